Source: an optimization exercise on an open RTL-to-GDS flow (aim: small area). Production flows keep margins and buffers that such runs may drop. The RTL was checked by simulation tests, not by an equivalence proof against the original design. Runs are listed by start time; runs that overlapped did not see each other's results, and the first one shown may already differ from the original design. Not every run is shown, and edits may drop behaviour that the tests do not exercise. No driver is modelled on the clock port, so clocking that relies on it looks cheaper here than on a real chip.

[flow/run.sh]
#!/bin/bash
# synth_recipe.tcl (not shown) runs the flow's synth.tcl, then flattens the netlist and writes it again
# the make line also repeats each setting of config.mk as NAME=value (left out here)
make -C /OpenROAD-flow-scripts/flow DESIGN_CONFIG=/design/flow/config.mk WORK_HOME=/design/flow/orfs CLKGATE_MAP_FILE= SYNTH_SCRIPT=/design/flow/synth_recipe.tcl finish
[flow/design.v]
module clickingNoise(i_clk, o_led, i_sel, i_rst);
input i_clk;
input [3:0]i_sel;
output reg o_led;
input i_rst;
reg[31:0] r_counter;
reg[31:0] r_offCounter;  
reg s;
reg reset;
wire onPulse;
wire offPulse;
wire [31:0] w_quot = (i_sel == 4'd0) ? 32'hFFFFFFFF : 32'd50 / i_sel;
always @(posedge i_clk)
begin
	if(i_rst == 1) begin
		o_led <= 0;
		r_counter <= 0;
		r_offCounter <= 0;
		s <= 0;
		reset <= 0;
	end else
	if(reset == 1) begin
		r_counter <= 0;
		r_offCounter <= 0;
		s <= 0;
		reset <= 0;
	end else begin
		if(offPulse == 1) s <= 1;
		r_counter <= r_counter + 1'b1;
		if(s == 0) begin
			o_led <= 0;	
		end
		if(s == 1) begin	
			o_led <= 1;
			r_offCounter <= r_offCounter + 1'b1;
			if(r_offCounter >= w_quot << 20)
			begin
				reset <= 1;
			end
		end
	end
end
assign offPulse = (r_counter == 30000);  
endmodule
module UARTrx 
  (
   input        i_Clock,
   input        i_RX_Serial,
   output       o_RX_DV,
   output [7:0] o_RX_Byte,
   input        i_Rst
   );
  parameter CLKS_PER_BIT = 5208;
  parameter IDLE         = 3'b000;
  parameter RX_START_BIT = 3'b001;
  parameter RX_DATA_BITS = 3'b010;
  parameter RX_STOP_BIT  = 3'b011;
  parameter CLEANUP      = 3'b100;
  reg [31:0]    r_Clock_Count;
  reg [2:0]     r_Bit_Index  ;  
  reg [7:0]     r_RX_Byte    ;
  reg           r_RX_DV      ;
  reg [2:0]     r_SM_Main    ;
  always @(posedge i_Clock)
  begin
    if (i_Rst)
    begin
      r_Clock_Count <= 0;
      r_Bit_Index   <= 0;
      r_RX_Byte     <= 0;
      r_RX_DV       <= 0;
      r_SM_Main     <= 0;
    end
    else
    case (r_SM_Main)
      IDLE :
        begin
          r_RX_DV       <= 1'b0;
          r_Clock_Count <= 0;
          r_Bit_Index   <= 0;
          if (i_RX_Serial == 1'b0)           
            r_SM_Main <= RX_START_BIT;
          else
            r_SM_Main <= IDLE;
        end
      RX_START_BIT :
        begin
          if (r_Clock_Count == (CLKS_PER_BIT-1) >> 1)
          begin
            if (i_RX_Serial == 1'b0)
            begin
              r_Clock_Count <= 0;   
              r_SM_Main     <= RX_DATA_BITS;
            end
            else
              r_SM_Main <= IDLE;
          end
          else
          begin
            r_Clock_Count <= r_Clock_Count + 1;
            r_SM_Main     <= RX_START_BIT;
          end
        end  
      RX_DATA_BITS :
        begin
          if (r_Clock_Count < CLKS_PER_BIT-1)
          begin
            r_Clock_Count <= r_Clock_Count + 1;
            r_SM_Main     <= RX_DATA_BITS;
          end
          else
          begin
            r_Clock_Count          <= 0;
            r_RX_Byte[r_Bit_Index] <= i_RX_Serial;
            if (r_Bit_Index < 7)
            begin
              r_Bit_Index <= r_Bit_Index + 1;
              r_SM_Main   <= RX_DATA_BITS;
            end
            else
            begin
              r_Bit_Index <= 0;
              r_SM_Main   <= RX_STOP_BIT;
            end
          end
        end  
      RX_STOP_BIT :
        begin
          if (r_Clock_Count < CLKS_PER_BIT-1)
          begin
            r_Clock_Count <= r_Clock_Count + 1;
				r_SM_Main     <= RX_STOP_BIT;
          end
          else
          begin
       	   r_RX_DV       <= 1'b1;
            r_Clock_Count <= 0;
            r_SM_Main     <= CLEANUP;
          end
        end  
      CLEANUP :
        begin
          r_SM_Main <= IDLE;
          r_RX_DV   <= 1'b0;
        end
      default :
        r_SM_Main <= IDLE;
    endcase
  end    
  assign o_RX_DV   = r_RX_DV;
  assign o_RX_Byte = ~r_RX_Byte;
endmodule  
module SEVEN_SEG(i_clk, o_led,o_led2,o_led3,o_seg,num,i_rst);
	input wire i_clk;
	output wire o_led;
	output wire o_led2;
	output wire o_led3;
	output reg[6:0] o_seg;
	input [7:0] num;
	input wire i_rst;
reg [12:0] counter;
reg [3:0] bcd;
function [6:0] sevseg;
input [3:0] bcd;
	case (bcd)  
            0 : sevseg = 7'b0000001;
            1 : sevseg = 7'b1001111;
            2 : sevseg = 7'b0010010;
            3 : sevseg = 7'b0000110;
            4 : sevseg = 7'b1001100;
            5 : sevseg = 7'b0100100;
            6 : sevseg = 7'b0100000;
            7 : sevseg = 7'b0001111;
            8 : sevseg = 7'b0000000;
            9 : sevseg = 7'b0000100;
            default : sevseg = 7'b1111111; 
	endcase
endfunction
always @(posedge i_clk) begin
	if(i_rst) counter <= 0;
	else counter <= counter + 1'b1;
end
always @(posedge i_clk)
begin
if(i_rst)
begin
	bcd <= 0;
	o_seg <= 0;
end
else
begin
if(!o_led)
begin
	bcd <= num % 10;
	o_seg <= sevseg(bcd);
end
if(!o_led2)
begin
	bcd <= (num % 100) / 10;
	o_seg <= sevseg(bcd);
end
if(!o_led3)
begin
	bcd <= (num % 1000) /100;
	o_seg <= sevseg(bcd);
end
end
end
assign o_led = !(counter[12:11] == 2'b11);
assign o_led2 = !(counter[12:11] == 2'b01);
assign o_led3 =  !(counter[12:11] == 2'b10);
endmodule
module Ghostbox(i_clk, o_buzzer,i_uart_serial,i_mode,o_sel1,o_sel10,o_sel100,o_sevseg,i_rst);
parameter SEV_SEG = 1;
parameter CLICKER = 2;
input [1:0]i_mode;
input i_uart_serial;
input i_clk;
input i_rst;
output o_sel1;
output o_sel10;
output o_sel100;
output [6:0] o_sevseg;
output o_buzzer;
wire uartDone;
wire[7:0]w_UARTrx;
reg [3:0]r_buzz_freq;
reg [7:0]r_sevseg_num;
clickingNoise CLICKER_INST(
	i_clk,
	o_buzzer,
	r_buzz_freq,
	i_rst
);
UARTrx UARTRX_INST
(
	i_clk,
	i_uart_serial,
	uartDone,
	w_UARTrx,
	i_rst
);
SEVEN_SEG SEV_SEG_INST
(
	i_clk,
	o_sel1,
	o_sel10,
	o_sel100,
	o_sevseg,
	r_sevseg_num,
	i_rst
);
always @(posedge i_clk) begin
if(i_rst) begin
	r_buzz_freq <= 1;
	r_sevseg_num <= 0;
end else begin
if(i_mode[0] == 1) r_sevseg_num <= ~w_UARTrx;
if(i_mode[1] == 1) r_buzz_freq <= ~w_UARTrx[3:0]; 
end
end
endmodule
[flow/config.mk]
export PLATFORM = sky130hd
export DESIGN_NAME = Ghostbox
export DESIGN_NICKNAME = Ghostbox
export VERILOG_FILES = /design/flow/design.v
export SDC_FILE = /design/flow/constraint.sdc
export NUM_CORES = 4
export LEC_CHECK = 0
export CAP_MARGIN = 20
export CORE_MARGIN = 2
export CORE_UTILIZATION = 40
export PLACE_DENSITY = 0.6
export SLEW_MARGIN = 20
[flow/constraint.sdc]
create_clock -name core_clock -period 80.0 [get_ports {i_clk}]
set_input_delay 16.0000 -clock core_clock [delete_from_list [all_inputs] [get_ports {i_clk}]]
set_output_delay 16.0000 -clock core_clock [all_outputs]
set_load 0.01 [all_outputs]
==> results of run 1 <==
==> cell type report <==
type | instances | area [µm²]
clock inverter | 12 | 206
timing repair buffer | 51 | 428
inverter | 98 | 368
sequential | 156 | 3120
clock buffer | 20 | 467
tap | 978 | 1220
multi-input combinational | 3858 | 26100
fill | 7883 | 43900
==> per-stage QoR <==
step / setup WS, ps / instance area (µm²) / std cells / utilization [%]
4_1_cts: 3180 / 31700 / 5164 / 41.8
3_5_place_dp: 3710 / 31000 / 5132 / 40.9
2_1_floorplan: 17020 / 30600 / 4298 / -
6_report: 7240 / 31900 / 5173 / 42.1
3_3_place_gp: 6330 / 31000 / 5132 / 40.9
5_1_grt: 43.1 / 31900 / 5173 / 42.1
==> final timing paths <==
path | slack [ps] | to | from
setup reg to reg | 7240 | CLICKER_INST.reset$_SDFF_PP0_ | r_buzz_freq[0]$_SDFFE_PP1P_
setup / recovery | 7240 | CLICKER_INST.reset$_SDFF_PP0_ | r_buzz_freq[0]$_SDFFE_PP1P_
hold / removal | 440 | SEV_SEG_INST.counter[0]$_SDFF_PP0_ | SEV_SEG_INST.counter[0]$_SDFF_PP0_
hold reg to reg | 440 | SEV_SEG_INST.counter[0]$_SDFF_PP0_ | SEV_SEG_INST.counter[0]$_SDFF_PP0_
==> sequential cells by signal, indices dropped and copies added, names as in the netlist, named ones only <==
| register | count |
|---|---|
| UARTRX_INST.r_Clock_Count | 32 |
| UARTRX_INST.r_Bit_Index | 3 |
| UARTRX_INST.r_RX_Byte | 8 |
| SEV_SEG_INST.o_seg | 7 |
| CLICKER_INST.r_offCounter | 32 |
| CLICKER_INST.o_led | 1 |
| UARTRX_INST.r_SM_Main | 3 |
| CLICKER_INST.s | 1 |
| CLICKER_INST.r_counter | 32 |
| r_buzz_freq | 4 |
| CLICKER_INST.reset | 1 |
| r_sevseg_num | 8 |
| SEV_SEG_INST.bcd | 4 |
| SEV_SEG_INST.counter | 13 |
==> metal layers <==
layer	part of all wire [%]	vias to the layer above	GRT usage (%)	routed length (µm)
met5	0	-	0	0
met2	46	1016	37.2	41700
met3	5.1	122	1.65	4660
met4	1.7	0	5.36	1550
li1	-	16200	-	-
met1	48	15300	31.4	43500
==> what timing repair did <==
action	4_1_cts	5_1_grt
endpoints found under the setup margin	0	1
gates resized for setup	0	24
hold endpoints to repair	0	0
buffers inserted	0	9
==> logic make-up (layout without fill, tap and decap cells) <==
| family | count (synthesis) | count (layout) | synth area share [%] |
|---|---|---|---|
| DFF | 156 | 156 | 10.2 |
| AOI/OAI and AO/OA | 1266 | 1266 | 30.5 |
| muxes | 133 | 133 | 4.61 |
| buffers and inverters | 284 | 181 | 4.85 |
| and+or+nand+nor | 1997 | 1997 | 34.8 |
| xor gates and xnor gates | 337 | 337 | 9.90 |
| adders and majority gates | 125 | 125 | 5.08 |
==> layout by cell type, fill, tap and decap left out, drive strengths merged, types with 32 or more instances in the layout <==
| cell | count |
|---|---|
| xnor2 | 185 |
| nor2b | 40 |
| nand4 | 91 |
| a2111oi | 32 |
| o2111ai | 32 |
| nor2 | 534 |
| or2 | 53 |
| mux2i | 93 |
| nand3 | 180 |
| xor2 | 151 |
| o31ai | 46 |
| buf | 37 |
| o21ai | 238 |
| a21oi | 269 |
| a31oi | 58 |
| and3 | 76 |
| or3 | 76 |
| nand2b | 59 |
| o21bai | 34 |
| dfxtp | 156 |
| nand2 | 374 |
| inv | 101 |
| and2 | 59 |
| nor4 | 98 |
| o211ai | 60 |
| ha | 121 |
| nor3 | 167 |
| a21o | 48 |
| o21a | 37 |
| a211oi | 57 |
| mux2 | 40 |
==> flow_summary_export.csv, run 1 <==
group,metric,value,unit
status,outcome,"finished clean",
drt,vias,32600,
synth,yosysWarningCount,4,
timing,setup_violations,0,
drt,drt_iter0_markers,2791,
timing,worst_pin_slew,1070,ps
floorplan,ios,16,
critical_path,cp_top_family,"simple AND/OR/NAND/NOR gates",
floorplan,num_rows,101,
critical_path,end_kind,"register",
clock_tree,clockBufferDepth,2,
timing,rsz0062_at_grt,"false",
hold_path,hp-class,"register to register",
global_route,grt_usage,22.4,%
critical_path,crit_top_cell,"o21ai_0",
floorplan,initial_core_util,40.3,%
clock_tree,cts_made_buffers,17,
run,maxCapViolations,0,
drt,viasPerCell,6.30,
critical_path,crit_cells,302,
floorplan,die_x,280,µm
critical_path,path_class,"register to register",
global_route,grt_pass1_wl,151000,µm
layout,drive_gt1_share,9.54,%
synth,avgSynthCellArea,7.11,µm²
timing,fmax,13.7,MHz
drt,drtAntennaViolNets,0,
critical_path,cp-start-kind,"register",
timing,finClkSkew,10.7,ps
critical_path,reg2reg_depth,302,
drt,wl_per_cell,17.7,µm
synth,synth_top_area_share,10.2,%
critical_path,worstPathRequired,80320,ps
floorplan,die_y,280,µm
synth,synthTopCellsByCount,"528 x nor2_1, 370 x nand2_1, 259 x a21oi_1",
placed_design,gp_congestion,0.903,
clock_tree,clock-sinks,156,
clock_tree,htreeDepth,4,
timing,slew_viol_final,0,
global_route,grt_pass1_vias,29400,
synth,yosysMostFrequentCell,"nor2_1",
global_route,overflow,0,
critical_path,critPathArrivalTime,73080,ps
timing,final_hold_viol_count,0,
synth,async_flop_share,0,%
floorplan,die-area,0.0787,mm²
clock_tree,root_buffer,"clkbuf_16",
synth,syn_nets,4424,
drt,remaining_drc_errors,0,
synth,synth_edf_count,0,
timing,finalCritPeriodShare,90.9,%
synth,synth_area_leaders,"dfxtp_1 10%, nor2_1 6.5%, xnor2_1 5.1%, ha_1 5.0%, nand2_1 4.5%",
hold_path,hold_path_depth,1,
layout,layout.nets,4308,
critical_path,cp_num_buf_inv,21,
timing,slew_headroom,26.4,%
synth,yosysUniqueCellTypes,162,
placed_design,dpl.hpwl,70900,µm
clock_tree,hold_buffers,0,
critical_path,cp_slowest_cell,"and3_1",
placed_design,io_buffers,15,
drt,routed_wl,91400,µm
critical_path,max_stage_delay,630,ps
layout,antenna_cells,0,
layout,syn_to_final_growth,4.37,%
timing,setup_tns,0,ps
synth,synth_area,0.0306,mm²
synth,yosysSeqAreaShare,10.2,%
floorplan,fp.coreArea,0.0758,mm²
clock_tree,cts_tree,"done",
timing,fin_crit,72760,ps
synth,post-synth-top-area-cell,"dfxtp_1",
clock_tree,insertion_delay,440,ps
synth,ys_ff_latch,156,
synth,ys_dominant_reg_cell,"dfxtp_1",
global_route,antenna_found_initial,0,
global_route,grt_max_degree,60,
drt,first_pass_iters,6,
timing,hold_ws,445,ps
critical_path,worstPathMaxFanout,55,
clock_tree,cts.clk_slew.worst_paths,70,ps
synth,synth_cells,4298,
Power of run 1 is left out: the tool's default activity adds up to more than one toggle a clock period on the data nets, which glitch-free logic cannot reach.
==> run 2: changes to the inputs <==
==> flow/design.v (replaced) <==
module clickingNoise(i_clk, o_led, i_sel, i_rst);
  input i_clk;
  input [3:0] i_sel;
  output reg o_led;
  input i_rst;
  reg [19:0] r_lo;
  reg [11:0] r_hi;
  reg r_on;
  wire lo_z = ~|r_lo[18:0];
  wire carry = r_lo[19] & lo_z;
  wire lo_ge;
  gb_limit LIMIT_INST({i_sel, r_hi[5:0]}, lo_ge);
  wire ge = (i_sel == 4'd0) ? (&r_hi[11:6] & lo_ge) : (|r_hi[11:6] | lo_ge);
  wire [11:0] hi_c;
  assign hi_c[0] = carry;
  genvar gi;
  generate for (gi = 1; gi < 12; gi = gi + 1) begin : hi_chain
    assign hi_c[gi] = hi_c[gi-1] & r_hi[gi-1];
  end endgenerate
  wire done = r_on & ge;
  always @(posedge i_clk) begin
    if (i_rst) begin
      r_lo <= 20'b01100001011000011111;
      r_hi <= 12'hFFF;
      r_on <= 1'b0;
      o_led <= 1'b0;
    end else begin
      o_led <= r_on | (o_led & ~r_lo[4]);
      if (done) begin
        r_lo <= 20'b00110000101100001111;
        r_hi <= 12'hFFF;
        r_on <= 1'b0;
      end else begin
        r_lo <= {r_lo[18:0], r_lo[19] ^ r_lo[16] ^ lo_z};
        r_hi <= r_hi ^ hi_c;
        if (carry) r_on <= 1'b1;
      end
    end
  end
endmodule
module gb_limit(input [9:0] x, output [0:0] z);
  wire new_n12, new_n13, new_n14, new_n15, new_n16, new_n17, new_n18,
    new_n19, new_n20, new_n21, new_n22, new_n23, new_n24, new_n25, new_n26,
    new_n27, new_n28, new_n29, new_n30, new_n31, new_n32, new_n33, new_n34,
    new_n35, new_n36, new_n37, new_n38, new_n39, new_n40, new_n41, new_n42,
    new_n43, new_n44, new_n45, new_n46, new_n47;
  assign new_n12 = ~x[5] & ~x[3];
  assign new_n13 = x[2] & x[1];
  assign new_n14 = x[0] & new_n13;
  assign new_n15 = ~x[2] & ~x[1];
  assign new_n16 = ~x[7] & new_n15;
  assign new_n17 = x[6] & ~new_n16;
  assign new_n18 = ~x[3] & ~new_n17;
  assign new_n19 = ~x[7] & ~x[6];
  assign new_n20 = ~new_n14 & new_n19;
  assign new_n21 = ~x[6] & ~x[0];
  assign new_n22 = new_n15 & new_n21;
  assign new_n23 = ~x[7] & ~x[5];
  assign new_n24 = ~new_n22 & ~new_n23;
  assign new_n25 = ~new_n20 & new_n24;
  assign new_n26 = ~new_n18 & new_n25;
  assign new_n27 = new_n14 & new_n26;
  assign new_n28 = new_n12 & ~new_n27;
  assign new_n29 = ~x[2] & new_n23;
  assign new_n30 = ~new_n17 & new_n29;
  assign new_n31 = x[8] & ~new_n30;
  assign new_n32 = ~new_n28 & new_n31;
  assign new_n33 = ~x[8] & ~new_n26;
  assign new_n34 = x[9] & x[2];
  assign new_n35 = ~x[4] & ~new_n34;
  assign new_n36 = ~new_n33 & ~new_n35;
  assign new_n37 = x[7] & x[5];
  assign new_n38 = ~x[9] & ~new_n37;
  assign new_n39 = x[8] & x[1];
  assign new_n40 = ~x[2] & ~new_n39;
  assign new_n41 = x[0] & ~new_n19;
  assign new_n42 = ~new_n40 & new_n41;
  assign new_n43 = ~x[4] & ~new_n13;
  assign new_n44 = new_n12 & new_n43;
  assign new_n45 = ~new_n42 & new_n44;
  assign new_n46 = ~new_n38 & ~new_n45;
  assign new_n47 = ~new_n36 & ~new_n46;
  assign z[0] = new_n32 | ~new_n47;
endmodule
module UARTrx (
    input        i_Clock,
    input        i_RX_Serial,
    output [7:0] o_RX_Byte,
    input        i_Rst
);
  localparam [3:0] IDLE = 4'b0000, START = 4'b0001, STOP = 4'b0010, CLEANUP = 4'b0011;
  reg [3:0] r_st;
  reg [12:0] r_cnt;
  reg [7:0] r_byte;
  wire tick = r_cnt[0] & ~r_cnt[1] & ~r_cnt[2] & ~r_cnt[5] & r_cnt[6] & ~r_cnt[7] & ~r_cnt[8] & r_cnt[9] & r_cnt[11];
  wire [12:0] cnt_step = {r_cnt[11:0], r_cnt[12] ^ r_cnt[2]};
  always @(posedge i_Clock) begin
    if (r_st == IDLE) r_cnt <= 13'b1000000011101;
    else if (tick) r_cnt <= 13'b0001011110100;
    else r_cnt <= cnt_step;
  end
  always @(posedge i_Clock) begin
    if (i_Rst) begin
      r_st <= IDLE;
      r_byte <= 8'd0;
    end else begin
      case (r_st)
        IDLE: if (!i_RX_Serial) r_st <= START;
        START: if (tick) r_st <= i_RX_Serial ? IDLE : 4'b1000;
        STOP: if (tick) r_st <= CLEANUP;
        CLEANUP: r_st <= IDLE;
        default: if (tick) begin
          r_byte[r_st[2:0]] <= i_RX_Serial;
          r_st <= (r_st == 4'b1111) ? STOP : {1'b1, r_st[2] ^ (r_st[1] & r_st[0]), r_st[1] ^ r_st[0], ~r_st[0]};
        end
      endcase
    end
  end
  assign o_RX_Byte = r_byte;
endmodule
module SEVEN_SEG(i_clk, o_led, o_led2, o_led3, o_seg, num, i_rst);
  input wire i_clk;
  output wire o_led;
  output wire o_led2;
  output wire o_led3;
  output wire [6:0] o_seg;
  input [7:0] num;
  input wire i_rst;
  reg [10:0] r_pre;
  reg [1:0] r_sel;
  reg [3:0] bcd;
  reg [3:0] r_prev;    
  wire pre_z = ~|r_pre[9:0];
  wire pre_carry = r_pre[10] & pre_z;
  always @(posedge i_clk) begin
    if (i_rst) begin
      r_pre <= 11'd0;
      r_sel <= 2'd0;
    end else begin
      r_pre <= {r_pre[9:0], r_pre[10] ^ r_pre[8] ^ pre_z};
      r_sel <= {r_sel[1] ^ (pre_carry & r_sel[0]), r_sel[0] ^ pre_carry};
    end
  end
  wire [3:0] digit;
  gb_digit DIGIT_INST({r_sel, num}, digit);
  always @(posedge i_clk) begin
    if (i_rst) begin
      bcd <= 4'd0;
      r_prev <= 4'd8;
    end else if (r_sel != 2'b00) begin
      bcd <= digit;
      r_prev <= bcd;
    end
  end
  gb_sevseg SEG_INST(r_prev, o_seg);
  assign o_led = !(r_sel == 2'b11);
  assign o_led2 = !(r_sel == 2'b01);
  assign o_led3 = !(r_sel == 2'b10);
endmodule
module gb_digit(input [9:0] x, output [3:0] z);
  wire new_n15, new_n16, new_n17, new_n18, new_n19, new_n20, new_n21,
    new_n22, new_n23, new_n24, new_n25, new_n26, new_n27, new_n28, new_n29,
    new_n30, new_n31, new_n32, new_n33, new_n34, new_n35, new_n36, new_n37,
    new_n38, new_n39, new_n40, new_n41, new_n42, new_n43, new_n44, new_n45,
    new_n46, new_n47, new_n48, new_n49, new_n50, new_n51, new_n52, new_n53,
    new_n54, new_n55, new_n56, new_n57, new_n58, new_n59, new_n60, new_n61,
    new_n62, new_n63, new_n64, new_n65, new_n66, new_n67, new_n68, new_n69,
    new_n70, new_n71, new_n72, new_n73, new_n74, new_n75, new_n76, new_n77,
    new_n78, new_n79, new_n80, new_n81, new_n82, new_n83, new_n84, new_n85,
    new_n86, new_n87, new_n88, new_n89, new_n90, new_n91, new_n92, new_n93,
    new_n94, new_n95, new_n96, new_n97, new_n98, new_n99, new_n100,
    new_n101, new_n102, new_n103, new_n105, new_n106, new_n107, new_n108,
    new_n109, new_n110, new_n111, new_n112, new_n113, new_n114, new_n115,
    new_n116, new_n117, new_n118, new_n119, new_n121, new_n122, new_n123,
    new_n124, new_n125, new_n126, new_n127, new_n128, new_n129, new_n130,
    new_n131, new_n132, new_n133, new_n134, new_n135, new_n136, new_n137,
    new_n139, new_n140, new_n141, new_n142, new_n143, new_n144, new_n145,
    new_n146, new_n147, new_n148, new_n149, new_n150;
  assign new_n15 = ~x[5] & ~x[4];
  assign new_n16 = ~x[3] & new_n15;
  assign new_n17 = ~x[9] & new_n16;
  assign new_n18 = x[7] & ~new_n17;
  assign new_n19 = x[6] & ~new_n18;
  assign new_n20 = ~x[4] & x[2];
  assign new_n21 = x[6] & new_n20;
  assign new_n22 = x[4] & ~x[2];
  assign new_n23 = ~x[6] & new_n22;
  assign new_n24 = x[5] & ~x[3];
  assign new_n25 = ~new_n23 & new_n24;
  assign new_n26 = ~new_n21 & new_n25;
  assign new_n27 = ~x[5] & x[3];
  assign new_n28 = x[6] & ~new_n22;
  assign new_n29 = ~new_n20 & ~new_n28;
  assign new_n30 = new_n27 & ~new_n29;
  assign new_n31 = ~new_n24 & ~new_n27;
  assign new_n32 = new_n23 & new_n31;
  assign new_n33 = ~new_n30 & ~new_n32;
  assign new_n34 = ~new_n26 & new_n33;
  assign new_n35 = ~x[1] & new_n34;
  assign new_n36 = ~new_n22 & ~new_n31;
  assign new_n37 = ~new_n20 & ~new_n27;
  assign new_n38 = ~new_n36 & ~new_n37;
  assign new_n39 = x[6] & ~new_n38;
  assign new_n40 = ~new_n20 & ~new_n22;
  assign new_n41 = ~new_n24 & ~new_n40;
  assign new_n42 = ~new_n22 & new_n24;
  assign new_n43 = ~new_n41 & ~new_n42;
  assign new_n44 = ~new_n31 & new_n43;
  assign new_n45 = ~x[6] & ~new_n44;
  assign new_n46 = ~new_n39 & ~new_n45;
  assign new_n47 = ~new_n35 & ~new_n46;
  assign new_n48 = x[9] & ~new_n47;
  assign new_n49 = x[1] & ~new_n34;
  assign new_n50 = ~new_n35 & ~new_n49;
  assign new_n51 = new_n29 & ~new_n31;
  assign new_n52 = ~new_n29 & new_n31;
  assign new_n53 = ~x[1] & ~new_n52;
  assign new_n54 = ~new_n51 & new_n53;
  assign new_n55 = ~new_n50 & ~new_n54;
  assign new_n56 = new_n48 & ~new_n55;
  assign new_n57 = ~new_n19 & ~new_n56;
  assign new_n58 = ~x[3] & ~x[2];
  assign new_n59 = x[4] & ~new_n58;
  assign new_n60 = ~x[9] & new_n59;
  assign new_n61 = ~x[1] & ~new_n38;
  assign new_n62 = new_n20 & new_n27;
  assign new_n63 = x[1] & ~new_n62;
  assign new_n64 = x[9] & ~new_n63;
  assign new_n65 = ~new_n61 & new_n64;
  assign new_n66 = ~x[7] & x[1];
  assign new_n67 = new_n24 & new_n66;
  assign new_n68 = new_n40 & new_n67;
  assign new_n69 = ~x[7] & ~new_n68;
  assign new_n70 = ~new_n65 & new_n69;
  assign new_n71 = ~new_n60 & ~new_n70;
  assign new_n72 = ~x[4] & new_n58;
  assign new_n73 = x[5] & ~new_n72;
  assign new_n74 = ~x[9] & ~new_n15;
  assign new_n75 = ~new_n73 & new_n74;
  assign new_n76 = ~new_n71 & ~new_n75;
  assign new_n77 = ~new_n57 & ~new_n76;
  assign new_n78 = x[7] & ~x[1];
  assign new_n79 = new_n38 & new_n78;
  assign new_n80 = new_n43 & new_n66;
  assign new_n81 = new_n62 & ~new_n66;
  assign new_n82 = ~new_n27 & new_n40;
  assign new_n83 = ~new_n24 & new_n78;
  assign new_n84 = ~new_n67 & ~new_n83;
  assign new_n85 = new_n82 & new_n84;
  assign new_n86 = ~new_n81 & ~new_n85;
  assign new_n87 = ~new_n80 & new_n86;
  assign new_n88 = ~new_n79 & new_n87;
  assign new_n89 = x[9] & ~new_n88;
  assign new_n90 = ~x[6] & new_n89;
  assign new_n91 = x[6] & x[5];
  assign new_n92 = ~x[6] & ~x[5];
  assign new_n93 = ~new_n91 & ~new_n92;
  assign new_n94 = x[7] & new_n93;
  assign new_n95 = ~x[9] & ~new_n94;
  assign new_n96 = x[6] & ~new_n89;
  assign new_n97 = ~new_n95 & ~new_n96;
  assign new_n98 = ~new_n90 & new_n97;
  assign new_n99 = ~x[7] & ~new_n55;
  assign new_n100 = ~new_n19 & new_n76;
  assign new_n101 = ~new_n99 & new_n100;
  assign new_n102 = new_n98 & new_n101;
  assign new_n103 = ~new_n77 & ~new_n102;
  assign z[3] = x[8] & ~new_n103;
  assign new_n105 = new_n98 & new_n103;
  assign new_n106 = x[8] & new_n105;
  assign new_n107 = ~x[4] & ~new_n93;
  assign new_n108 = ~new_n30 & new_n107;
  assign new_n109 = ~x[9] & x[8];
  assign new_n110 = x[4] & new_n30;
  assign new_n111 = new_n109 & ~new_n110;
  assign new_n112 = ~new_n108 & new_n111;
  assign new_n113 = x[6] & x[4];
  assign new_n114 = ~new_n92 & ~new_n113;
  assign new_n115 = ~x[7] & ~new_n114;
  assign new_n116 = ~x[4] & new_n24;
  assign new_n117 = ~new_n94 & ~new_n116;
  assign new_n118 = ~new_n115 & new_n117;
  assign new_n119 = new_n112 & new_n118;
  assign z[2] = new_n106 | new_n119;
  assign new_n121 = ~new_n105 & new_n112;
  assign new_n122 = x[9] & x[8];
  assign new_n123 = ~new_n55 & new_n122;
  assign new_n124 = ~new_n121 & ~new_n123;
  assign new_n125 = x[6] & ~new_n16;
  assign new_n126 = ~x[8] & ~new_n125;
  assign new_n127 = x[7] & ~new_n126;
  assign new_n128 = new_n124 & new_n127;
  assign new_n129 = new_n34 & new_n59;
  assign new_n130 = ~x[6] & x[3];
  assign new_n131 = ~x[4] & ~new_n130;
  assign new_n132 = ~x[9] & ~new_n131;
  assign new_n133 = ~new_n129 & new_n132;
  assign new_n134 = ~new_n127 & ~new_n133;
  assign new_n135 = ~new_n48 & new_n134;
  assign new_n136 = new_n103 & new_n135;
  assign new_n137 = ~new_n124 & new_n136;
  assign z[1] = new_n128 | new_n137;
  assign new_n139 = new_n34 & new_n109;
  assign new_n140 = ~new_n54 & new_n139;
  assign new_n141 = new_n127 & ~new_n140;
  assign new_n142 = x[1] & new_n46;
  assign new_n143 = new_n34 & ~new_n142;
  assign new_n144 = new_n109 & ~new_n143;
  assign new_n145 = ~x[8] & new_n91;
  assign new_n146 = ~new_n72 & new_n145;
  assign new_n147 = ~x[7] & ~new_n146;
  assign new_n148 = ~new_n144 & new_n147;
  assign new_n149 = ~new_n141 & ~new_n148;
  assign new_n150 = x[0] & new_n122;
  assign z[0] = new_n149 | new_n150;
endmodule
module gb_sevseg(input [3:0] x, output [6:0] z);
  wire new_n12, new_n13, new_n14, new_n15, new_n16, new_n17, new_n18,
    new_n19, new_n21, new_n22, new_n24, new_n26;
  assign new_n12 = ~x[3] & x[0];
  assign new_n13 = ~x[1] & ~new_n12;
  assign new_n14 = ~x[2] & ~x[1];
  assign new_n15 = x[3] & ~new_n14;
  assign new_n16 = ~x[3] & new_n14;
  assign new_n17 = ~new_n15 & ~new_n16;
  assign new_n18 = ~new_n13 & new_n17;
  assign new_n19 = ~new_n12 & new_n14;
  assign z[6] = ~new_n18 & ~new_n19;
  assign new_n21 = x[2] & x[1];
  assign new_n22 = x[0] & new_n21;
  assign z[3] = z[6] | new_n22;
  assign new_n24 = x[2] & ~z[3];
  assign z[5] = new_n15 | new_n24;
  assign new_n26 = ~new_n13 & ~new_n24;
  assign z[1] = new_n15 | new_n26;
  assign z[4] = ~new_n12 & z[1];
  assign z[2] = x[0] | z[6];
  assign z[0] = ~new_n17 | new_n22;
endmodule
module Ghostbox(i_clk, o_buzzer, i_uart_serial, i_mode, o_sel1, o_sel10, o_sel100, o_sevseg, i_rst);
  input [1:0] i_mode;
  input i_uart_serial;
  input i_clk;
  input i_rst;
  output o_sel1;
  output o_sel10;
  output o_sel100;
  output [6:0] o_sevseg;
  output o_buzzer;
  wire [7:0] w_byte;
  reg [3:0] r_buzz_freq;
  reg [7:0] r_sevseg_num;
  clickingNoise CLICKER_INST(i_clk, o_buzzer, r_buzz_freq, i_rst);
  UARTrx UARTRX_INST(i_clk, i_uart_serial, w_byte, i_rst);
  SEVEN_SEG SEV_SEG_INST(i_clk, o_sel1, o_sel10, o_sel100, o_sevseg, r_sevseg_num, i_rst);
  always @(posedge i_clk) begin
    if (i_rst) begin
      r_buzz_freq <= 4'd1;
      r_sevseg_num <= 8'd0;
    end else begin
      if (i_mode[0]) r_sevseg_num <= w_byte;
      if (i_mode[1]) r_buzz_freq <= w_byte[3:0];
    end
  end
endmodule
==> run 2 against run 1 <==
- still clean on timing, DRC and antenna
- non-clock buffer count shrank 35
- die area down 86%
- count of clock-buffer cells in the layout fell by 11
- utilization increased by 3.2 points
- first-iteration DRC count decreased by 94%
- worst setup slack improved by 54000 ps
- routed wire length fell by 91%
- worst hold slack worse by 31 ps
- largest cell class unchanged
- highest routed layer unchanged
==> flow_summary_export.csv, run 2 <==
group,metric,value,unit
layout,largestRegisters,"CLICKER_INST.r_lo x20, UARTRX_INST.r_cnt x13, CLICKER_INST.r_hi x12",
critical_path,max_stage_delay,520,ps
clock_tree,clockBufferDepth,2,
critical_path,worstPathRequired,64000,ps
layout,largest_reg_flops,20,
synth,avgSynthCellArea,9.02,µm²
global_route,overflow,0,
drt,wl_per_cell,12.9,µm
drt,remaining_drc_errors,0,
drt,drtAntennaViolNets,0,
timing,finClkSkew,15.4,ps
timing,worst_pin_slew,649,ps
floorplan,fp.coreArea,0.0103,mm²
synth,synthTopCellsByCount,"92 x dfxtp_1, 40 x nor2_1, 37 x nand2_1",
floorplan,die-area,0.0114,mm²
timing,slew_headroom,56.1,%
layout,drive_gt1_share,6.30,%
clock_tree,cts.clk_slew.worst_paths,90,ps
global_route,grt_pass1_vias,3036,
drt,vias,3246,
synth,syn_nets,498,
layout,fill_cells,1023,
clock_tree,htreeDepth,3,
floorplan,ios,16,
status,outcome,"finished clean",
synth,ys_ff_latch,92,
synth,ys_dominant_reg_cell,"dfxtp_1",
critical_path,end_kind,"output pin",
synth,synth_cells,468,
clock_tree,cts_tree,"done",
global_route,grt_max_degree,55,
global_route,grt_pass1_wl,14200,µm
clock_tree,post_cts_buffers,0,
layout,syn_to_final_growth,10.3,%
timing,finalCritPeriodShare,23.0,%
drt,drt_iter0_markers,171,
critical_path,crit_path_cell_trace,"or2_2 -> ha_1 -> nor2_1 -> a21oi_1 -> a31o_2 -> clkdlybuf4s50_1",
floorplan,num_rows,37,
placed_design,io_buffers,15,
synth,yosysUniqueCellTypes,58,
layout,antenna_cells,0,
critical_path,path_class,"register to output pin",
synth,synth_top_area_share,43.7,%
timing,fin_crit,18390,ps
timing,fmax,54.4,MHz
clock_tree,ctsResizeCount,0,
timing,setup_tns,0,ps
drt,routed_wl,7870,µm
drt,first_pass_iters,4,
timing,setup_violations,0,
synth,yosysSeqAreaShare,43.7,%
synth,post-synth-top-area-cell,"dfxtp_1",
clock_tree,cts_made_buffers,9,
placed_design,gp_congestion,0.890,
synth,yosysWarningCount,4,
synth,synth_edf_count,0,
synth,yosysMostFrequentCell,"dfxtp_1",
floorplan,initial_core_util,41.1,%
critical_path,cp_slowest_cell,"clkdlybuf4s50_1",
run,maxCapViolations,0,
layout,layout_common_cells,"92 x dfxtp_1, 40 x nor2_1, 37 x nand2_1, 32 x a21oi_1",
critical_path,worstPathMaxFanout,7,
critical_path,cp-start-kind,"register",
critical_path,critPathArrivalTime,2390,ps
drt,viasPerCell,5.30,
timing,slew_viol_final,0,
clock_tree,hold_buffers,0,
layout,mostFrequentLayoutCell,"dfxtp_1",
global_route,grt_usage,15.1,%
placed_design,dpl.hpwl,5400,µm
synth,async_flop_share,0,%
clock_tree,clock-sinks,92,
floorplan,die_x,107,µm
hold_path,hp-class,"register to register",
clock_tree,insertion_delay,360,ps
layout,layout.nets,501,
timing,rsz0062_at_grt,"false",
synth,synth_area,0.00422,mm²
clock_tree,root_buffer,"clkbuf_8",
global_route,antenna_found_initial,0,
synth,synth_area_leaders,"dfxtp_1 44%, ha_1 7.4%, mux2i_1 4.0%, a21oi_1 3.8%, nand2b_1 3.7%",
floorplan,die_y,107,µm
timing,final_hold_viol_count,0,
layout,top_register,"CLICKER_INST.r_lo",
## run 2: through the flow
step / cell area (µm²) / utilization, % / hold WS, ps / setup WS [ps] / cells
after global placement: 4440 / 43.2 / 394 / 62060 / 596
final: 4650 / 45.3 / 413 / 61610 / 612
after CTS: 4640 / 45.2 / 418 / 61600 / 612
after floorplan: 4220 / - / 386 / 62600 / 468
after global routing: 4650 / 45.3 / 456 / 61420 / 612
after detailed placement: 4440 / 43.2 / 393 / 62010 / 596
## run 2: cell type report
cell class	instances	area, µm²	area share, %
sequential	92	1840	39.6
clock buffer	9	124	2.66
tap	136	170	3.66
clock inverter	7	80.1	1.72
inverter	19	71.3	1.53
multi-input combinational	333	2210	47.6
timing repair buffer	16	153	3.28
## run 2: critical path: cells and delay by family, from the launching register on
family / cells / cell delay [ps]
buf+inv: 1 / 520
compound gates: 2 / 450
flops: 1 / 370
simple gates: 2 / 350
fa+ha+maj: 1 / 340
## run 2: logic make-up (layout without fill, tap and decap cells)
logic type               count (synthesis)  in the layout  synth area share (%)
multiplexers                            17             17                  4.03
AND/OR/NAND/NOR                        173            173                  21.5
buffers and inverters                   43             51                  4.09
adder cells (fa/ha/maj)                 25             25                  7.41
XOR/XNOR                                 7              7                  1.45
AO/OA/AOI/OAI                          111            111                  17.9
flip-flops                              92             92                  43.7
## run 2: metal layers
metal	up-vias	track usage, %	wire length, µm
li1	1660	-	-
met1	1515	20.4	3870
met2	57	23.9	3580
met3	14	2.67	268
met4	0	6.31	150
met5	-	0	0
## run 2: path summary, 6_finish.rpt
check                                      startpoint                               end  slack, ps  cells past startpoint
hold / removal        UARTRX_INST.r_cnt[3]$_SDFF_PP1_   UARTRX_INST.r_cnt[4]$_SDFF_PP1_        410                      1
hold reg to reg       UARTRX_INST.r_cnt[3]$_SDFF_PP1_   UARTRX_INST.r_cnt[4]$_SDFF_PP1_        410                      1
setup reg to reg      CLICKER_INST.r_lo[2]$_SDFF_PP1_  CLICKER_INST.r_hi[11]$_SDFF_PP1_      76700                     17
setup / recovery  SEV_SEG_INST.r_prev[2]$_SDFFE_PP0P_                       o_sevseg[5]      61610                      6
Power of run 2 is not shown: the default activity estimate is doubtful for this run.
==> run 3: changes to the inputs <==
==> flow/flow/run.sh (new file) <==
#!/bin/bash
# Layout flow: the standard synthesis, then its combinational logic re-mapped for
# area (flip-flops untouched), then the standard ORFS layout steps with
# small port buffers and no CTS dummy loads. Each tool's output goes to a log here.
set -euo pipefail
R=$PWD/orfs/results/sky130hd/Ghostbox/base
LIB=$FLOW_HOME/platforms/sky130hd/lib/sky130_fd_sc_hd__tt_025C_1v80.lib
bash standard.sh synth > synth.log 2>&1
cp "$R/1_2_yosys.v" std_1_2_yosys.v
ABCSCRIPT="${ABCSCRIPT:-strash;&get -n;&deepsyn -T 200;&put;dch;map -a;topo}" \
  bash flow/reopt.sh std_1_2_yosys.v "$R/1_2_yosys.v" "$LIB" > reopt.log 2>&1
rm -f "$R/1_synth.odb" "$R/1_synth.sdc"
export BUFFER_PORTS_ARGS="-buffer_cell sky130_fd_sc_hd__buf_1"
export CTS_ARGS="-sink_clustering_enable -repair_clock_nets -dont_use_dummy_load"
bash standard.sh finish > layout.log 2>&1
==> flow/flow/reopt.sh (new file) <==
#!/bin/bash
# reopt.sh IN.v OUT.v LIB SECONDS : re-optimise the combinational logic of a mapped
# netlist with ABC deepsyn, keeping every flip-flop instance (name, cell, pins) as is.
set -euo pipefail
IN=$1; OUT=$2; LIB=$3; T=${4:-120}
DU="sky130_fd_sc_hd__probe_p_8 sky130_fd_sc_hd__probec_p_8 sky130_fd_sc_hd__lpflow_bleeder_1 sky130_fd_sc_hd__lpflow_clkbufkapwr_1 sky130_fd_sc_hd__lpflow_clkbufkapwr_16 sky130_fd_sc_hd__lpflow_clkbufkapwr_2 sky130_fd_sc_hd__lpflow_clkbufkapwr_4 sky130_fd_sc_hd__lpflow_clkbufkapwr_8 sky130_fd_sc_hd__lpflow_clkinvkapwr_1 sky130_fd_sc_hd__lpflow_clkinvkapwr_16 sky130_fd_sc_hd__lpflow_clkinvkapwr_2 sky130_fd_sc_hd__lpflow_clkinvkapwr_4 sky130_fd_sc_hd__lpflow_clkinvkapwr_8 sky130_fd_sc_hd__lpflow_decapkapwr_12 sky130_fd_sc_hd__lpflow_decapkapwr_3 sky130_fd_sc_hd__lpflow_decapkapwr_4 sky130_fd_sc_hd__lpflow_decapkapwr_6 sky130_fd_sc_hd__lpflow_decapkapwr_8 sky130_fd_sc_hd__lpflow_inputiso0n_1 sky130_fd_sc_hd__lpflow_inputiso0p_1 sky130_fd_sc_hd__lpflow_inputiso1n_1 sky130_fd_sc_hd__lpflow_inputiso1p_1 sky130_fd_sc_hd__lpflow_inputisolatch_1 sky130_fd_sc_hd__lpflow_isobufsrc_1 sky130_fd_sc_hd__lpflow_isobufsrc_16 sky130_fd_sc_hd__lpflow_isobufsrc_2 sky130_fd_sc_hd__lpflow_isobufsrc_4 sky130_fd_sc_hd__lpflow_isobufsrc_8 sky130_fd_sc_hd__lpflow_isobufsrckapwr_16 sky130_fd_sc_hd__lpflow_lsbuf_lh_hl_isowell_tap_1 sky130_fd_sc_hd__lpflow_lsbuf_lh_hl_isowell_tap_2 sky130_fd_sc_hd__lpflow_lsbuf_lh_hl_isowell_tap_4 sky130_fd_sc_hd__lpflow_lsbuf_lh_isowell_4 sky130_fd_sc_hd__lpflow_lsbuf_lh_isowell_tap_1 sky130_fd_sc_hd__lpflow_lsbuf_lh_isowell_tap_2 sky130_fd_sc_hd__lpflow_lsbuf_lh_isowell_tap_4 sky130_fd_sc_hd__fill_1 sky130_fd_sc_hd__fill_2 sky130_fd_sc_hd__fill_4 sky130_fd_sc_hd__fill_8 sky130_fd_sc_hd__einvn_0 sky130_fd_sc_hd__einvn_1 sky130_fd_sc_hd__einvn_2 sky130_fd_sc_hd__einvn_4 sky130_fd_sc_hd__einvn_8 sky130_fd_sc_hd__einvp_1 sky130_fd_sc_hd__einvp_2 sky130_fd_sc_hd__einvp_4 sky130_fd_sc_hd__einvp_8 sky130_fd_sc_hd__ebufn_1 sky130_fd_sc_hd__ebufn_2 sky130_fd_sc_hd__ebufn_4 sky130_fd_sc_hd__ebufn_8"
DUA=""
for c in $DU; do DUA="$DUA -dont_use $c"; done
W=$(mktemp -d "$PWD/reopt.XXXX")
if [ -n "${ABCSCRIPT:-}" ]; then
  echo "$ABCSCRIPT" | tr ';' '\n' > "$W/deep.abc"
else
cat > "$W/deep.abc" <<EOF
strash
&get -n
&deepsyn -T $T
&put
dch
map -a
topo
EOF
fi
cat > "$W/ff.v" <<EOF
(* blackbox *)
module sky130_fd_sc_hd__dfxtp_1(input CLK, input D, output Q);
endmodule
EOF
cat > "$W/reopt.ys" <<EOF
read_verilog -lib $W/ff.v
read_liberty -ignore_redef -ignore_miss_func $LIB
read_verilog $IN
hierarchy -top Ghostbox
flatten
opt_clean -purge
tee -o $W/before.txt stat -liberty $LIB
abc -liberty $LIB $DUA -script $W/deep.abc
read_liberty -lib -ignore_redef $LIB
opt_clean -purge
hilomap -singleton -hicell sky130_fd_sc_hd__conb_1 HI -locell sky130_fd_sc_hd__conb_1 LO
insbuf -buf sky130_fd_sc_hd__buf_4 A X
splitnets
opt_clean -purge
check -assert
tee -o $W/after.txt stat -liberty $LIB
write_verilog -noattr -nohex -nodec $OUT
EOF
yosys -q -l "$W/yosys.log" "$W/reopt.ys"
grep "Chip area" "$W/before.txt" "$W/after.txt"
==> flow/standard.sh (new file) <==
#!/bin/bash
# synth_recipe.tcl (not shown) runs the flow's synth.tcl, then flattens the netlist and writes it again
# the make line also repeats each setting of config.mk as NAME=value (left out here)
make -C /OpenROAD-flow-scripts/flow DESIGN_CONFIG=/design/flow/config.mk WORK_HOME=/design/flow/orfs CLKGATE_MAP_FILE= SYNTH_SCRIPT=/design/flow/synth_recipe.tcl "${@:-finish}"
removed: flow/run.sh
==> run 3 against run 2 <==
- still clean on timing, DRC and antenna
- non-clock buffer count rose by 1
- sequential share of layout area is 5.8 points higher
- cell count grew 5.6%
- sequential cell count did not move
- die area is 10% lower
- maximum frequency is 4.0% higher
- area after synthesis is 10% lower
- count of clock-buffer cells in the layout unchanged
- critical path depth fell by 1
- register-to-register slack about the same
- routed wire length is 2.2% lower
==> flow_summary_export.csv, run 3 <==
group,metric,value,unit
layout,mostFrequentLayoutCell,"nor2_1",
drt,drt_iter0_markers,197,
critical_path,worstPathMaxFanout,25,
layout,drive_gt1_share,2.99,%
critical_path,cp-start-kind,"input pin",
timing,fin_crit,17680,ps
layout,syn_to_final_growth,7.45,%
timing,final_hold_viol_count,0,
synth,yosysWarningCount,4,
drt,vias,3314,
drt,drtAntennaViolNets,0,
timing,rsz0062_at_grt,"false",
synth,synth_cells,516,
layout,largestRegisters,"CLICKER_INST.r_lo x20, UARTRX_INST.r_cnt x13, CLICKER_INST.r_hi x12",
global_route,grt_pass1_wl,13400,µm
global_route,grt_pass1_vias,2992,
floorplan,ios,16,
critical_path,worstPathRequired,80250,ps
placed_design,io_buffers,15,
timing,hold_ws,402,ps
timing,setup_tns,0,ps
global_route,overflow,0,
critical_path,critPathArrivalTime,17920,ps
timing,fmax,56.6,MHz
clock_tree,cts_tree,"done",
status,outcome,"finished clean",
floorplan,die_x,101,µm
critical_path,path_class,"input pin to register",
critical_path,end_kind,"register",
drt,routed_wl,7700,µm
synth,synth_area,0.00378,mm²
timing,slew_headroom,40.1,%
timing,finClkSkew,20.7,ps
critical_path,crit_path_start,"i_rst",
clock_tree,cts_made_buffers,9,
placed_design,place_area,0.00394,mm²
run,maxCapViolations,0,
floorplan,num_rows,35,
clock_tree,cts.clk_slew.worst_paths,90,ps
clock_tree,insertion_delay,360,ps
global_route,grt_max_degree,31,
clock_tree,clock-sinks,92,
floorplan,initial_core_util,41.1,%
drt,viasPerCell,5.13,
synth,avgSynthCellArea,7.33,µm²
floorplan,die-area,0.0102,mm²
clock_tree,ctsResizeCount,0,
layout,seq_area,0.00184,mm²
timing,setup_violations,0,
hold_path,hp-class,"register to register",
timing,finalCritPeriodShare,22.1,%
global_route,grt_usage,16.1,%
floorplan,fp.coreArea,0.00920,mm²
clock_tree,clockBufferDepth,2,
layout,layout.nets,542,
synth,syn_nets,521,
clock_tree,htreeDepth,3,
placed_design,gp_congestion,0.919,
layout,top_register,"CLICKER_INST.r_lo",
floorplan,die_y,101,µm
layout,fin_area,0.00406,mm²
clock_tree,hold_buffers,0,
layout,antenna_cells,0,
clock_tree,root_buffer,"clkbuf_8",
global_route,antenna_found_initial,0,
layout,largest_reg_flops,20,
critical_path,r2r_start,"r_sevseg_num[5]$_SDFFE_PP0P_",
timing,slew_viol_final,0,
clock_tree,post_cts_buffers,0,
layout,layout_common_cells,"95 x nor2_1, 93 x clkinv_1, 92 x dfxtp_1, 68 x nand2_1, 42 x o21ai_0",
drt,first_pass_iters,4,
hold_path,worstHoldStart,"SEV_SEG_INST.r_pre[3]$_SDFF_PP0_",
drt,remaining_drc_errors,0,
layout,fill_cells,944,
layout,multiInputGateArea,0.00154,mm²
drt,wl_per_cell,11.9,µm
placed_design,dpl.hpwl,5680,µm
timing,worst_pin_slew,895,ps
run 3: cell types whose count changed in the layout (fill, tap and decap cells not counted), sizes merged, moves of 17 or more:
| cell | before | now |
|---|---|---|
| nand2b | 25 | 0 |
| nor2 | 40 | 95 |
| ha | 25 | 0 |
| inv | 23 | 0 |
| mux2i | 17 | 0 |
| nand2 | 37 | 68 |
| clkinv | 1 | 93 |
| o21ai | 19 | 42 |
run 3: worst paths after layout:
kind	slack, ps	depth (start not counted)	to
worst max register to register	76700	18	SEV_SEG_INST.bcd[1]$_SDFFE_PP0P_
worst max-delay path	62320	5	CLICKER_INST.r_lo[9]$_SDFF_PP1_
worst min register to register	400	2	SEV_SEG_INST.r_pre[4]$_SDFF_PP0_
worst min-delay path	400	2	SEV_SEG_INST.r_pre[4]$_SDFF_PP0_
run 3: cell type report:
type                       count  share of cell area [%]
multi-input combinational    324                    37.9
tap                          111                    3.42
sequential                    92                    45.3
clock buffer                   9                    3.05
timing repair buffer          17                    1.76
inverter                      93                    8.59
run 3: routing by layer:
layer / part of all wire [%] / vias up / track usage, %
met4: 1.0 / 0 / 6.44
li1: - / 1740 / -
met5: 0 / - / 0
met2: 47 / 49 / 26.4
met3: 3.2 / 10 / 3.11
met1: 49 / 1515 / 20.9
run 3: per-stage QoR:
step | utilization [%] | setup slack, ps | cells
after global routing | 44.2 | 62110 | 646
after global placement | 42.8 | 61940 | 637
after CTS | 44.2 | 62270 | 646
after floorplan | - | 62730 | 516
final | 44.2 | 62320 | 646
after detailed placement | 42.8 | 61890 | 637
run 3: critical path, cell delays in order:
cell      delay [ps]
buf_1             70
buf_4            210
nor2_1           720
clkinv_1         510
or2_2            390
Power of run 3 is not shown: the default activity estimate is doubtful for this run.
==> run 4: changes to the inputs <==
--- a/flow/design.v
+++ b/flow/design.v
@@ -4,9 +4,10 @@
   output reg o_led;
   input i_rst;
-  reg [19:0] r_lo;
+  reg [19:0] r_lo;    
+  wire [19:0] lo = r_lo ^ 20'b10101010101010101010;
   reg [11:0] r_hi;
   reg r_on;
-  wire lo_z = ~|r_lo[18:0];
-  wire carry = r_lo[19] & lo_z;
+  wire lo_z = ~|lo[18:0];
+  wire carry = lo[19] & lo_z;
   wire lo_ge;
   gb_limit LIMIT_INST({i_sel, r_hi[5:0]}, lo_ge);
@@ -21,16 +22,16 @@
   always @(posedge i_clk) begin
     if (i_rst) begin
-      r_lo <= 20'b01100001011000011111;
+      r_lo <= 20'b11001011110010110101;
       r_hi <= 12'hFFF;
       r_on <= 1'b0;
       o_led <= 1'b0;
     end else begin
-      o_led <= r_on | (o_led & ~r_lo[4]);
+      o_led <= r_on | (o_led & ~lo[4]);
       if (done) begin
-        r_lo <= 20'b00110000101100001111;
+        r_lo <= 20'b10011010000110100101;
         r_hi <= 12'hFFF;
         r_on <= 1'b0;
       end else begin
-        r_lo <= {r_lo[18:0], r_lo[19] ^ r_lo[16] ^ lo_z};
+        r_lo <= {lo[18:0], lo[19] ^ lo[16] ^ lo_z} ^ 20'b10101010101010101010;
         r_hi <= r_hi ^ hi_c;
         if (carry) r_on <= 1'b1;
@@ -91,12 +92,13 @@
   localparam [3:0] IDLE = 4'b0000, START = 4'b0001, STOP = 4'b0010, CLEANUP = 4'b0011;
   reg [3:0] r_st;
-  reg [12:0] r_cnt;
+  reg [12:0] r_cnt;    
+  wire [12:0] cnt = r_cnt ^ 13'b0101010101010;
   reg [7:0] r_byte;
-  wire tick = r_cnt[0] & ~r_cnt[1] & ~r_cnt[2] & ~r_cnt[5] & r_cnt[6] & ~r_cnt[7] & ~r_cnt[8] & r_cnt[9] & r_cnt[11];
-  wire [12:0] cnt_step = {r_cnt[11:0], r_cnt[12] ^ r_cnt[2]};
+  wire tick = ~cnt[0] & ~cnt[2] & cnt[4] & ~cnt[7] & ~cnt[8] & ~cnt[9] & ~cnt[10] & cnt[11] & ~cnt[12];
+  wire [12:0] cnt_step = {cnt[11:0], cnt[12] ^ cnt[5]};
   always @(posedge i_Clock) begin
-    if (r_st == IDLE) r_cnt <= 13'b1000000011101;
-    else if (tick) r_cnt <= 13'b0001011110100;
-    else r_cnt <= cnt_step;
+    if (r_st == IDLE) r_cnt <= 13'b0100100001110;
+    else if (tick) r_cnt <= 13'b0101001001110;
+    else r_cnt <= cnt_step ^ 13'b0101010101010;
   end
   always @(posedge i_Clock) begin
@@ -127,16 +129,17 @@
   input [7:0] num;
   input wire i_rst;
-  reg [10:0] r_pre;
+  reg [10:0] r_pre;    
+  wire [10:0] pre = r_pre ^ 11'b01010101010;
   reg [1:0] r_sel;
   reg [3:0] bcd;
   reg [3:0] r_prev;    
-  wire pre_z = ~|r_pre[9:0];
-  wire pre_carry = r_pre[10] & pre_z;
+  wire pre_z = ~|pre[9:0];
+  wire pre_carry = pre[10] & pre_z;
   always @(posedge i_clk) begin
     if (i_rst) begin
-      r_pre <= 11'd0;
+      r_pre <= 11'b01010101010;
       r_sel <= 2'd0;
     end else begin
-      r_pre <= {r_pre[9:0], r_pre[10] ^ r_pre[8] ^ pre_z};
+      r_pre <= {pre[9:0], pre[10] ^ pre[8] ^ pre_z} ^ 11'b01010101010;
       r_sel <= {r_sel[1] ^ (pre_carry & r_sel[0]), r_sel[0] ^ pre_carry};
     end
==> flow/flow/run.sh (replaced) <==
#!/bin/bash
# Layout flow: the standard synthesis, then its combinational logic re-mapped for
# area (flip-flops untouched), then the standard ORFS layout steps with
# small port buffers and a lighter clock tree. Each tool's output goes to a log here.
set -euo pipefail
R=$PWD/orfs/results/sky130hd/Ghostbox/base
LIB=$FLOW_HOME/platforms/sky130hd/lib/sky130_fd_sc_hd__tt_025C_1v80.lib
ABCSCRIPT=""; DEEPT=300
export BUFFER_PORTS_ARGS="-buffer_cell sky130_fd_sc_hd__buf_1"
export CTS_ARGS="-sink_clustering_enable -repair_clock_nets -dont_use_dummy_load"
[ -f flow/params.sh ] && source flow/params.sh
bash standard.sh synth > synth.log 2>&1
cp "$R/1_2_yosys.v" std_1_2_yosys.v
ABCSCRIPT="$ABCSCRIPT" bash flow/reopt.sh std_1_2_yosys.v "$R/1_2_yosys.v" "$LIB" "$DEEPT" > reopt.log 2>&1
rm -f "$R/1_synth.odb" "$R/1_synth.sdc"
bash standard.sh finish > layout.log 2>&1
--- a/flow/flow/reopt.sh
+++ b/flow/flow/reopt.sh
@@ -3,22 +3,12 @@
 # netlist with ABC deepsyn, keeping every flip-flop instance (name, cell, pins) as is.
 set -euo pipefail
-IN=$1; OUT=$2; LIB=$3; T=${4:-120}
+IN=$(realpath "$1"); OUT=$2; LIB=$3; T=${4:-120}
 DU="sky130_fd_sc_hd__probe_p_8 sky130_fd_sc_hd__probec_p_8 sky130_fd_sc_hd__lpflow_bleeder_1 sky130_fd_sc_hd__lpflow_clkbufkapwr_1 sky130_fd_sc_hd__lpflow_clkbufkapwr_16 sky130_fd_sc_hd__lpflow_clkbufkapwr_2 sky130_fd_sc_hd__lpflow_clkbufkapwr_4 sky130_fd_sc_hd__lpflow_clkbufkapwr_8 sky130_fd_sc_hd__lpflow_clkinvkapwr_1 sky130_fd_sc_hd__lpflow_clkinvkapwr_16 sky130_fd_sc_hd__lpflow_clkinvkapwr_2 sky130_fd_sc_hd__lpflow_clkinvkapwr_4 sky130_fd_sc_hd__lpflow_clkinvkapwr_8 sky130_fd_sc_hd__lpflow_decapkapwr_12 sky130_fd_sc_hd__lpflow_decapkapwr_3 sky130_fd_sc_hd__lpflow_decapkapwr_4 sky130_fd_sc_hd__lpflow_decapkapwr_6 sky130_fd_sc_hd__lpflow_decapkapwr_8 sky130_fd_sc_hd__lpflow_inputiso0n_1 sky130_fd_sc_hd__lpflow_inputiso0p_1 sky130_fd_sc_hd__lpflow_inputiso1n_1 sky130_fd_sc_hd__lpflow_inputiso1p_1 sky130_fd_sc_hd__lpflow_inputisolatch_1 sky130_fd_sc_hd__lpflow_isobufsrc_1 sky130_fd_sc_hd__lpflow_isobufsrc_16 sky130_fd_sc_hd__lpflow_isobufsrc_2 sky130_fd_sc_hd__lpflow_isobufsrc_4 sky130_fd_sc_hd__lpflow_isobufsrc_8 sky130_fd_sc_hd__lpflow_isobufsrckapwr_16 sky130_fd_sc_hd__lpflow_lsbuf_lh_hl_isowell_tap_1 sky130_fd_sc_hd__lpflow_lsbuf_lh_hl_isowell_tap_2 sky130_fd_sc_hd__lpflow_lsbuf_lh_hl_isowell_tap_4 sky130_fd_sc_hd__lpflow_lsbuf_lh_isowell_4 sky130_fd_sc_hd__lpflow_lsbuf_lh_isowell_tap_1 sky130_fd_sc_hd__lpflow_lsbuf_lh_isowell_tap_2 sky130_fd_sc_hd__lpflow_lsbuf_lh_isowell_tap_4 sky130_fd_sc_hd__fill_1 sky130_fd_sc_hd__fill_2 sky130_fd_sc_hd__fill_4 sky130_fd_sc_hd__fill_8 sky130_fd_sc_hd__einvn_0 sky130_fd_sc_hd__einvn_1 sky130_fd_sc_hd__einvn_2 sky130_fd_sc_hd__einvn_4 sky130_fd_sc_hd__einvn_8 sky130_fd_sc_hd__einvp_1 sky130_fd_sc_hd__einvp_2 sky130_fd_sc_hd__einvp_4 sky130_fd_sc_hd__einvp_8 sky130_fd_sc_hd__ebufn_1 sky130_fd_sc_hd__ebufn_2 sky130_fd_sc_hd__ebufn_4 sky130_fd_sc_hd__ebufn_8"
 DUA=""
 for c in $DU; do DUA="$DUA -dont_use $c"; done
-W=$(mktemp -d "$PWD/reopt.XXXX")
-if [ -n "${ABCSCRIPT:-}" ]; then
-  echo "$ABCSCRIPT" | tr ';' '\n' > "$W/deep.abc"
-else
-cat > "$W/deep.abc" <<EOF
-strash
-&get -n
-&deepsyn -T $T
-&put
-dch
-map -a
-topo
-EOF
-fi
+run_one() {
+W=$1; S=$2
+mkdir -p "$W"
+echo "$S" | tr ';' '\n' > "$W/deep.abc"
 cat > "$W/ff.v" <<EOF
 (* blackbox *)
@@ -43,6 +33,32 @@
 check -assert
 tee -o $W/after.txt stat -liberty $LIB
-write_verilog -noattr -nohex -nodec $OUT
+write_verilog -noattr -nohex -nodec $W/out.v
 EOF
 yosys -q -l "$W/yosys.log" "$W/reopt.ys"
-grep "Chip area" "$W/before.txt" "$W/after.txt"
+awk '/Chip area/ {print $NF}' "$W/after.txt" > "$W/area.txt"
+}
+# candidate scripts: deepsyn with different seeds, then different mappers
+SCRIPTS=(
+"strash;&get -n;&deepsyn -T $T -S 1;&put;dch -p;amap;topo"
+"strash;&get -n;&deepsyn -T $T -S 2;&put;amap;topo"
+"strash;&get -n;&deepsyn -T $T -S 3;&put;dc2;dch;amap;topo"
+"strash;&get -n;&deepsyn -T $T -S 4;&put;dch;map -a;topo"
+)
+if [ -n "${ABCSCRIPT:-}" ]; then SCRIPTS=("$ABCSCRIPT"); fi
+B=$(mktemp -d "$PWD/reopt.XXXX")
+i=0
+for S in "${SCRIPTS[@]}"; do
+  run_one "$B/c$i" "$S" > "$B/c$i.log" 2>&1 &
+  i=$((i+1))
+done
+wait
+best=""; ba=""
+for d in "$B"/c*/; do
+  [ -s "$d/area.txt" ] || continue
+  a=$(cat "$d/area.txt"); echo "candidate $d: $a ($(head -c 300 "$d/deep.abc" | tr '\n' ';'))"
+  if [ -z "$ba" ] || awk "BEGIN{exit !($a < $ba)}"; then ba=$a; best=$d; fi
+done
+[ -n "$best" ] || { echo "no candidate"; exit 1; }
+echo "best: $best $ba"
+grep "Chip area" "$best/before.txt"
+cp "$best/out.v" "$OUT"
--- a/flow/config.mk
+++ b/flow/config.mk
@@ -8,5 +8,5 @@
 export CAP_MARGIN = 20
 export CORE_MARGIN = 2
-export CORE_UTILIZATION = 40
-export PLACE_DENSITY = 0.6
+export CORE_UTILIZATION = 70
+export PLACE_DENSITY = 0.85
 export SLEW_MARGIN = 20
==> run 4 against run 3 <==
- cell area shrank 6.6%
- critical path type unchanged
- critical endpoint is now CLICKER_INST.r_hi[11]$_SDFF_PP1_
- global-route usage up 10 points
- routed wire length shrank 9.4%
- largest cell class unchanged
==> flow_summary_export.csv, run 4 <==
group,metric,value,unit
status,outcome,"finished clean",
floorplan,fp.coreArea,0.00501,mm²
layout,mostFrequentLayoutCell,"dfxtp_1",
drt,first_pass_iters,4,
drt,wl_per_cell,13.0,µm
layout,drive_gt1_share,2.15,%
global_route,grt_pass1_vias,2690,
clock_tree,cts.clk_slew.worst_paths,80,ps
critical_path,regToRegSetupSlack,75740,ps
layout,fill_cells,402,
timing,worst_pin_slew,1000,ps
clock_tree,post_cts_buffers,0,
placed_design,place_area,0.00367,mm²
layout,layout_common_cells,"92 x dfxtp_1, 79 x nor2_1, 61 x nand2_1, 55 x clkinv_1, 40 x o21ai_0",
drt,viasPerCell,5.72,
critical_path,crit_path_cell_trace,"buf_1 -> buf_4 -> nor2_1 -> clkinv_1 -> a21oi_1 -> o21ai_0",
synth,syn_nets,453,
hold_path,hp-class,"register to register",
timing,hold_ws,371,ps
placed_design,gp_congestion,0.846,
critical_path,worstPathMaxFanout,24,
clock_tree,htreeDepth,3,
layout,largestRegisters,"CLICKER_INST.r_lo x20, UARTRX_INST.r_cnt x13, CLICKER_INST.r_hi x12",
timing,slew_headroom,33.0,%
drt,remaining_drc_errors,0,
critical_path,cp_slowest_cell,"nor2_1",
global_route,overflow,0,
clock_tree,root_buffer,"clkbuf_8",
layout,largest_reg_flops,20,
timing,setup_tns,0,ps
critical_path,worstPathRequired,80230,ps
critical_path,cp-start-kind,"input pin",
clock_tree,cts_made_buffers,9,
clock_tree,clock-sinks,92,
layout,multiInputGateArea,0.00147,mm²
clock_tree,cts_tree,"done",
synth,synth_cells,448,
critical_path,end_kind,"register",
critical_path,cp_num_buf_inv,3,
timing,fin_crit,17650,ps
layout,fin_area,0.00380,mm²
critical_path,critPathArrivalTime,17880,ps
global_route,antenna_found_initial,0,
critical_path,path_class,"input pin to register",
timing,finalCritPeriodShare,22.1,%
clock_tree,hold_buffers,0,
timing,setup_violations,0,
run,maxCapViolations,0,
critical_path,max_stage_delay,790,ps
layout,layout.nets,473,
clock_tree,insertion_delay,360,ps
layout,antenna_cells,0,
layout,syn_to_final_growth,6.23,%
timing,fmax,56.7,MHz
floorplan,num_rows,26,
layout,seq_area,0.00184,mm²
synth,yosysWarningCount,4,
drt,routed_wl,6980,µm
global_route,grt_pass1_wl,11400,µm
synth,synth_area,0.00357,mm²
drt,drtAntennaViolNets,0,
synth,avgSynthCellArea,7.98,µm²
floorplan,die-area,0.00569,mm²
timing,rsz0062_at_grt,"false",
floorplan,die_y,75.5,µm
floorplan,die_x,75.5,µm
drt,drt_iter0_markers,206,
layout,top_register,"CLICKER_INST.r_lo",
clock_tree,clockBufferDepth,2,
clock_tree,ctsResizeCount,0,
drt,vias,3066,
global_route,grt_usage,26.4,%
global_route,grt_max_degree,25,
floorplan,initial_core_util,71.3,%
timing,finClkSkew,21.4,ps
critical_path,cp_top_family,"simple AND/OR/NAND/NOR gates",
timing,slew_viol_final,0,
placed_design,dpl.hpwl,4970,µm
floorplan,ios,16,
timing,final_hold_viol_count,0,
placed_design,io_buffers,15,
-- run 4: worst paths after layout --
kind                                                  startpoint                               end  cells past startpoint
worst max-delay path                                       i_rst  CLICKER_INST.r_hi[11]$_SDFF_PP1_                      6
worst min register to register  CLICKER_INST.r_lo[12]$_SDFF_PP1_  CLICKER_INST.r_lo[13]$_SDFF_PP1_                      1
worst min-delay path            CLICKER_INST.r_lo[12]$_SDFF_PP1_  CLICKER_INST.r_lo[13]$_SDFF_PP1_                      1
worst max register to register   CLICKER_INST.r_hi[9]$_SDFF_PP1_  CLICKER_INST.r_hi[11]$_SDFF_PP1_                     11
-- run 4: per-layer routing --
metal / part of all wire [%] / GRT usage, % / vias to the layer above
li1: - / - / 1583
met1: 47 / 32.8 / 1382
met2: 47 / 43.6 / 82
met3: 4.1 / 6.35 / 19
met4: 2.1 / 12.1 / 0
met5: 0 / 0 / -
-- run 4: worst reg2reg max path, delay by kind of cell (launching register included) --
| family | cells | cell delay, ps |
|---|---|---|
| buffers and inverters | 2 | 770 |
| AND/OR/NAND/NOR | 3 | 1420 |
| AO/OA/AOI/OAI | 6 | 1620 |
| flip-flops | 1 | 330 |
-- run 4: final cells by class --
| class | instances | share of cell area (%) |
|---|---|---|
| Tap cell | 70 | 2.31 |
| Inverter | 55 | 5.44 |
| Timing Repair Buffer | 16 | 1.68 |
| Multi-Input combinational cell | 294 | 38.8 |
| Clock buffer | 9 | 3.26 |
| Sequential cell | 92 | 48.5 |
-- run 4: per-stage QoR --
stage,utilization (%),std cells,setup WS [ps]
after floorplan,-,448,62800
after global placement,73.3,527,62160
after detailed placement,73.3,527,62040
after CTS,75.8,536,62350
after global routing,75.8,536,62180
final,75.8,536,62350
Power of run 4 is not shown: the default activity estimate is doubtful for this run.
==> run 5: changes to the inputs <==
==> flow/flow/params.sh (new file) <==
ABCSCRIPT="strash;dch;map -a;topo"
CTS_ARGS="$CTS_ARGS -buf_list sky130_fd_sc_hd__clkbuf_16"
==> run 5 against run 4 <==
- sequential share of layout area is 4.9 points lower
- cell count is 15% higher
- critical path type unchanged
- die area is 8.6% higher
- sequential cell count stayed put
- routed wire length is 26% higher
- count of clock-buffer cells in the layout stayed put
==> flow_summary_export.csv, run 5 <==
group,metric,value,unit
floorplan,ios,16,
drt,drt_iter0_markers,227,
clock_tree,insertion_delay,340,ps
clock_tree,clockBufferDepth,2,
placed_design,io_buffers,15,
critical_path,worstPathRequired,80250,ps
layout,layout.nets,553,
drt,viasPerCell,5.90,
synth,synth_cells,528,
timing,final_hold_viol_count,0,
clock_tree,post_cts_buffers,0,
timing,worst_pin_slew,698,ps
hold_path,hold_path_depth,1,
critical_path,worstPathMaxFanout,30,
floorplan,fp.coreArea,0.00544,mm²
placed_design,place_worst_setup_slack,61710,ps
timing,fmax,55.7,MHz
layout,largestRegisters,"CLICKER_INST.r_lo x20, UARTRX_INST.r_cnt x13, CLICKER_INST.r_hi x12",
clock_tree,cts.clk_slew.worst_paths,60,ps
critical_path,end_kind,"register",
timing,hold_ws,385,ps
timing,setup_tns,0,ps
timing,fin_ws,62040,ps
run,maxCapViolations,0,
layout,largest_reg_flops,20,
global_route,grt_max_degree,31,
drt,routed_wl,8780,µm
critical_path,max_stage_delay,630,ps
timing,finClkSkew,14.0,ps
layout,mostFrequentLayoutCell,"nor2_1",
critical_path,cp-start-kind,"input pin",
clock_tree,hold_buffers,0,
global_route,grt_pass1_vias,3485,
critical_path,critPathArrivalTime,18220,ps
timing,fin_crit,17960,ps
layout,fin_util,77.7,%
floorplan,die-area,0.00618,mm²
placed_design,dpl.hpwl,6210,µm
layout,top_register,"CLICKER_INST.r_lo",
clock_tree,clock-sinks,92,
clock_tree,root_buffer,"clkbuf_16",
critical_path,crit_top_cell,"clkinv_1",
synth,syn_nets,533,
synth,synth_area,0.00390,mm²
drt,vias,3648,
floorplan,num_rows,27,
critical_path,crit_path_cell_trace,"buf_1 -> buf_4 -> clkinv_1 -> nand2_1 -> clkinv_1 -> o21ai_0",
synth,avgSynthCellArea,7.38,µm²
timing,slew_headroom,53.2,%
drt,wl_per_cell,14.2,µm
global_route,grt_pass1_wl,15000,µm
drt,first_pass_iters,5,
timing,setup_violations,0,
placed_design,gp_congestion,0.984,
timing,rsz0062_at_grt,"false",
clock_tree,cts_made_buffers,9,
global_route,overflow,0,
layout,syn_to_final_growth,8.38,%
timing,slew_viol_final,0,
critical_path,path_class,"input pin to register",
status,outcome,"finished clean",
layout,fill_cells,437,
hold_path,hp-class,"register to register",
global_route,antenna_found_initial,0,
drt,drtAntennaViolNets,0,
global_route,grt_usage,30.5,%
layout,drive_gt1_share,3.11,%
clock_tree,ctsResizeCount,0,
layout,layout_common_cells,"96 x nor2_1, 92 x dfxtp_1, 70 x clkinv_1, 63 x a21oi_1, 59 x nand2_1",
floorplan,die_x,78.6,µm
critical_path,reg2reg_depth,18,
drt,remaining_drc_errors,0,
critical_path,cp_slowest_cell,"clkinv_1",
floorplan,initial_core_util,71.7,%
timing,finalCritPeriodShare,22.5,%
layout,antenna_cells,0,
synth,yosysWarningCount,4,
clock_tree,htreeDepth,3,
clock_tree,cts_tree,"done",
floorplan,die_y,78.6,µm
==> run 5: through the flow <==
step	cells	instance area [µm²]
floorplan	528	3900
global placement	609	4000
detailed placement	609	4000
CTS	618	4220
global route	618	4220
finish	618	4220
==> run 5: worst paths after layout <==
path                                   startpoint                               end  slack (ps)
setup / recovery                            i_rst   CLICKER_INST.r_hi[5]$_SDFF_PP1_       62040
hold / removal    UARTRX_INST.r_cnt[1]$_SDFF_PP1_   UARTRX_INST.r_cnt[2]$_SDFF_PP1_         390
setup reg to reg     r_sevseg_num[4]$_SDFFE_PP0P_  SEV_SEG_INST.bcd[1]$_SDFFE_PP0P_       76690
hold reg to reg   UARTRX_INST.r_cnt[1]$_SDFF_PP1_   UARTRX_INST.r_cnt[2]$_SDFF_PP1_         390
==> run 5: layout make-up <==
type / count / area, µm² / share of cell area [%]
clock buffer: 9 / 225 / 5.33
inverter: 70 / 263 / 6.22
tap: 72 / 90.1 / 2.13
sequential: 92 / 1840 / 43.6
multi-input combinational: 359 / 1740 / 41.2
timing repair buffer: 16 / 63.8 / 1.51
==> run 5: routing by layer <==
metal	part of all wire, %	global-route usage (%)
met1	44	37.3
met2	49	52.3
met3	5.5	7.36
met4	1.6	11.1
met5	0	0
==> run 5: worst max-delay path, delay by kind of cell <==
kind,cells,cell delay [ps]
and+or+nand+nor,1,550
buffers and inverters,4,1450
AOI/OAI and AO/OA,1,200
Power of run 5 is not shown: the default activity estimate is doubtful for this run.
==> run 6: changes to the inputs <==
==> flow/design.v (replaced) <==
module clickingNoise(i_clk, o_led, i_sel, i_rst);
  input i_clk;
  input [3:0] i_sel;
  output reg o_led;
  input i_rst;
  reg [19:0] r_lo;    
  wire [19:0] lo = r_lo ^ 20'b10101010101010101010;
  reg [11:0] r_hi;
  reg r_on;
  wire lo_z = ~|lo[18:0];
  wire carry = lo[19] & lo_z;
  wire lo_ge;
  gb_limit LIMIT_INST({i_sel, r_hi[5:0]}, lo_ge);
  wire ge = (i_sel == 4'd0) ? (&r_hi[11:6] & lo_ge) : (|r_hi[11:6] | lo_ge);
  wire [11:0] hi_c;
  assign hi_c[0] = carry;
  genvar gi;
  generate for (gi = 1; gi < 12; gi = gi + 1) begin : hi_chain
    assign hi_c[gi] = hi_c[gi-1] & r_hi[gi-1];
  end endgenerate
  wire done = r_on & ge;
  always @(posedge i_clk) begin
    if (i_rst) begin
      r_lo <= 20'b11001011110010110101;
      r_hi <= 12'hFFF;
      r_on <= 1'b0;
      o_led <= 1'b0;
    end else begin
      o_led <= r_on | (o_led & ~lo[4]);
      if (done) begin
        r_lo <= 20'b10011010000110100101;
        r_hi <= 12'hFFF;
        r_on <= 1'b0;
      end else begin
        r_lo <= {lo[18:0], lo[19] ^ lo[16] ^ lo_z} ^ 20'b10101010101010101010;
        r_hi <= r_hi ^ hi_c;
        if (carry) r_on <= 1'b1;
      end
    end
  end
endmodule
module gb_limit(input [9:0] x, output [0:0] z);
  wire new_n12, new_n13, new_n14, new_n15, new_n16, new_n17, new_n18,
    new_n19, new_n20, new_n21, new_n22, new_n23, new_n24, new_n25, new_n26,
    new_n27, new_n28, new_n29, new_n30, new_n31, new_n32, new_n33, new_n34,
    new_n35, new_n36, new_n37, new_n38, new_n39, new_n40, new_n41, new_n42,
    new_n43, new_n44, new_n45, new_n46, new_n47;
  assign new_n12 = ~x[5] & ~x[3];
  assign new_n13 = x[2] & x[1];
  assign new_n14 = x[0] & new_n13;
  assign new_n15 = ~x[2] & ~x[1];
  assign new_n16 = ~x[7] & new_n15;
  assign new_n17 = x[6] & ~new_n16;
  assign new_n18 = ~x[3] & ~new_n17;
  assign new_n19 = ~x[7] & ~x[6];
  assign new_n20 = ~new_n14 & new_n19;
  assign new_n21 = ~x[6] & ~x[0];
  assign new_n22 = new_n15 & new_n21;
  assign new_n23 = ~x[7] & ~x[5];
  assign new_n24 = ~new_n22 & ~new_n23;
  assign new_n25 = ~new_n20 & new_n24;
  assign new_n26 = ~new_n18 & new_n25;
  assign new_n27 = new_n14 & new_n26;
  assign new_n28 = new_n12 & ~new_n27;
  assign new_n29 = ~x[2] & new_n23;
  assign new_n30 = ~new_n17 & new_n29;
  assign new_n31 = x[8] & ~new_n30;
  assign new_n32 = ~new_n28 & new_n31;
  assign new_n33 = ~x[8] & ~new_n26;
  assign new_n34 = x[9] & x[2];
  assign new_n35 = ~x[4] & ~new_n34;
  assign new_n36 = ~new_n33 & ~new_n35;
  assign new_n37 = x[7] & x[5];
  assign new_n38 = ~x[9] & ~new_n37;
  assign new_n39 = x[8] & x[1];
  assign new_n40 = ~x[2] & ~new_n39;
  assign new_n41 = x[0] & ~new_n19;
  assign new_n42 = ~new_n40 & new_n41;
  assign new_n43 = ~x[4] & ~new_n13;
  assign new_n44 = new_n12 & new_n43;
  assign new_n45 = ~new_n42 & new_n44;
  assign new_n46 = ~new_n38 & ~new_n45;
  assign new_n47 = ~new_n36 & ~new_n46;
  assign z[0] = new_n32 | ~new_n47;
endmodule
module UARTrx (
    input        i_Clock,
    input        i_RX_Serial,
    output [7:0] o_RX_Byte,
    input        i_Rst
);
  localparam [3:0] IDLE = 4'b0000, START = 4'b0001, STOP = 4'b0010, CLEANUP = 4'b0011;
  reg [3:0] r_st;
  reg [12:0] r_cnt;    
  wire [12:0] cnt = r_cnt ^ 13'b0101010101010;
  reg [7:0] r_byte;
  wire tick = ~cnt[0] & ~cnt[2] & cnt[4] & ~cnt[7] & ~cnt[8] & ~cnt[9] & ~cnt[10] & cnt[11] & ~cnt[12];
  wire [12:0] cnt_step = {cnt[11:0], cnt[12] ^ cnt[5]};
  always @(posedge i_Clock) begin
    if (r_st == IDLE) r_cnt <= 13'b0100100001110;
    else if (tick) r_cnt <= 13'b0101001001110;
    else r_cnt <= cnt_step ^ 13'b0101010101010;
  end
  always @(posedge i_Clock) begin
    if (i_Rst) begin
      r_st <= IDLE;
      r_byte <= 8'd0;
    end else begin
      case (r_st)
        IDLE: if (!i_RX_Serial) r_st <= START;
        START: if (tick) r_st <= i_RX_Serial ? IDLE : 4'b1000;
        STOP: if (tick) r_st <= CLEANUP;
        CLEANUP: r_st <= IDLE;
        default: if (tick) begin
          r_byte[r_st[2:0]] <= i_RX_Serial;
          r_st <= (r_st == 4'b1111) ? STOP : {1'b1, r_st[2] ^ (r_st[1] & r_st[0]), r_st[1] ^ r_st[0], ~r_st[0]};
        end
      endcase
    end
  end
  assign o_RX_Byte = r_byte;
endmodule
module SEVEN_SEG(i_clk, o_led, o_led2, o_led3, o_seg, num, i_rst);
  input wire i_clk;
  output wire o_led;
  output wire o_led2;
  output wire o_led3;
  output wire [6:0] o_seg;
  input [7:0] num;
  input wire i_rst;
  reg [10:0] r_pre;    
  wire [10:0] pre = r_pre ^ 11'b01010101010;
  reg [1:0] r_sel;
  reg [3:0] bcd;
  reg [3:0] r_prev;    
  wire pre_z = ~|pre[9:0];
  wire pre_carry = pre[10] & pre_z;
  always @(posedge i_clk) begin
    if (i_rst) begin
      r_pre <= 11'b01010101010;
      r_sel <= 2'd0;
    end else begin
      r_pre <= {pre[9:0], pre[10] ^ pre[8] ^ pre_z} ^ 11'b01010101010;
      r_sel <= {r_sel[1] ^ (pre_carry & r_sel[0]), r_sel[0] ^ pre_carry};
    end
  end
  wire [3:0] digit;
  gb_digit DIGIT_INST({r_sel, num}, digit);
  always @(posedge i_clk) begin
    if (i_rst) begin
      bcd <= 4'd0;
      r_prev <= 4'd8;
    end else if (r_sel != 2'b00) begin
      bcd <= digit;
      r_prev <= bcd;
    end
  end
  gb_sevseg SEG_INST(r_prev, o_seg);
  assign o_led = !(r_sel == 2'b11);
  assign o_led2 = !(r_sel == 2'b01);
  assign o_led3 = !(r_sel == 2'b10);
endmodule
module gb_digit(input [9:0] x, output [3:0] z);
  wire [7:0] qr;
  gb_divmod5 DM_INST(x[7:1], qr);
  gb_digsel DS_INST({x[9:8], qr, x[0]}, z);
endmodule
module gb_divmod5(input [6:0] x, output [7:0] z);
  wire new_n16, new_n18, new_n19, new_n20, new_n21, new_n22, new_n23,
    new_n24, new_n26, new_n27, new_n28, new_n29, new_n30, new_n31, new_n32,
    new_n33, new_n34, new_n35, new_n37, new_n38, new_n39, new_n40, new_n41,
    new_n42, new_n43, new_n44, new_n45, new_n46, new_n47, new_n48, new_n49,
    new_n50, new_n51, new_n52, new_n53, new_n55, new_n56, new_n57, new_n58,
    new_n59, new_n60, new_n61, new_n62, new_n63, new_n64, new_n65, new_n66,
    new_n67, new_n68, new_n69, new_n70, new_n71, new_n72, new_n73, new_n74,
    new_n75, new_n76, new_n77, new_n78, new_n79, new_n80, new_n81, new_n82,
    new_n83, new_n84, new_n85, new_n86, new_n88, new_n89, new_n91, new_n92,
    new_n93, new_n94, new_n96, new_n97, new_n98, new_n99, new_n100,
    new_n101, new_n102, new_n103, new_n104, new_n105, new_n106, new_n107,
    new_n108, new_n109;
  assign new_n16 = ~x[5] & ~x[4];
  assign z[7] = x[6] & ~new_n16;
  assign new_n18 = x[6] & ~x[4];
  assign new_n19 = ~x[5] & ~new_n18;
  assign new_n20 = ~x[6] & x[4];
  assign new_n21 = x[5] & ~x[3];
  assign new_n22 = ~new_n20 & new_n21;
  assign new_n23 = x[5] & new_n18;
  assign new_n24 = ~new_n22 & ~new_n23;
  assign z[6] = ~new_n19 & new_n24;
  assign new_n26 = ~new_n18 & ~new_n20;
  assign new_n27 = x[2] & new_n18;
  assign new_n28 = new_n21 & ~new_n27;
  assign new_n29 = ~new_n26 & new_n28;
  assign new_n30 = ~new_n21 & new_n26;
  assign new_n31 = ~x[5] & x[3];
  assign new_n32 = ~new_n21 & ~new_n31;
  assign new_n33 = x[4] & ~x[2];
  assign new_n34 = new_n32 & new_n33;
  assign new_n35 = ~new_n30 & ~new_n34;
  assign z[5] = ~new_n29 & new_n35;
  assign new_n37 = ~x[1] & new_n31;
  assign new_n38 = new_n26 & new_n37;
  assign new_n39 = x[1] & new_n21;
  assign new_n40 = ~new_n37 & ~new_n39;
  assign new_n41 = x[1] & ~new_n31;
  assign new_n42 = ~new_n20 & ~new_n41;
  assign new_n43 = new_n40 & ~new_n42;
  assign new_n44 = ~new_n38 & ~new_n43;
  assign new_n45 = ~x[2] & ~new_n44;
  assign new_n46 = ~x[1] & new_n20;
  assign new_n47 = ~new_n32 & ~new_n46;
  assign new_n48 = x[1] & new_n18;
  assign new_n49 = ~new_n47 & ~new_n48;
  assign new_n50 = ~new_n21 & ~new_n49;
  assign new_n51 = ~new_n28 & ~new_n50;
  assign new_n52 = ~new_n45 & ~new_n51;
  assign new_n53 = ~x[6] & new_n34;
  assign z[4] = new_n52 | new_n53;
  assign new_n55 = ~x[2] & x[0];
  assign new_n56 = ~x[3] & new_n48;
  assign new_n57 = ~new_n43 & ~new_n56;
  assign new_n58 = new_n21 & ~new_n57;
  assign new_n59 = ~new_n38 & ~new_n58;
  assign new_n60 = new_n55 & ~new_n59;
  assign new_n61 = x[2] & ~x[0];
  assign new_n62 = ~new_n55 & ~new_n61;
  assign new_n63 = z[5] & ~new_n62;
  assign new_n64 = ~z[5] & ~new_n61;
  assign new_n65 = ~x[1] & new_n47;
  assign new_n66 = new_n57 & ~new_n65;
  assign new_n67 = ~new_n64 & new_n66;
  assign new_n68 = ~new_n63 & new_n67;
  assign new_n69 = ~new_n60 & ~new_n68;
  assign new_n70 = x[6] & new_n69;
  assign new_n71 = ~new_n37 & ~new_n55;
  assign new_n72 = ~new_n40 & ~new_n62;
  assign new_n73 = ~new_n71 & ~new_n72;
  assign new_n74 = ~new_n21 & ~new_n41;
  assign new_n75 = x[0] & new_n74;
  assign new_n76 = ~new_n71 & ~new_n75;
  assign new_n77 = ~new_n73 & new_n76;
  assign new_n78 = new_n40 & new_n62;
  assign new_n79 = x[4] & ~new_n78;
  assign new_n80 = ~new_n77 & new_n79;
  assign new_n81 = new_n61 & ~new_n74;
  assign new_n82 = ~x[4] & ~new_n81;
  assign new_n83 = ~new_n73 & new_n82;
  assign new_n84 = ~new_n80 & ~new_n83;
  assign new_n85 = ~new_n70 & ~new_n84;
  assign new_n86 = x[6] & new_n84;
  assign z[0] = ~new_n85 & ~new_n86;
  assign new_n88 = x[0] & ~z[0];
  assign new_n89 = ~x[0] & z[0];
  assign z[3] = new_n88 | new_n89;
  assign new_n91 = x[0] & new_n20;
  assign new_n92 = new_n32 & ~new_n91;
  assign new_n93 = x[1] & ~new_n92;
  assign new_n94 = new_n34 & new_n93;
  assign z[2] = ~new_n69 | new_n94;
  assign new_n96 = ~x[2] & new_n59;
  assign new_n97 = z[0] & ~new_n96;
  assign new_n98 = ~x[1] & ~new_n22;
  assign new_n99 = ~x[0] & new_n18;
  assign new_n100 = ~new_n98 & ~new_n99;
  assign new_n101 = new_n18 & new_n31;
  assign new_n102 = ~new_n100 & ~new_n101;
  assign new_n103 = ~new_n93 & ~new_n102;
  assign new_n104 = new_n43 & new_n75;
  assign new_n105 = ~new_n103 & ~new_n104;
  assign new_n106 = new_n97 & new_n105;
  assign new_n107 = x[2] & ~new_n59;
  assign new_n108 = ~new_n97 & ~new_n105;
  assign new_n109 = ~new_n107 & ~new_n108;
  assign z[1] = new_n106 | ~new_n109;
endmodule
module gb_digsel(input [10:0] x, output [3:0] z);
  wire new_n16, new_n17, new_n18, new_n19, new_n20, new_n21, new_n22,
    new_n23, new_n24, new_n25, new_n26, new_n27, new_n28, new_n29, new_n30,
    new_n31, new_n32, new_n33, new_n35, new_n36, new_n38, new_n39, new_n40,
    new_n41, new_n42, new_n43, new_n44, new_n45, new_n46, new_n47, new_n48,
    new_n50, new_n51, new_n52, new_n53;
  assign new_n16 = ~x[6] & ~x[5];
  assign new_n17 = x[7] & ~new_n16;
  assign new_n18 = x[8] & new_n17;
  assign new_n19 = ~x[2] & ~x[1];
  assign new_n20 = x[3] & ~new_n19;
  assign new_n21 = ~new_n18 & ~new_n20;
  assign new_n22 = x[9] & new_n21;
  assign new_n23 = x[10] & new_n22;
  assign new_n24 = x[3] & new_n23;
  assign new_n25 = ~x[10] & new_n22;
  assign new_n26 = x[7] & ~x[5];
  assign new_n27 = ~x[8] & ~new_n26;
  assign new_n28 = ~x[6] & ~new_n27;
  assign new_n29 = ~new_n16 & ~new_n27;
  assign new_n30 = ~x[8] & ~x[6];
  assign new_n31 = ~new_n29 & ~new_n30;
  assign new_n32 = new_n28 & ~new_n31;
  assign new_n33 = new_n25 & new_n32;
  assign z[3] = new_n24 | new_n33;
  assign new_n35 = x[2] & new_n23;
  assign new_n36 = new_n25 & new_n31;
  assign z[2] = new_n35 | new_n36;
  assign new_n38 = x[1] & new_n23;
  assign new_n39 = ~x[9] & new_n21;
  assign new_n40 = x[8] & new_n39;
  assign new_n41 = ~new_n25 & ~new_n40;
  assign new_n42 = x[9] & ~x[5];
  assign new_n43 = ~x[7] & new_n28;
  assign new_n44 = ~new_n17 & ~new_n43;
  assign new_n45 = ~new_n42 & ~new_n44;
  assign new_n46 = new_n42 & new_n44;
  assign new_n47 = ~new_n45 & ~new_n46;
  assign new_n48 = ~new_n41 & new_n47;
  assign z[1] = new_n38 | new_n48;
  assign new_n50 = x[0] & new_n23;
  assign new_n51 = new_n39 & ~new_n44;
  assign new_n52 = x[4] & new_n25;
  assign new_n53 = ~new_n51 & ~new_n52;
  assign z[0] = new_n50 | ~new_n53;
endmodule
module gb_sevseg(input [3:0] x, output [6:0] z);
  wire new_n12, new_n13, new_n14, new_n15, new_n16, new_n17, new_n18,
    new_n19, new_n21, new_n22, new_n24, new_n26;
  assign new_n12 = ~x[3] & x[0];
  assign new_n13 = ~x[1] & ~new_n12;
  assign new_n14 = ~x[2] & ~x[1];
  assign new_n15 = x[3] & ~new_n14;
  assign new_n16 = ~x[3] & new_n14;
  assign new_n17 = ~new_n15 & ~new_n16;
  assign new_n18 = ~new_n13 & new_n17;
  assign new_n19 = ~new_n12 & new_n14;
  assign z[6] = ~new_n18 & ~new_n19;
  assign new_n21 = x[2] & x[1];
  assign new_n22 = x[0] & new_n21;
  assign z[3] = z[6] | new_n22;
  assign new_n24 = x[2] & ~z[3];
  assign z[5] = new_n15 | new_n24;
  assign new_n26 = ~new_n13 & ~new_n24;
  assign z[1] = new_n15 | new_n26;
  assign z[4] = ~new_n12 & z[1];
  assign z[2] = x[0] | z[6];
  assign z[0] = ~new_n17 | new_n22;
endmodule
module Ghostbox(i_clk, o_buzzer, i_uart_serial, i_mode, o_sel1, o_sel10, o_sel100, o_sevseg, i_rst);
  input [1:0] i_mode;
  input i_uart_serial;
  input i_clk;
  input i_rst;
  output o_sel1;
  output o_sel10;
  output o_sel100;
  output [6:0] o_sevseg;
  output o_buzzer;
  wire [7:0] w_byte;
  reg [3:0] r_buzz_freq;
  reg [7:0] r_sevseg_num;
  clickingNoise CLICKER_INST(i_clk, o_buzzer, r_buzz_freq, i_rst);
  UARTrx UARTRX_INST(i_clk, i_uart_serial, w_byte, i_rst);
  SEVEN_SEG SEV_SEG_INST(i_clk, o_sel1, o_sel10, o_sel100, o_sevseg, r_sevseg_num, i_rst);
  always @(posedge i_clk) begin
    if (i_rst) begin
      r_buzz_freq <= 4'd1;
      r_sevseg_num <= 8'd0;
    end else begin
      if (i_mode[0]) r_sevseg_num <= w_byte;
      if (i_mode[1]) r_buzz_freq <= w_byte[3:0];
    end
  end
endmodule
==> flow/flow/run.sh (replaced) <==
#!/bin/bash
set -euo pipefail
R=$PWD/orfs/results/sky130hd/Ghostbox/base
LIB=$FLOW_HOME/platforms/sky130hd/lib/sky130_fd_sc_hd__tt_025C_1v80.lib
ABCSCRIPT=""; DEEPT=300; CLK_SLEW_LIMIT=0.112
export BUFFER_PORTS_ARGS="-buffer_cell sky130_fd_sc_hd__buf_1"
export CTS_ARGS="-sink_clustering_enable -repair_clock_nets -dont_use_dummy_load"
[ -f flow/params.sh ] && source flow/params.sh
bash standard.sh synth > synth.log 2>&1
cp "$R/1_2_yosys.v" std_1_2_yosys.v
ABCSCRIPT="$ABCSCRIPT" bash flow/reopt.sh std_1_2_yosys.v "$R/1_2_yosys.v" "$LIB" "$DEEPT" > reopt.log 2>&1
rm -f "$R/1_synth.odb" "$R/1_synth.sdc"
bash standard.sh cts > cts.log 2>&1
cp "$R/4_cts.odb" 4_cts_before_shrink.odb
CLK_LIB="$LIB" CLK_ODB_IN=4_cts_before_shrink.odb CLK_SDC="$R/4_cts.sdc" CLK_ODB_OUT="$R/4_cts.odb" \
  CLK_RC="$FLOW_HOME/platforms/sky130hd/setRC.tcl" CLK_SLEW_LIMIT=$CLK_SLEW_LIMIT CLK_ROOT=0 \
  openroad -no_init -exit flow/shrink_clk.tcl > shrink_clk.log 2>&1
bash standard.sh finish > layout.log 2>&1
==> flow/flow/shrink_clk.tcl (new file) <==
# Downsize clock tree buffers while every flip-flop clock pin keeps a small slew.
# Usage (env): CLK_LIB, CLK_ODB_IN, CLK_SDC, CLK_ODB_OUT, CLK_RC, CLK_SLEW_LIMIT (ns)
read_liberty $::env(CLK_LIB)
read_db $::env(CLK_ODB_IN)
read_sdc $::env(CLK_SDC)
source $::env(CLK_RC)
set limit $::env(CLK_SLEW_LIMIT)
proc worst_clk_slew {} {
  estimate_parasitics -placement
  set w 0
  foreach p [get_pins -hierarchical */CLK] {
    foreach k {slew_max_rise slew_max_fall} {
      set s [get_property $p $k]
      if {$s > $w} { set w $s }
    }
  }
  return $w
}
set bufs {}
set root {}
foreach inst [get_cells *] {
  set m [get_property $inst ref_name]
  if {[string match sky130_fd_sc_hd__clkbuf_* $m]} {
    if {[string match clkbuf_0_* [get_full_name $inst]]} { set root $inst } else { lappend bufs $inst }
  }
}
puts "start worst clock slew [worst_clk_slew]"
if {[info exists ::env(CLK_ROOT)] && $::env(CLK_ROOT)} { lappend bufs $root }
foreach inst $bufs {
  if {$inst == {}} continue
  set orig [get_property $inst ref_name]
  foreach cand {sky130_fd_sc_hd__clkbuf_2 sky130_fd_sc_hd__clkbuf_4} {
    if {$cand == $orig} break
    replace_cell $inst $cand
    set w [worst_clk_slew]
    if {$w <= $limit} {
      puts "[get_full_name $inst]: $orig -> $cand (worst $w)"
      set orig ""
      break
    }
    replace_cell $inst $orig
  }
}
puts "end worst clock slew [worst_clk_slew]"
write_db $::env(CLK_ODB_OUT)
removed: flow/flow/params.sh
==> run 6 against run 5 <==
- cell count fell by 13%
- global-route usage fell by 4.6 points
- critical endpoint is now r_sevseg_num[4]$_SDFFE_PP0P_
- critical path type unchanged
- routed wire length fell by 21%
- worst hold slack got worse by 22 ps
- count of clock-buffer cells in the layout did not move
==> flow_summary_export.csv, run 6 <==
group,metric,value,unit
status,outcome,"finished clean",
layout,syn_to_final_growth,5.21,%
synth,yosysWarningCount,4,
layout,seq_area,0.00184,mm²
timing,final_hold_viol_count,0,
hold_path,hp-class,"register to register",
clock_tree,htreeDepth,3,
drt,remaining_drc_errors,0,
layout,fill_cells,407,
clock_tree,hold_buffers,0,
layout,multiInputGateArea,0.00147,mm²
global_route,grt_pass1_wl,11400,µm
floorplan,initial_core_util,71.4,%
drt,vias,3015,
clock_tree,cts.clk_slew.worst_paths,110,ps
drt,routed_wl,6920,µm
layout,layout.nets,474,
layout,antenna_cells,0,
synth,synth_cells,450,
placed_design,io_buffers,15,
clock_tree,clockBufferDepth,2,
timing,setup_tns,0,ps
global_route,globalRouteMet2Util,45.7,%
timing,finalCritPeriodShare,22.4,%
timing,slew_viol_final,0,
layout,mostFrequentLayoutCell,"dfxtp_1",
clock_tree,ctsResizeCount,0,
critical_path,path_class,"input pin to register",
drt,wl_per_cell,12.9,µm
clock_tree,cts_made_buffers,9,
timing,fmax,55.9,MHz
synth,avgSynthCellArea,7.95,µm²
placed_design,dpl.hpwl,5130,µm
global_route,globalRoute.busiestLayer,"met2",
global_route,antenna_found_initial,0,
critical_path,worstPathMaxFanout,26,
floorplan,ios,16,
clock_tree,insertion_delay,370,ps
run,maxCapViolations,0,
critical_path,cp-start-kind,"input pin",
floorplan,num_rows,26,
clock_tree,post_cts_buffers,0,
clock_tree,cts_tree,"done",
layout,drive_gt1_share,2.14,%
timing,worst_pin_slew,883,ps
drt,drtAntennaViolNets,0,
clock_tree,clock-sinks,92,
timing,slew_headroom,41.2,%
timing,fin_crit,17890,ps
floorplan,die_x,75.5,µm
global_route,gr-usage-met1,31.7,%
clock_tree,root_buffer,"clkbuf_8",
timing,rsz0062_at_grt,"false",
drt,viasPerCell,5.61,
global_route,overflow,0,
floorplan,fp.coreArea,0.00501,mm²
global_route,grt_usage,25.9,%
drt,drt_iter0_markers,134,
global_route,grt_max_degree,27,
layout,top_register,"CLICKER_INST.r_lo",
floorplan,die-area,0.00570,mm²
layout,fin_util,75.1,%
layout,largestRegisters,"CLICKER_INST.r_lo x20, UARTRX_INST.r_cnt x13, CLICKER_INST.r_hi x12",
drt,first_pass_iters,4,
timing,finClkSkew,36.7,ps
synth,synth_area,0.00358,mm²
global_route,grt_pass1_vias,2738,
placed_design,gp_congestion,0.983,
layout,layout_common_cells,"92 x dfxtp_1, 81 x nor2_1, 60 x nand2_1, 57 x clkinv_1, 39 x o21ai_0",
critical_path,end_kind,"register",
global_route,groute.layer.met3.usage,5.16,%
critical_path,worstPathRequired,80240,ps
critical_path,critPathArrivalTime,18130,ps
synth,syn_nets,455,
floorplan,die_y,75.5,µm
layout,largest_reg_flops,20,
timing,setup_violations,0,
[run 6: changes by cell type in the layout (fill, tap and decap cells not counted), sizes merged, moves of 4 or more]
cell	delta
o21ai	-7
a21oi	-43
and3	+4
nor3	-15
nand3	-7
nor2	-14
nand4	-5
a311oi	-8
clkinv	-13
o22ai	+16
[run 6: routing by layer]
metal | vias up | wire (µm)
met3 | 11 | 229
li1 | 1572 | -
met5 | - | 0
met4 | 0 | 94
met1 | 1379 | 3270
met2 | 53 | 3320
[run 6: critical path, stage by stage]
cell	delay, ps
buf_1	640
clkinv_1	860
nand2_1	490
o22ai_1	130
[run 6: layout make-up]
cell class | count | area share, %
timing repair buffer | 15 | 1.50
multi-input combinational | 294 | 39.1
tap | 70 | 2.33
sequential | 92 | 48.9
inverter | 57 | 5.68
clock buffer | 9 | 2.46
[run 6: final timing paths]
kind | start | end | slack (ps) | depth (start not counted)
max | i_rst | r_sevseg_num[4]$_SDFFE_PP0P_ | 62110 | 4
min | SEV_SEG_INST.r_pre[2]$_SDFF_PP0_ | SEV_SEG_INST.r_pre[3]$_SDFF_PP1_ | 360 | 1
max reg2reg | CLICKER_INST.r_lo[16]$_SDFF_PP0_ | CLICKER_INST.r_hi[11]$_SDFF_PP1_ | 76530 | 16
min reg2reg | SEV_SEG_INST.r_pre[2]$_SDFF_PP0_ | SEV_SEG_INST.r_pre[3]$_SDFF_PP1_ | 360 | 1
[run 6: through the flow]
stage | worst slack [ps] | instance area, µm² | instances | hold WS (ps)
3_3_place_gp | 61820 | 3670 | 528 | 356
4_1_cts | 62110 | 3790 | 537 | 379
2_1_floorplan | 62750 | 3580 | 450 | 352
6_report | 62110 | 3760 | 537 | 363
3_5_place_dp | 61750 | 3670 | 528 | 362
5_1_grt | 61890 | 3760 | 537 | 371
Power of run 6 is not shown: the default activity estimate is doubtful for this run.
==> run 7: changes to the inputs <==
--- a/flow/flow/run.sh
+++ b/flow/flow/run.sh
@@ -3,5 +3,5 @@
 R=$PWD/orfs/results/sky130hd/Ghostbox/base
 LIB=$FLOW_HOME/platforms/sky130hd/lib/sky130_fd_sc_hd__tt_025C_1v80.lib
-ABCSCRIPT=""; DEEPT=300; CLK_SLEW_LIMIT=0.112
+ABCSCRIPT=""; DEEPT=120; CLK_SLEW_LIMIT=0.112
 export BUFFER_PORTS_ARGS="-buffer_cell sky130_fd_sc_hd__buf_1"
 export CTS_ARGS="-sink_clustering_enable -repair_clock_nets -dont_use_dummy_load"
--- a/flow/flow/reopt.sh
+++ b/flow/flow/reopt.sh
@@ -39,10 +39,10 @@
 }
 # candidate scripts: deepsyn with different seeds, then different mappers
-SCRIPTS=(
-"strash;&get -n;&deepsyn -T $T -S 1;&put;dch -p;amap;topo"
-"strash;&get -n;&deepsyn -T $T -S 2;&put;amap;topo"
-"strash;&get -n;&deepsyn -T $T -S 3;&put;dc2;dch;amap;topo"
-"strash;&get -n;&deepsyn -T $T -S 4;&put;dch;map -a;topo"
-)
+SCRIPTS=()
+NSEED=${NSEED:-12}
+for s in $(seq 1 $NSEED); do
+  if [ $((s % 2)) -eq 1 ]; then M="dch -p;amap"; else M="amap"; fi
+  SCRIPTS+=("strash;&get -n;&deepsyn -T $T -S $s;&put;$M;topo")
+done
 if [ -n "${ABCSCRIPT:-}" ]; then SCRIPTS=("$ABCSCRIPT"); fi
 B=$(mktemp -d "$PWD/reopt.XXXX")
@@ -51,4 +51,5 @@
   run_one "$B/c$i" "$S" > "$B/c$i.log" 2>&1 &
   i=$((i+1))
+  while [ "$(jobs -rp | wc -l)" -ge 4 ]; do sleep 2; done
 done
 wait
==> run 7 against run 6 <==
- sequential share of layout area decreased by 0.21 points
- count of clock-buffer cells in the layout unchanged
- cell count rose by 0.37%
- cell area is 0.43% higher
==> flow_summary_export.csv, run 7 <==
group,metric,value,unit
status,outcome,"finished clean",
drt,drtAntennaViolNets,0,
critical_path,critPathArrivalTime,1770,ps
drt,drt_iter0_markers,214,
global_route,grt_pass1_vias,2716,
layout,layout_common_cells,"93 x nor2_1, 92 x dfxtp_1, 60 x clkinv_1, 56 x nand2_1, 39 x o21ai_0",
clock_tree,ctsResizeCount,0,
hold_path,hp-class,"register to register",
critical_path,cp_num_buf_inv,2,
floorplan,fp.coreArea,0.00501,mm²
placed_design,io_buffers,15,
global_route,grt_pass1_wl,11500,µm
global_route,overflow,0,
critical_path,max_stage_delay,340,ps
critical_path,end_kind,"output pin",
clock_tree,root_buffer,"clkbuf_8",
critical_path,cp_slowest_cell,"dfxtp_1",
global_route,antenna_found_initial,0,
synth,syn_nets,455,
timing,setup_tns,0,ps
critical_path,worstPathRequired,64000,ps
timing,slew_viol_final,0,
drt,routed_wl,7120,µm
floorplan,die_y,75.5,µm
floorplan,initial_core_util,71.4,%
critical_path,crit_path_start,"SEV_SEG_INST.r_prev[1]$_SDFFE_PP0P_",
timing,fin_crit,17770,ps
critical_path,timing.rr.end,"CLICKER_INST.r_hi[11]$_SDFF_PP1_",
layout,top_register,"CLICKER_INST.r_lo",
critical_path,cp_top_family,"simple AND/OR/NAND/NOR gates",
hold_path,worstHoldEndpoint,"CLICKER_INST.r_lo[2]$_SDFF_PP1_",
clock_tree,cts_made_buffers,9,
global_route,grt_max_degree,27,
placed_design,dpl.hpwl,5180,µm
critical_path,path_class,"register to output pin",
drt,remaining_drc_errors,0,
layout,largestRegisters,"CLICKER_INST.r_lo x20, UARTRX_INST.r_cnt x13, CLICKER_INST.r_hi x12",
drt,vias,3120,
clock_tree,cts_tree,"done",
drt,dr_wl_met2,3330,µm
critical_path,worstPathMaxFanout,4,
global_route,grt_usage,26.3,%
layout,layout.nets,476,
floorplan,die_x,75.5,µm
critical_path,crit_path_cell_trace,"nor2_1 -> nor2_1 -> clkinv_1 -> o311ai_0 -> or2_0 -> o21ai_0 -> buf_1",
hold_path,worstHoldStart,"CLICKER_INST.r_lo[1]$_SDFF_PP0_",
synth,avgSynthCellArea,7.94,µm²
critical_path,cp-start-kind,"register",
drt,maxUsedRoutingLayer,"met4",
clock_tree,clockBufferDepth,2,
clock_tree,clock-sinks,92,
timing,rsz0062_at_grt,"false",
clock_tree,hold_buffers,0,
layout,syn_to_final_growth,5.74,%
synth,synth_cells,450,
drt,route.met3.wl,254,µm
run,maxCapViolations,0,
floorplan,num_rows,26,
drt,wl_met1,3430,µm
layout,largest_reg_flops,20,
critical_path,r2r_start,"CLICKER_INST.r_lo[16]$_SDFF_PP0_",
timing,slew_headroom,52.9,%
critical_path,crit_top_cell,"nor2_1",
drt,first_pass_iters,5,
clock_tree,insertion_delay,350,ps
critical_path,reg2reg_depth,17,
drt,wl_per_cell,13.2,µm
timing,worst_pin_slew,703,ps
timing,finalCritPeriodShare,22.2,%
timing,final_hold_viol_count,0,
clock_tree,htreeDepth,3,
layout,mostFrequentLayoutCell,"nor2_1",
timing,fmax,56.3,MHz
critical_path,regToRegSetupSlack,76500,ps
clock_tree,post_cts_buffers,0,
placed_design,gp_congestion,0.914,
clock_tree,cts.clk_slew.worst_paths,110,ps
hold_path,hold_path_depth,1,
floorplan,die-area,0.00569,mm²
synth,yosysWarningCount,4,
floorplan,ios,16,
timing,setup_violations,0,
drt,viasPerCell,5.79,
layout,drive_gt1_share,2.35,%
synth,synth_area,0.00357,mm²
timing,finClkSkew,31.1,ps
layout,antenna_cells,0,
==> run 7: area by class of cell <==
type | instances | area, µm²
clock buffers | 9 | 98.8
fillers | 415 | 1230
inverters | 60 | 225
multi-input cells | 291 | 1460
flip-flops and latches | 92 | 1840
well taps | 70 | 87.6
repair buffers | 17 | 71.3
==> run 7: per-layer routing <==
metal	global-route usage [%]	vias up
li1	-	1579
met1	34.8	1445
met2	43.5	83
met3	4.23	13
met4	10.3	0
met5	0	-
==> run 7: how the worst max path moves through the flow <==
stage	end	depth (start not counted)
final	o_sevseg[5]	7
after global routing	o_sevseg[5]	7
after CTS	o_sevseg[5]	7
after detailed placement	r_sevseg_num[4]$_SDFFE_PP0P_	5
after global placement	r_sevseg_num[4]$_SDFFE_PP0P_	5
after floorplan	o_sevseg[5]	7
==> run 7: worst reg2reg max path: stages, from the launching register on <==
cell	delay, ps
dfxtp_1	340
or4b_1	500
nor4b_1	310
nand4_1	130
nor3_1	230
nand2_1	170
nor2_1	210
nand2_1	110
nor2_1	160
nand2_1	120
nor3_1	410
nand2_1	100
clkinv_1	70
and3_1	190
nand2_1	80
nor2_1	150
nand2_1	70
o211ai_1	70
==> run 7: stage by stage <==
stage / utilization, % / hold slack (ps) / instance area, µm² / setup WS (ps) / std cells
after floorplan: - / 352 / 3570 / 62740 / 450
after global placement: 73.5 / 359 / 3680 / 62380 / 530
after detailed placement: 73.5 / 360 / 3680 / 62310 / 530
after CTS: 75.9 / 378 / 3800 / 62210 / 539
after global routing: 75.4 / 357 / 3780 / 62020 / 539
final: 75.4 / 357 / 3780 / 62230 / 539
Power of run 7 is not shown: the default activity estimate is doubtful for this run.
==> run 8: changes to the inputs <==
--- a/flow/flow/run.sh
+++ b/flow/flow/run.sh
@@ -3,5 +3,5 @@
 R=$PWD/orfs/results/sky130hd/Ghostbox/base
 LIB=$FLOW_HOME/platforms/sky130hd/lib/sky130_fd_sc_hd__tt_025C_1v80.lib
-ABCSCRIPT=""; DEEPT=120; CLK_SLEW_LIMIT=0.112
+ABCSCRIPT=""; DEEPT=300; CLK_SLEW_LIMIT=0.112
 export BUFFER_PORTS_ARGS="-buffer_cell sky130_fd_sc_hd__buf_1"
 export CTS_ARGS="-sink_clustering_enable -repair_clock_nets -dont_use_dummy_load"
==> flow/flow/params.sh (new file) <==
ABCSCRIPT="strash;dch;map -a;topo"
CTS_ARGS="-repair_clock_nets -dont_use_dummy_load"
--- a/flow/flow/reopt.sh
+++ b/flow/flow/reopt.sh
@@ -39,10 +39,10 @@
 }
 # candidate scripts: deepsyn with different seeds, then different mappers
-SCRIPTS=()
-NSEED=${NSEED:-12}
-for s in $(seq 1 $NSEED); do
-  if [ $((s % 2)) -eq 1 ]; then M="dch -p;amap"; else M="amap"; fi
-  SCRIPTS+=("strash;&get -n;&deepsyn -T $T -S $s;&put;$M;topo")
-done
+SCRIPTS=(
+"strash;&get -n;&deepsyn -T $T -S 1;&put;dch -p;amap;topo"
+"strash;&get -n;&deepsyn -T $T -S 2;&put;amap;topo"
+"strash;&get -n;&deepsyn -T $T -S 3;&put;dc2;dch;amap;topo"
+"strash;&get -n;&deepsyn -T $T -S 4;&put;dch;map -a;topo"
+)
 if [ -n "${ABCSCRIPT:-}" ]; then SCRIPTS=("$ABCSCRIPT"); fi
 B=$(mktemp -d "$PWD/reopt.XXXX")
@@ -51,5 +51,4 @@
   run_one "$B/c$i" "$S" > "$B/c$i.log" 2>&1 &
   i=$((i+1))
-  while [ "$(jobs -rp | wc -l)" -ge 4 ]; do sleep 2; done
 done
 wait
==> run 8 against run 7 <==
- critical path type is now input pin to register
- sequential cell count stayed put
- cell count increased by 18%
- critical path depth fell by 1
- largest cell class unchanged
==> flow_summary_export.csv, run 8 <==
group,metric,value,unit
timing,fin_ws,61860,ps
clock_tree,clockBufferDepth,2,
critical_path,worstPathRequired,80260,ps
timing,fin_crit,18140,ps
global_route,grt_max_degree,35,
clock_tree,cts_made_buffers,9,
layout,layout.nets,572,
clock_tree,hold_buffers,0,
layout,mostFrequentLayoutCell,"nor2_1",
timing,final_hold_viol_count,0,
synth,syn_nets,552,
hold_path,hold_path_depth,1,
drt,remaining_drc_errors,0,
layout,largest_reg_flops,20,
drt,drt_iter0_markers,322,
global_route,overflow,0,
synth,synth_area,0.00394,mm²
hold_path,hp-class,"register to register",
critical_path,cp-start-kind,"input pin",
clock_tree,htreeDepth,3,
drt,viasPerCell,5.71,
floorplan,die-area,0.00624,mm²
layout,fin_area,0.00413,mm²
layout,largestRegisters,"CLICKER_INST.r_lo x20, UARTRX_INST.r_cnt x13, CLICKER_INST.r_hi x12",
clock_tree,clock-sinks,92,
global_route,grt_pass1_vias,3335,
timing,finalCritPeriodShare,22.7,%
placed_design,io_buffers,15,
layout,top_register,"CLICKER_INST.r_lo",
critical_path,crit_top_cell,"clkinv_1",
clock_tree,cts_tree,"done",
synth,yosysWarningCount,4,
layout,layout_common_cells,"107 x nor2_1, 92 x dfxtp_1, 89 x clkinv_1, 66 x nand2_1, 52 x a21oi_1",
floorplan,num_rows,27,
critical_path,path_class,"input pin to register",
floorplan,fp.coreArea,0.00547,mm²
drt,vias,3639,
clock_tree,ctsResizeCount,0,
global_route,grt_usage,28.7,%
clock_tree,root_buffer,"clkbuf_8",
clock_tree,insertion_delay,370,ps
drt,wl_per_cell,13.0,µm
timing,setup_tns,0,ps
status,outcome,"finished clean",
drt,routed_wl,8270,µm
timing,slew_headroom,43.9,%
placed_design,place_worst_setup_slack,61590,ps
floorplan,initial_core_util,72.0,%
global_route,antenna_found_initial,0,
timing,worst_pin_slew,836,ps
drt,drtAntennaViolNets,0,
clock_tree,post_cts_buffers,0,
placed_design,dpl.hpwl,6160,µm
synth,synth_cells,547,
layout,drive_gt1_share,2.30,%
timing,slew_viol_final,0,
drt,first_pass_iters,5,
critical_path,reg2reg_depth,14,
critical_path,critPathArrivalTime,18390,ps
timing,fmax,55.1,MHz
global_route,grt_pass1_wl,14200,µm
floorplan,die_y,79.0,µm
timing,setup_violations,0,
floorplan,ios,16,
placed_design,place_area,0.00404,mm²
layout,syn_to_final_growth,4.92,%
floorplan,die_x,79.0,µm
critical_path,cp_slowest_cell,"clkinv_1",
timing,rsz0062_at_grt,"false",
run,maxCapViolations,0,
critical_path,crit_path_cell_trace,"buf_1 -> buf_4 -> clkinv_1 -> nand2_1 -> clkinv_1 -> o21ai_0",
critical_path,max_stage_delay,730,ps
layout,antenna_cells,0,
timing,hold_ws,369,ps
critical_path,end_kind,"register",
clock_tree,cts.clk_slew.worst_paths,110,ps
placed_design,gp_congestion,0.950,
timing,finClkSkew,34.2,ps
critical_path,worstPathMaxFanout,34,
synth,avgSynthCellArea,7.20,µm²
==> run 8: critical path, delay by kind of cell <==
family	cells	cell delay, ps
buffers and inverters	4	1580
AND/OR/NAND/NOR	1	580
AO/OA/AOI/OAI	1	220
==> run 8: cell type report <==
cell class                 instances  area (µm²)
timing repair buffer              16        63.8
clock buffer                       9        92.6
multi-input combinational        359        1710
fill                             460        1340
inverter                          89         334
sequential                        92        1840
tap                               72        90.1
==> run 8: stage by stage <==
step                utilization (%)  cells
finish                         75.5    637
global route                   75.5    637
CTS                            76.1    637
detailed placement             73.8    628
global placement               73.8    628
floorplan                         -    547
==> run 8: routing by layer <==
| layer | vias to the layer above | share of wire (%) | global-route usage (%) |
|---|---|---|---|
| met2 | 114 | 47 | 47.2 |
| li1 | 1881 | - | - |
| met3 | 17 | 5.6 | 4.89 |
| met5 | - | 0 | 0 |
| met1 | 1627 | 45 | 36.7 |
| met4 | 0 | 2.3 | 14.1 |
==> run 8: worst paths after layout <==
path                              startpoint                                to  slack (ps)
max                                    i_rst   CLICKER_INST.r_hi[4]$_SDFF_PP1_       61860
min reg2reg  CLICKER_INST.r_lo[6]$_SDFF_PP0_   CLICKER_INST.r_lo[7]$_SDFF_PP1_         370
min          CLICKER_INST.r_lo[6]$_SDFF_PP0_   CLICKER_INST.r_lo[7]$_SDFF_PP1_         370
max reg2reg     r_sevseg_num[6]$_SDFFE_PP0P_  SEV_SEG_INST.bcd[0]$_SDFFE_PP0P_       76900
Power of run 8 is not shown: the default activity estimate is doubtful for this run.
==> run 9: changes to the inputs <==
==> flow/flow/params.sh (replaced) <==
ABCSCRIPT="strash;dch;map -a;topo"
CTS_ARGS="-sink_clustering_enable -sink_clustering_size 30 -sink_clustering_max_diameter 100 -sink_clustering_levels 1 -repair_clock_nets -dont_use_dummy_load"
==> run 9 against run 8 <==
- global-route usage unchanged
- synthesized cell count is the same
- sequential share of layout area unchanged
- clock skew unchanged
- first-iteration DRC count unchanged
- critical path depth unchanged
- non-clock buffer count unchanged
- maximum frequency did not move
- routed wire length unchanged
- via count is the same
- register-to-register slack hardly changed
- largest cell class unchanged
==> flow_summary_export.csv, run 9 <==
group,metric,value,unit
status,outcome,"finished clean",
drt,wl_per_cell,13.0,µm
critical_path,critPathArrivalTime,18390,ps
layout,syn_to_final_growth,4.92,%
timing,slew_headroom,43.9,%
timing,slew_viol_final,0,
clock_tree,post_cts_buffers,0,
drt,drtAntennaViolNets,0,
synth,avgSynthCellArea,7.20,µm²
clock_tree,insertion_delay,370,ps
clock_tree,htreeDepth,3,
synth,synth_cells,547,
synth,yosysWarningCount,4,
floorplan,initial_core_util,72.0,%
synth,syn_nets,552,
global_route,grt_max_degree,35,
global_route,grt_pass1_vias,3335,
timing,setup_tns,0,ps
critical_path,cp-start-kind,"input pin",
drt,viasPerCell,5.71,
timing,worst_pin_slew,836,ps
layout,largest_reg_flops,20,
timing,finalCritPeriodShare,22.7,%
layout,top_register,"CLICKER_INST.r_lo",
layout,drive_gt1_share,2.30,%
layout,antenna_cells,0,
placed_design,io_buffers,15,
timing,fmax,55.1,MHz
timing,finClkSkew,34.2,ps
run,maxCapViolations,0,
timing,setup_violations,0,
clock_tree,hold_buffers,0,
critical_path,worstPathRequired,80260,ps
clock_tree,cts.clk_slew.worst_paths,110,ps
floorplan,num_rows,27,
layout,mostFrequentLayoutCell,"nor2_1",
drt,drt_iter0_markers,322,
timing,hold_ws,369,ps
clock_tree,cts_made_buffers,9,
critical_path,path_class,"input pin to register",
hold_path,hp-class,"register to register",
drt,vias,3639,
global_route,grt_pass1_wl,14200,µm
timing,fin_crit,18140,ps
global_route,grt_usage,28.7,%
floorplan,die-area,0.00624,mm²
drt,remaining_drc_errors,0,
timing,final_hold_viol_count,0,
floorplan,ios,16,
critical_path,end_kind,"register",
clock_tree,ctsResizeCount,0,
clock_tree,clockBufferDepth,2,
floorplan,die_x,79.0,µm
layout,layout.nets,572,
global_route,antenna_found_initial,0,
global_route,overflow,0,
drt,first_pass_iters,5,
placed_design,gp_congestion,0.950,
clock_tree,clock-sinks,92,
layout,layout_common_cells,"107 x nor2_1, 92 x dfxtp_1, 89 x clkinv_1, 66 x nand2_1, 52 x a21oi_1",
synth,synth_area,0.00394,mm²
critical_path,worstPathMaxFanout,34,
floorplan,die_y,79.0,µm
placed_design,dpl.hpwl,6160,µm
layout,largestRegisters,"CLICKER_INST.r_lo x20, UARTRX_INST.r_cnt x13, CLICKER_INST.r_hi x12",
drt,routed_wl,8270,µm
timing,rsz0062_at_grt,"false",
clock_tree,cts_tree,"done",
clock_tree,root_buffer,"clkbuf_8",
floorplan,fp.coreArea,0.00547,mm²
[run 9: area by class of cell]
| class | instances | area (µm²) |
|---|---|---|
| Timing Repair Buffer | 16 | 63.8 |
| Inverter | 89 | 334 |
| Tap cell | 72 | 90.1 |
| Fill cell | 460 | 1340 |
| Sequential cell | 92 | 1840 |
| Clock buffer | 9 | 92.6 |
| Multi-Input combinational cell | 359 | 1710 |
[run 9: metrics by stage]
stage,setup WS [ps],std cells,instance area (µm²),utilization (%)
after CTS,61930,637,4170,76.1
after global routing,61600,637,4130,75.5
after detailed placement,61590,628,4040,73.8
after floorplan,62660,547,3940,-
final,61860,637,4130,75.5
after global placement,61670,628,4040,73.8
[run 9: per-layer routing]
layer | share of wire (%) | vias up | track usage [%] | wire length (µm)
li1 | - | 1881 | - | -
met1 | 45 | 1627 | 36.7 | 3720
met2 | 47 | 114 | 47.2 | 3900
met3 | 5.6 | 17 | 4.89 | 461
met4 | 2.3 | 0 | 14.1 | 191
met5 | 0 | - | 0 | 0
[run 9: path summary, 6_finish.rpt]
kind / end / slack [ps] / startpoint / cells past startpoint
hold / removal: CLICKER_INST.r_lo[7]$_SDFF_PP1_ / 370 / CLICKER_INST.r_lo[6]$_SDFF_PP0_ / 1
setup / recovery: CLICKER_INST.r_hi[4]$_SDFF_PP1_ / 61860 / i_rst / 6
setup reg to reg: SEV_SEG_INST.bcd[0]$_SDFFE_PP0P_ / 76900 / r_sevseg_num[6]$_SDFFE_PP0P_ / 14
hold reg to reg: CLICKER_INST.r_lo[7]$_SDFF_PP1_ / 370 / CLICKER_INST.r_lo[6]$_SDFF_PP0_ / 1
[run 9: critical path, stage by stage]
cell	delay (ps)
buf_1	60
buf_4	280
clkinv_1	730
nand2_1	580
clkinv_1	510
o21ai_0	220
Power of run 9 is not shown: the default activity estimate is doubtful for this run.
==> run 10: changes to the inputs <==
--- a/flow/flow/run.sh
+++ b/flow/flow/run.sh
@@ -3,5 +3,5 @@
 R=$PWD/orfs/results/sky130hd/Ghostbox/base
 LIB=$FLOW_HOME/platforms/sky130hd/lib/sky130_fd_sc_hd__tt_025C_1v80.lib
-ABCSCRIPT=""; DEEPT=300; CLK_SLEW_LIMIT=0.112
+ABCSCRIPT=""; DEEPT=120; CLK_SLEW_LIMIT=0.112
 export BUFFER_PORTS_ARGS="-buffer_cell sky130_fd_sc_hd__buf_1"
 export CTS_ARGS="-sink_clustering_enable -repair_clock_nets -dont_use_dummy_load"
--- a/flow/flow/reopt.sh
+++ b/flow/flow/reopt.sh
@@ -3,5 +3,5 @@
 # netlist with ABC deepsyn, keeping every flip-flop instance (name, cell, pins) as is.
 set -euo pipefail
-IN=$(realpath "$1"); OUT=$2; LIB=$3; T=${4:-120}
+IN=$(realpath "$1"); OUT=$2; LIB=$3; T=${4:-120}; CT=${CONET:-$T}
 DU="sky130_fd_sc_hd__probe_p_8 sky130_fd_sc_hd__probec_p_8 sky130_fd_sc_hd__lpflow_bleeder_1 sky130_fd_sc_hd__lpflow_clkbufkapwr_1 sky130_fd_sc_hd__lpflow_clkbufkapwr_16 sky130_fd_sc_hd__lpflow_clkbufkapwr_2 sky130_fd_sc_hd__lpflow_clkbufkapwr_4 sky130_fd_sc_hd__lpflow_clkbufkapwr_8 sky130_fd_sc_hd__lpflow_clkinvkapwr_1 sky130_fd_sc_hd__lpflow_clkinvkapwr_16 sky130_fd_sc_hd__lpflow_clkinvkapwr_2 sky130_fd_sc_hd__lpflow_clkinvkapwr_4 sky130_fd_sc_hd__lpflow_clkinvkapwr_8 sky130_fd_sc_hd__lpflow_decapkapwr_12 sky130_fd_sc_hd__lpflow_decapkapwr_3 sky130_fd_sc_hd__lpflow_decapkapwr_4 sky130_fd_sc_hd__lpflow_decapkapwr_6 sky130_fd_sc_hd__lpflow_decapkapwr_8 sky130_fd_sc_hd__lpflow_inputiso0n_1 sky130_fd_sc_hd__lpflow_inputiso0p_1 sky130_fd_sc_hd__lpflow_inputiso1n_1 sky130_fd_sc_hd__lpflow_inputiso1p_1 sky130_fd_sc_hd__lpflow_inputisolatch_1 sky130_fd_sc_hd__lpflow_isobufsrc_1 sky130_fd_sc_hd__lpflow_isobufsrc_16 sky130_fd_sc_hd__lpflow_isobufsrc_2 sky130_fd_sc_hd__lpflow_isobufsrc_4 sky130_fd_sc_hd__lpflow_isobufsrc_8 sky130_fd_sc_hd__lpflow_isobufsrckapwr_16 sky130_fd_sc_hd__lpflow_lsbuf_lh_hl_isowell_tap_1 sky130_fd_sc_hd__lpflow_lsbuf_lh_hl_isowell_tap_2 sky130_fd_sc_hd__lpflow_lsbuf_lh_hl_isowell_tap_4 sky130_fd_sc_hd__lpflow_lsbuf_lh_isowell_4 sky130_fd_sc_hd__lpflow_lsbuf_lh_isowell_tap_1 sky130_fd_sc_hd__lpflow_lsbuf_lh_isowell_tap_2 sky130_fd_sc_hd__lpflow_lsbuf_lh_isowell_tap_4 sky130_fd_sc_hd__fill_1 sky130_fd_sc_hd__fill_2 sky130_fd_sc_hd__fill_4 sky130_fd_sc_hd__fill_8 sky130_fd_sc_hd__einvn_0 sky130_fd_sc_hd__einvn_1 sky130_fd_sc_hd__einvn_2 sky130_fd_sc_hd__einvn_4 sky130_fd_sc_hd__einvn_8 sky130_fd_sc_hd__einvp_1 sky130_fd_sc_hd__einvp_2 sky130_fd_sc_hd__einvp_4 sky130_fd_sc_hd__einvp_8 sky130_fd_sc_hd__ebufn_1 sky130_fd_sc_hd__ebufn_2 sky130_fd_sc_hd__ebufn_4 sky130_fd_sc_hd__ebufn_8"
 DUA=""
@@ -11,4 +11,5 @@
 mkdir -p "$W"
 echo "$S" | tr ';' '\n' > "$W/deep.abc"
+echo "$S" | sed "s/-T [0-9]*/-T $CT/" | tr ';' '\n' > "$W/cone.abc"
 cat > "$W/ff.v" <<EOF
 (* blackbox *)
@@ -24,4 +25,8 @@
 opt_clean -purge
 tee -o $W/before.txt stat -liberty $LIB
+select -set bcdff t:sky130_fd_sc_hd__dfxtp_1 n:*bcd* %i
+select -set cone @bcdff %ci*:-sky130_fd_sc_hd__dfxtp_1[Q] @bcdff %d
+abc -liberty $LIB $DUA -script $W/cone.abc @cone
+select -clear
 abc -liberty $LIB $DUA -script $W/deep.abc
 read_liberty -lib -ignore_redef $LIB
@@ -39,10 +44,10 @@
 }
 # candidate scripts: deepsyn with different seeds, then different mappers
-SCRIPTS=(
-"strash;&get -n;&deepsyn -T $T -S 1;&put;dch -p;amap;topo"
-"strash;&get -n;&deepsyn -T $T -S 2;&put;amap;topo"
-"strash;&get -n;&deepsyn -T $T -S 3;&put;dc2;dch;amap;topo"
-"strash;&get -n;&deepsyn -T $T -S 4;&put;dch;map -a;topo"
-)
+SCRIPTS=()
+NSEED=${NSEED:-12}
+for s in $(seq 1 $NSEED); do
+  if [ $((s % 2)) -eq 1 ]; then M="dch -p;amap"; else M="amap"; fi
+  SCRIPTS+=("strash;&get -n;&deepsyn -T $T -S $s;&put;$M;topo")
+done
 if [ -n "${ABCSCRIPT:-}" ]; then SCRIPTS=("$ABCSCRIPT"); fi
 B=$(mktemp -d "$PWD/reopt.XXXX")
@@ -51,4 +56,5 @@
   run_one "$B/c$i" "$S" > "$B/c$i.log" 2>&1 &
   i=$((i+1))
+  while [ "$(jobs -rp | wc -l)" -ge 4 ]; do sleep 2; done
 done
 wait
removed: flow/flow/params.sh
==> run 10 against run 9 <==
- area after synthesis fell by 9.8%
- global-route usage fell by 3.3 points
- count of clock-buffer cells in the layout did not move
- non-clock buffer count did not move
- synthesized cell count fell by 20%
- register-to-register slack got worse by 270 ps
- sequential cell count did not move
- routed wire length fell by 21%
- maximum frequency rose by 2.2%
- critical endpoint is now o_sevseg[5]
- cell area fell by 9.5%
- critical path depth rose by 1
==> flow_summary_export.csv, run 10 <==
group,metric,value,unit
critical_path,cp-start-kind,"register",
timing,fmax,56.3,MHz
floorplan,fp.coreArea,0.00482,mm²
synth,yosysWarningCount,4,
status,outcome,"finished clean",
clock_tree,cts_made_buffers,9,
critical_path,cp_top_family,"simple AND/OR/NAND/NOR gates",
clock_tree,hold_buffers,0,
drt,remaining_drc_errors,0,
layout,antenna_cells,0,
timing,setup_tns,0,ps
layout,syn_to_final_growth,5.28,%
clock_tree,insertion_delay,350,ps
global_route,grt_pass1_wl,11100,µm
synth,syn_nets,445,
timing,slew_viol_final,0,
timing,worst_pin_slew,1040,ps
floorplan,die-area,0.00566,mm²
layout,layout_common_cells,"92 x dfxtp_1, 83 x nor2_1, 59 x clkinv_1, 51 x nand2_1, 35 x o21ai_0",
critical_path,reg2reg_depth,15,
floorplan,initial_core_util,73.8,%
critical_path,crit_path_cell_trace,"nor2_1 -> nor2_1 -> clkinv_1 -> o311ai_0 -> or2_0 -> o21ai_0 -> buf_1",
clock_tree,post_cts_buffers,0,
global_route,grt_pass1_vias,2626,
global_route,overflow,0,
clock_tree,root_buffer,"clkbuf_8",
timing,rsz0062_at_grt,"false",
drt,first_pass_iters,4,
clock_tree,clockBufferDepth,2,
drt,wl_per_cell,12.4,µm
hold_path,worstHoldEndpoint,"SEV_SEG_INST.r_pre[10]$_SDFF_PP0_",
layout,drive_gt1_share,2.18,%
placed_design,dpl.hpwl,4690,µm
run,maxCapViolations,0,
clock_tree,clock-sinks,92,
synth,synth_area,0.00355,mm²
timing,setup_violations,0,
clock_tree,cts_tree,"done",
drt,vias,2974,
layout,layout.nets,465,
timing,finalCritPeriodShare,22.2,%
clock_tree,htreeDepth,3,
layout,largestRegisters,"CLICKER_INST.r_lo x20, UARTRX_INST.r_cnt x13, CLICKER_INST.r_hi x12",
critical_path,worstPathMaxFanout,4,
hold_path,worstHoldStart,"SEV_SEG_INST.r_pre[9]$_SDFF_PP1_",
critical_path,max_stage_delay,350,ps
floorplan,die_y,75.3,µm
layout,mostFrequentLayoutCell,"dfxtp_1",
drt,drtAntennaViolNets,0,
floorplan,num_rows,25,
critical_path,cp_slowest_cell,"dfxtp_1",
floorplan,ios,16,
floorplan,die_x,75.3,µm
critical_path,r2r_start,"CLICKER_INST.r_lo[8]$_SDFF_PP0_",
placed_design,io_buffers,15,
timing,fin_crit,17750,ps
critical_path,crit_path_start,"SEV_SEG_INST.r_prev[1]$_SDFFE_PP0P_",
layout,top_register,"CLICKER_INST.r_lo",
timing,finClkSkew,35.3,ps
timing,slew_headroom,30.6,%
placed_design,gp_congestion,0.954,
drt,drt_iter0_markers,186,
timing,final_hold_viol_count,0,
global_route,antenna_found_initial,0,
drt,viasPerCell,5.66,
critical_path,regToRegSetupSlack,76630,ps
synth,synth_cells,440,
global_route,grt_usage,25.4,%
critical_path,crit_top_cell,"nor2_1",
layout,largest_reg_flops,20,
hold_path,hp-class,"register to register",
clock_tree,cts.clk_slew.worst_paths,110,ps
clock_tree,ctsResizeCount,0,
critical_path,end_kind,"output pin",
critical_path,worstPathRequired,64000,ps
hold_path,hold_path_depth,1,
critical_path,cp_num_buf_inv,2,
critical_path,critPathArrivalTime,1750,ps
synth,avgSynthCellArea,8.08,µm²
critical_path,path_class,"register to output pin",
drt,routed_wl,6500,µm
global_route,grt_max_degree,27,
critical_path,timing.rr.end,"CLICKER_INST.r_hi[10]$_SDFF_PP1_",
[run 10: cell types whose count changed in the layout (fill, tap and decap cells not counted), moves of 4 or more]
cell,change
a211oi_1,-6
a21oi_1,-36
a311oi_1,-4
a32o_1,+4
clkinv_1,-30
nand2_1,-15
nand3_1,-8
nor2_1,-24
nor4_1,-7
o21ai_0,-9
o22ai_1,+8
or2_0,+5
[run 10: area by class of cell]
| type | count | area, µm² |
|---|---|---|
| multi-input cells | 282 | 1440 |
| repair buffers | 16 | 63.8 |
| well taps | 67 | 83.8 |
| clock buffers | 9 | 92.6 |
| fillers | 346 | 1070 |
| inverters | 59 | 221 |
| flip-flops and latches | 92 | 1840 |
[run 10: worst max-delay path by stage]
stage / slack, ps / end / depth (start not counted)
global route: 61980 / o_sevseg[5] / 7
global placement: 62060 / CLICKER_INST.r_hi[11]$_SDFF_PP1_ / 6
CTS: 62250 / o_sevseg[5] / 7
finish: 62250 / o_sevseg[5] / 7
floorplan: 62750 / o_sevseg[5] / 7
detailed placement: 61980 / CLICKER_INST.r_hi[11]$_SDFF_PP1_ / 6
[run 10: worst reg2reg max path: stages (launching register included)]
cell     delay, ps
dfxtp_1        330
or4b_1         510
nor4b_1        290
nand4_1        120
nor3_1         300
nand2_1        140
nor2_1         180
nand2_1        120
nor2_1         170
and3_1         220
nand2_1         80
nor2_1         160
and3_1         220
nand2_1         90
nor2_1         160
o21ai_0        100
[run 10: metrics by stage]
| step | instance area [µm²] | setup WS (ps) | hold WS (ps) | utilization, % | instances |
|---|---|---|---|---|---|
| floorplan | 3550 | 62750 | 352 | - | 440 |
| global placement | 3650 | 62060 | 366 | 75.8 | 516 |
| detailed placement | 3650 | 61980 | 369 | 75.8 | 516 |
| CTS | 3770 | 62250 | 376 | 78.3 | 525 |
| global route | 3740 | 61980 | 391 | 77.7 | 525 |
| finish | 3740 | 62250 | 380 | 77.7 | 525 |
[run 10: per-layer routing]
metal / global-route usage, % / vias to the layer above / part of all wire, %
li1: - / 1560 / -
met1: 33.3 / 1329 / 50
met2: 41.5 / 69 / 44
met3: 4.02 / 16 / 3.9
met4: 11.7 / 0 / 2.2
met5: 0 / - / 0
Power of run 10 is not shown: the default activity estimate is doubtful for this run.
==> run 11: changes to the inputs <==
--- a/flow/flow/run.sh
+++ b/flow/flow/run.sh
@@ -3,5 +3,5 @@
 R=$PWD/orfs/results/sky130hd/Ghostbox/base
 LIB=$FLOW_HOME/platforms/sky130hd/lib/sky130_fd_sc_hd__tt_025C_1v80.lib
-ABCSCRIPT=""; DEEPT=120; CLK_SLEW_LIMIT=0.112
+ABCSCRIPT=""; DEEPT=90; CLK_SLEW_LIMIT=0.112; export NSEED=20
 export BUFFER_PORTS_ARGS="-buffer_cell sky130_fd_sc_hd__buf_1"
 export CTS_ARGS="-sink_clustering_enable -repair_clock_nets -dont_use_dummy_load"
==> run 11 against run 10 <==
- still clean
- first-iteration DRC count increased by 2.2%
- sequential cell count unchanged
- maximum frequency decreased by 1.4%
- routed wire length increased by 10%
- utilization decreased by 0.052 points
- non-clock buffer count unchanged
- clock skew about the same
- area after synthesis decreased by 0.14%
- cell area about the same
- count of clock-buffer cells in the layout unchanged
- die area decreased by 0.13%
- global-route usage increased by 2.7 points
- critical path type unchanged
- critical endpoint unchanged
- highest routed layer unchanged
==> flow_summary_export.csv, run 11 <==
group,metric,value,unit
clock_tree,root_buffer,"clkbuf_8",
layout,fill_cells,373,
timing,slew_viol_final,0,
drt,remaining_drc_errors,0,
critical_path,critPathArrivalTime,2000,ps
placed_design,io_buffers,15,
global_route,grt_pass1_wl,12000,µm
timing,fin_crit,18000,ps
layout,mostFrequentLayoutCell,"dfxtp_1",
layout,top_register,"CLICKER_INST.r_lo",
global_route,grt_usage,28.1,%
layout,syn_to_final_growth,5.36,%
clock_tree,insertion_delay,360,ps
synth,avgSynthCellArea,8.22,µm²
floorplan,initial_core_util,73.7,%
clock_tree,clockBufferDepth,2,
layout,layout_common_cells,"92 x dfxtp_1, 78 x nor2_1, 53 x nand2_1, 52 x clkinv_1, 32 x o21ai_0",
global_route,overflow,0,
timing,setup_tns,0,ps
floorplan,die_y,75.2,µm
drt,vias,3016,
global_route,antenna_found_initial,0,
placed_design,dpl.hpwl,5200,µm
layout,largest_reg_flops,20,
layout,largestRegisters,"CLICKER_INST.r_lo x20, UARTRX_INST.r_cnt x13, CLICKER_INST.r_hi x12",
synth,syn_nets,437,
timing,setup_violations,0,
global_route,grt_max_degree,27,
synth,synth_cells,432,
floorplan,die_x,75.2,µm
timing,fmax,55.6,MHz
timing,rsz0062_at_grt,"false",
clock_tree,cts_tree,"done",
synth,yosysWarningCount,4,
clock_tree,post_cts_buffers,0,
drt,wl_per_cell,13.9,µm
status,outcome,"finished clean",
timing,finalCritPeriodShare,22.5,%
drt,routed_wl,7180,µm
hold_path,hp-class,"register to register",
floorplan,ios,16,
clock_tree,ctsResizeCount,0,
timing,slew_headroom,55.0,%
timing,hold_ws,375,ps
critical_path,end_kind,"output pin",
placed_design,gp_congestion,0.925,
critical_path,reg2reg_depth,16,
drt,drtAntennaViolNets,0,
timing,final_hold_viol_count,0,
global_route,grt_pass1_vias,2674,
layout,antenna_cells,0,
drt,first_pass_iters,7,
floorplan,fp.coreArea,0.00482,mm²
layout,layout.nets,457,
run,maxCapViolations,0,
timing,worst_pin_slew,671,ps
layout,drive_gt1_share,2.44,%
synth,synth_area,0.00355,mm²
critical_path,worstPathRequired,64000,ps
clock_tree,cts_made_buffers,9,
floorplan,die-area,0.00566,mm²
clock_tree,cts.clk_slew.worst_paths,110,ps
critical_path,path_class,"register to output pin",
timing,finClkSkew,35.1,ps
floorplan,num_rows,25,
clock_tree,hold_buffers,0,
drt,viasPerCell,5.83,
clock_tree,htreeDepth,3,
critical_path,worstPathMaxFanout,4,
drt,drt_iter0_markers,190,
critical_path,cp-start-kind,"register",
hold_path,hold_path_depth,1,
clock_tree,clock-sinks,92,
[run 11: worst paths after layout]
kind	from	endpoint	slack (ps)
max	SEV_SEG_INST.r_prev[1]$_SDFFE_PP0P_	o_sevseg[5]	62000
max reg2reg	CLICKER_INST.r_lo[8]$_SDFF_PP0_	CLICKER_INST.r_hi[11]$_SDFF_PP1_	76430
min reg2reg	CLICKER_INST.r_lo[14]$_SDFF_PP0_	CLICKER_INST.r_lo[15]$_SDFF_PP1_	370
min	CLICKER_INST.r_lo[14]$_SDFF_PP0_	CLICKER_INST.r_lo[15]$_SDFF_PP1_	370
[run 11: metal layers]
metal,global-route usage (%),share of wire [%]
met1,38.4,48
met2,44.7,46
met3,4.82,4.7
met4,11.1,1.6
met5,0,0
[run 11: final cells by class]
cell class              count  area (µm²)  area share [%]
inverters                  52         195            5.22
multi-input cells         281        1460            39.1
clock buffers               9        92.6            2.48
well taps                  67        83.8            2.24
repair buffers             16        63.8            1.71
flip-flops and latches     92        1840            49.2
[run 11: critical path, cell delays in order (launching register included)]
cell and delay, ps:
dfxtp_1 350, or2_0 230, nand2_1 120, o21ai_0 130, o21a_1 140, or3_1 350, o21ai_0 140, buf_1 170
[run 11: per-stage QoR]
step	utilization [%]	area [µm²]	instances	worst slack, ps
floorplan	-	3550	432	62510
global placement	75.7	3640	508	62050
detailed placement	75.7	3640	508	61960
CTS	78.2	3770	517	62020
global route	77.6	3740	517	61830
finish	77.6	3740	517	62000
Power of run 11 is not shown: the default activity estimate is doubtful for this run.

## separate check: timing with driven ports
No port has a modelled driver above. Below, the same layouts with a new extraction and two added sets of constraints.
Step 1 assumes that a clkbuf_16 drives the clock port and a buf_2 every other input.
Step 2, shift: input delay + t, output delay - t, t = (earliest + latest rising clock arrival at the registers) / 2. This alone moves slack from input paths to output paths.
Three values: ideal ports, drivers, drivers and shift; two values: the first two.
| run | shift t [ns] | setup slack, ns | worst setup path at the end | clock arrival spread, ns | cell pins on the clock port's net |
|---|---|---|---|---|---|
| run 1 | 0.483 | 7.241 / 7.241 / 7.241 | register to register | 0.011 / 0.011 | 1 |
| run 2 | 0.385 | 61.612 / 61.580 / 61.965 | register to output | 0.015 / 0.016 | 1 |
| run 3 | 0.369 | 62.324 / 62.335 / 61.966 | input to register | 0.030 / 0.031 | 1 |
| run 4 | 0.376 | 62.350 / 62.326 / 61.984 | input to register | 0.021 / 0.022 | 1 |
| run 5 | 0.366 | 62.037 / 62.046 / 61.679 | input to register | 0.015 / 0.015 | 1 |
| run 6 | 0.376 | 62.111 / 62.112 / 61.736 | input to register | 0.037 / 0.037 | 1 |
| run 7 | 0.365 | 62.227 / 62.198 / 62.300 | input to register | 0.032 / 0.032 | 1 |
| run 8 | 0.383 | 61.864 / 61.872 / 61.490 | input to register | 0.035 / 0.035 | 1 |
| run 9 | 0.383 | 61.864 / 61.872 / 61.490 | input to register | 0.035 / 0.035 | 1 |
| run 10 | 0.365 | 62.251 / 62.223 / 61.972 | input to register | 0.038 / 0.038 | 1 |
| run 11 | 0.366 | 61.998 / 61.972 / 62.301 | input to register | 0.035 / 0.035 | 1 |
After both steps every run listed still meets setup and hold. For run 6, which loses most, drivers alone change the setup slack by +0.001 ns; drivers and shift together by -0.375 ns.
